Context: an optimization exercise on an open-source flow, tuned for small area. The choices shown serve that exercise and are no tape-out recipe. The RTL was checked by simulation tests, not by an equivalence proof against the original design. The runs stand in the order in which they began. Some may have run side by side, so a run need not build on the results above it, and the first need not be the original design. Some runs may be left out. An edit can pass the tests and still lose a function that they never use. In runs 8 to 10 the design's own scripts or RTL, not TritonCTS, make the clock network. The flow treats the clock pin as an ideal source. Dropping or thinning the clock tree relies on that and would not hold on a real chip. Power and IR drop assume default switching activity.

==> design/flow/constraint.sdc <==
create_clock -name core_clock -period 10.0 [get_ports {clk}]
set_input_delay 2.0000 -clock core_clock [delete_from_list [all_inputs] [get_ports {clk}]]
set_output_delay 2.0000 -clock core_clock [all_outputs]
set_load 0.01 [all_outputs]
==> design/flow/design.v <==
module debounce_persist #(
  parameter [15:0] DB_CYCLES   = 16'd1000,    
  parameter [15:0] PERS_CYCLES = 16'd50000,   
  parameter [15:0] RCV_CYCLES  = 16'd5000     
)(
  input  wire clk,
  input  wire rst_n,
  input  wire sig_in,     
  output reg  sig_hi,     
  output reg  sig_pers,   
  output reg  sig_lo      
);
  reg [15:0] cnt_hi;
  reg [15:0] cnt_lo;
  always @(posedge clk or negedge rst_n) begin
    if (!rst_n) begin
      cnt_hi   <= 16'd0;
      cnt_lo   <= 16'd0;
      sig_hi   <= 1'b0;
      sig_pers <= 1'b0;
      sig_lo   <= 1'b0;
    end else begin
      if (sig_in) begin
        if (cnt_hi < PERS_CYCLES) cnt_hi <= cnt_hi + 16'd1;  
        cnt_lo <= 16'd0;
      end else begin
        if (cnt_lo < RCV_CYCLES)  cnt_lo <= cnt_lo + 16'd1;  
        cnt_hi <= 16'd0;
      end
      sig_hi   <= (cnt_hi >= DB_CYCLES);
      sig_pers <= (cnt_hi >= PERS_CYCLES);
      sig_lo   <= (cnt_lo >= RCV_CYCLES);
    end
  end
endmodule
module bms_fsm #(
  parameter integer DB_V   = 1000,
  parameter integer PERS_V = 50000,
  parameter integer RCV_V  = 5000,
  parameter integer DB_T   = 1000,
  parameter integer PERS_T = 50000,
  parameter integer RCV_T  = 5000,
  parameter integer DB_I   = 500,
  parameter integer PERS_I = 10000,
  parameter integer RCV_I  = 2000
)(
  input  wire clk,
  input  wire rst_n,
  input  wire ov_raw, uv_raw, ot_raw, ut_raw, oc_raw,
  input  wire msk_ov, msk_uv, msk_ot, msk_ut, msk_oc,
  input  wire chg_en,           
  input  wire fault_clear_en,   
  output reg  [3:0] state_1hot  
);
  wire ov, uv, ot, ut, oc;
  assign ov = ov_raw & msk_ov;
  assign uv = uv_raw & msk_uv;
  assign ot = ot_raw & msk_ot;
  assign ut = ut_raw & msk_ut;
  assign oc = oc_raw & msk_oc;
  wire ov_hi, ov_pers, ov_lo;
  wire uv_hi, uv_pers, uv_lo;
  wire ot_hi, ot_lo;
  wire ut_hi, ut_pers,  ut_lo;
  wire oc_hi, oc_pers,  oc_lo;
  debounce_persist #(.DB_CYCLES(DB_V), .PERS_CYCLES(PERS_V), .RCV_CYCLES(RCV_V))
  dp_ov (.clk(clk), .rst_n(rst_n), .sig_in(ov), .sig_hi(ov_hi), .sig_pers(ov_pers), .sig_lo(ov_lo));
  debounce_persist #(.DB_CYCLES(DB_V), .PERS_CYCLES(PERS_V), .RCV_CYCLES(RCV_V))
  dp_uv (.clk(clk), .rst_n(rst_n), .sig_in(uv), .sig_hi(uv_hi), .sig_pers(uv_pers), .sig_lo(uv_lo));
  debounce_persist #(.DB_CYCLES(DB_T), .PERS_CYCLES(PERS_T), .RCV_CYCLES(RCV_T))
  dp_ot (.clk(clk), .rst_n(rst_n), .sig_in(ot), .sig_hi(ot_hi), .sig_pers( ), .sig_lo(ot_lo));
  debounce_persist #(.DB_CYCLES(DB_T), .PERS_CYCLES(PERS_T), .RCV_CYCLES(RCV_T))
  dp_ut (.clk(clk), .rst_n(rst_n), .sig_in(ut), .sig_hi(ut_hi), .sig_pers(ut_pers), .sig_lo(ut_lo));
  debounce_persist #(.DB_CYCLES(DB_I), .PERS_CYCLES(PERS_I), .RCV_CYCLES(RCV_I))
  dp_oc (.clk(clk), .rst_n(rst_n), .sig_in(oc), .sig_hi(oc_hi), .sig_pers(oc_pers), .sig_lo(oc_lo));
  reg want_shutdown, want_fault, want_warn, clear_ok;
  always @* begin
    want_shutdown = ot_hi | (ut_hi & chg_en) | ov_hi | oc_hi | uv_pers;
    want_fault    = (ov_pers | uv_pers | oc_pers | (ut_pers & ~chg_en));
    want_warn     = (uv_hi | oc_hi | (ut_hi & ~chg_en));
    clear_ok      = ov_lo & uv_lo & ut_lo & oc_lo;  
  end
  localparam [1:0] S_NORM  = 2'd0;
  localparam [1:0] S_WARN  = 2'd1;
  localparam [1:0] S_FAULT = 2'd2;
  localparam [1:0] S_SHUT  = 2'd3;
  reg [1:0] cur, nxt;
  always @* begin
    nxt = cur;
    case (cur)
      S_SHUT: begin
        nxt = S_SHUT;
      end
      default: begin
        if (want_shutdown)
          nxt = S_SHUT;
        else if (want_fault)
          nxt = S_FAULT;
        else if (want_warn)
          nxt = S_WARN;
        else if (cur == S_WARN) begin
          if (clear_ok) nxt = S_NORM;
        end else if (cur == S_FAULT) begin
          if (fault_clear_en && clear_ok) nxt = S_WARN; 
        end else begin
          nxt = S_NORM;
        end
      end
    endcase
  end
  always @(posedge clk or negedge rst_n) begin
    if (!rst_n) cur <= S_NORM;
    else        cur <= nxt;
  end
  always @* begin
    case (cur)
      S_NORM : state_1hot = 4'b0001;
      S_WARN : state_1hot = 4'b0010;
      S_FAULT: state_1hot = 4'b0100;
      S_SHUT : state_1hot = 4'b1000;
      default: state_1hot = 4'b0001;
    endcase
  end
endmodule
==> design/flow/config.mk <==
export PLATFORM = sky130hd
export DESIGN_NAME = bms_fsm
export DESIGN_NICKNAME = bms_fsm
export VERILOG_FILES = /design/flow/design.v
export SDC_FILE = /design/flow/constraint.sdc
export NUM_CORES = 4
export LEC_CHECK = 0
export CAP_MARGIN = 20
export CORE_MARGIN = 2
export CORE_UTILIZATION = 40
export SLEW_MARGIN = 20
==> design/flow/run.sh <==
#!/bin/bash
# synth_recipe.tcl (not shown) runs the flow's synth.tcl, then flattens the netlist and writes it again
# the make line also repeats each setting of config.mk as NAME=value (left out here)
make -C /OpenROAD-flow-scripts/flow DESIGN_CONFIG=/design/flow/config.mk WORK_HOME=/design/flow/orfs CLKGATE_MAP_FILE= SYNTH_SCRIPT=/design/flow/synth_recipe.tcl finish
==> reports/qor.csv, run 1 <==
stage,metric,value,unit
placed_design,Cells after DPL,1092,
power,Clk network pwr share,47.3,%
cts,setup repair bufs after CTS,0,
synthesis,Yosys reg bits,159,
cts,Clock Sinks,159,
cts,Max H-tree Level,4,
worst_setup_path,"Data arrival, critical path",1710,ps
power,Leak Pwr,3.84,nW
synthesis,Yosys top cell area share,49.3,%
worst_setup_path,Worst Setup Start Kind,flop,
global_routing,pin count of the biggest net entering global routing,89,
worst_setup_path,worst-path cell chain,nor2b_1 -> clkdlybuf4s50_1,
synthesis,register area share after synthesis,49.3,%
route,highest metal used,met4,
power,Seq pwr share,45.9,%
die,die area,21300,um2
synthesis,Post-synth top flop,dfrtp_1,
synthesis,synth unique cells,58,
worst_setup_path,Worst path top cell family by delay,buffers and inverters,
final_layout,diode count,0,
global_routing,via count of the first global-routing pass,5745,
timing,Slew Limit Fails,0,
synthesis,largest family of logic cells by synthesized area,simple AND/OR/NAND/NOR gates,
route,DR WL met3,412,um
final_layout,Area growth syn-to-layout,12.9,%
cts,CTS tree,built,
route,DR vias,5881,
route,detailed-routed wire length on met2,6910,um
timing,Hold Fails Final Rpt,0,
die,Die Y,146,um
power,Comb power frac,6.7,%
die,width of the die,146,um
power,Pint,1.18,mW
synthesis,Post-Synth XOR/XNOR Area,8.79,%
cts,CTS Hold Bufs,0,
final_layout,post-layout util,46.4,%
placed_design,Final GP Congestion,0.799,
cts,post_cts resized,0,
die,Initial Util,41.1,%
timing,Slew HR,40.6,%
synthesis,number of synthesized flops with an enable pin,0,
worst_setup_path,crit path buf inv count,1,
synthesis,cells after synthesis,840,
worst_setup_path,"Max stage delay cell, worst path",clkdlybuf4s50_1,
cts,Max clock buf depth,2,
final_layout,Layout Nets,878,
synthesis,mux cell area share after synthesis,0.992,%
timing,RSZ-0062 raised after global routing,false,
timing,Tmin final,3710,ps
timing,final setup fails,0,
synthesis,compound-gate portion of the synthesized area,12.8,%
synthesis,"Cell Area, Synth",8070,um2
synthesis,"Avg Cell Area, Syn",9.61,um2
synthesis,post-synthesis adder-cell area fraction,2.79,%
job,# Max-Cap Violations,0,
worst_setup_path,WP data required,8000,ps
synthesis,Synthesis Warnings,3,
synthesis,Syn Nets,872,
route,DR DRC count,0,
cts,Clock Tree Root,clkbuf_16,
timing,FMAX,269,MHz
global_routing,GRT overflow,0,
route,Pre-Repair DR Iteration Count,4,
timing,Worst Skew,11.9,ps
synthesis,"FFs w/ async S/R, synth",100,%
power,sw frac,22.6,%
power,switching power,0.346,mW
worst_setup_path,WS Path Type,reg2out,
placed_design,# port buffers,17,
timing,setup TNS,0,ps
route,M1 WL,7930,um
route,Antenna Nets Post-Route,0,
final_layout,Post-Layout Cell Count,1122,
route,WL final,15500,um
global_routing,global-route wire length before repair,27600,um
status,status,no timing/DRC/antenna violations,
power,Power Density,168,nW/um2
cts,clk latency of the worst-skew pair,420,ps
power,Max VDD drop,0.107,mV
synthesis,simple-gate share of the synthesized area,22.3,%
route,drt via density,5.24,
worst_hold_path,Worst Hold Class,reg2reg,
global_routing,Tot GR Track Use,15.5,%
synthesis,"area leader, netlist",dfrtp_1,
global_routing,initial antenna violation count,0,
worst_setup_path,Worst path max stage delay,610,ps
die,IO Count,18,
synthesis,Synth area leaders,"dfrtp_1 49%, xnor2_1 6.9%, nor2_1 5.9%, nand3_1 2.9%, a21oi_1 2.9%",
die,FP Rows,51,
worst_setup_path,CP endpoint kind,output port,
worst_setup_path,CP max FO,5,
route,Avg WL per Cell,13.8,um
placed_design,Post-DP HPWL,10000,um
final_layout,share of layout cells above drive strength 1,6.07,%
timing,final worst path period share,37.1,%
die,core area,19700,um2
timing,Worst-Margin Slew,891,ps
route,starting DRC count in detailed routing,381,
cts,number of CTS-inserted buffers,17,
cts,Worst-path clk slew,60,ps
## cells in the final DEF (no fill, tap or decap), drive strengths merged, types with 8 or more instances in the layout
cell type	netlist	final
o211ai	12	12
xnor2	64	64
nand2	48	48
o21ai	27	27
inv	31	32
clkdlybuf4s50	0	16
a21oi	47	47
ha	18	18
nand4	24	24
or3	15	15
and2	30	30
and4	10	10
mux2i	8	8
and3	16	16
nor3	19	19
nor2	128	128
a31oi	8	8
dfrtp	159	159
nor4	9	9
xor2	17	17
clkbuf	24	20
nand3	48	48
a211oi	17	17
## state kept, by name, summed over array words and instances, names as in the netlist, 2 cells and up
register      flops
dp_ut.cnt_hi     16
dp_ov.cnt_hi     16
dp_uv.cnt_lo     16
dp_ut.cnt_lo     16
dp_ot.cnt_hi     16
dp_oc.cnt_lo     16
dp_oc.cnt_hi     16
cur               2
dp_ov.cnt_lo     16
dp_uv.cnt_hi     16
## cell families after synthesis
| kind of cell | after synthesis |
|---|---|
| adder cells (fa/ha/maj) | 18 |
| AND/OR/NAND/NOR | 361 |
| flip-flops | 159 |
| buffers and inverters | 62 |
| multiplexers | 8 |
| XOR/XNOR | 81 |
| AO/OA/AOI/OAI | 151 |
## area by class of cell
cell class	instances	area [um2]
fillers	1900	10500
flip-flops and latches	159	3980
multi-input cells	619	3850
clock buffers	20	447
well taps	265	332
clock inverters	10	210
repair buffers	18	179
inverters	31	116
## per-stage QoR
stage	setup WS (ps)	hold slack, ps	cell area, um2	total power, mW
floorplan	7110	444	8070	0.777
global placement	6400	462	8460	0.815
detailed placement	6390	463	8460	0.819
CTS	6260	482	9110	1.55
global route	6200	496	9120	1.60
finish	6290	476	9120	1.53
## Yosys cell counts (15+ instances only)
cell type / n
a21oi_1: 46
and2_1: 29
and3_1: 15
clkbuf_1: 24
dfrtp_1: 159
ha_1: 18
inv_1: 31
nand2_1: 48
nand3_1: 47
nand4_1: 24
nor2_1: 127
nor3_1: 19
o21ai_0: 22
xnor2_1: 64
xor2_1: 17
## path summary, 6_finish.rpt
kind                             startpoint                to  slack (ps)  cells past startpoint
hold reg to reg            dp_oc.cnt_lo[11]  dp_oc.cnt_lo[11]         480                      1
max in group asynchronous             rst_n   dp_ut.cnt_lo[5]        6970                      2
setup reg to reg           dp_uv.cnt_hi[12]   dp_uv.cnt_hi[9]        7810                      5
setup / recovery                     cur[1]     state_1hot[2]        6290                      2
hold / removal             dp_oc.cnt_lo[11]  dp_oc.cnt_lo[11]         480                      1
min in group asynchronous             rst_n  dp_ut.cnt_lo[15]        1650                      1
## worst register-to-register path: stages, from the launching register on
cell,delay [ps]
dfrtp_1,420
nor4_1,380
o21ai_1,340
and2_1,310
or4_1,510
a21oi_1,150
## per-layer routing
layer / GRT usage [%] / up-vias
met2: 24.0 / 49
met4: 4.22 / 0
met3: 4.06 / 14
met5: 0 / -
met1: 21.8 / 2851
li1: - / 2967
## power by group through the flow
stage / Sequential, mW / Combinational [mW] / Clock (mW)
3_5_place_dp: 0.714 / 0.105 / 0
3_3_place_gp: 0.713 / 0.102 / 0
2_1_floorplan: 0.706 / 0.0714 / 0
4_1_cts: 0.702 / 0.106 / 0.744
5_1_grt: 0.708 / 0.121 / 0.768
6_report: 0.703 / 0.103 / 0.724
==> run 2, diff against run 1 <==
==> design/flow/design.v (replaced) <==
module debounce_persist #(
  parameter integer N    = 10,
  parameter integer TA   = 2,
  parameter integer TB   = 9,
  parameter integer XNOR = 0,
  parameter [N-1:0] LOAD = {N{1'b0}},
  parameter [N-1:0] RST  = {N{1'b0}}
)(
  input  wire         clk,
  input  wire         rst_n,
  input  wire         step,
  output reg  [N-1:0] q
);
  wire fb = q[TA] ^ q[TB] ^ (XNOR != 0);
  always @(posedge clk or negedge rst_n) begin
    if (!rst_n)    q <= RST;
    else if (step) q <= {~q[N-2:0], fb};
    else           q <= LOAD;
  end
endmodule
module bms_fsm #(
  parameter integer DB_V   = 1000,
  parameter integer PERS_V = 50000,
  parameter integer RCV_V  = 5000,
  parameter integer DB_T   = 1000,
  parameter integer PERS_T = 50000,
  parameter integer RCV_T  = 5000,
  parameter integer DB_I   = 500,
  parameter integer PERS_I = 10000,
  parameter integer RCV_I  = 2000
)(
  input  wire clk,
  input  wire rst_n,
  input  wire ov_raw, uv_raw, ot_raw, ut_raw, oc_raw,
  input  wire msk_ov, msk_uv, msk_ot, msk_ut, msk_oc,
  input  wire chg_en,
  input  wire fault_clear_en,
  output reg  [3:0] state_1hot  
);
  wire ov = ov_raw & msk_ov;
  wire uv = uv_raw & msk_uv;
  wire ot = ot_raw & msk_ot;
  wire ut = ut_raw & msk_ut;
  wire oc = oc_raw & msk_oc;
  wire a  = ov | uv | ut;
  reg uv_d, ut_d, oc_d, a_d;
  wire [9:0] c_ot;
  debounce_persist #(.N(10), .TA(2), .TB(9), .XNOR(0), .LOAD(10'd97), .RST(10'd97))
    u_c_ot (.clk(clk), .rst_n(rst_n), .step(ot), .q(c_ot));
  wire [9:0] c_ov;
  debounce_persist #(.N(10), .TA(2), .TB(9), .XNOR(0), .LOAD(10'd97), .RST(10'd97))
    u_c_ov (.clk(clk), .rst_n(rst_n), .step(ov), .q(c_ov));
  wire [10:0] c_oc;
  debounce_persist #(.N(11), .TA(1), .TB(10), .XNOR(0), .LOAD(11'd2046), .RST(11'd0))
    u_c_oc (.clk(clk), .rst_n(rst_n), .step(oc == oc_d), .q(c_oc));
  wire [15:0] c_uv;
  debounce_persist #(.N(16), .TA(6), .TB(15), .XNOR(1), .LOAD(16'd33856), .RST(16'd33856))
    u_c_uv (.clk(clk), .rst_n(rst_n), .step(uv), .q(c_uv));
  wire [15:0] c_ut;
  debounce_persist #(.N(16), .TA(6), .TB(15), .XNOR(1), .LOAD(16'd49119), .RST(16'd8208))
    u_c_ut (.clk(clk), .rst_n(rst_n), .step(ut ? ut_d : ~(a | a_d)), .q(c_ut));
  wire ot_1000 = ((c_ot & 10'd765) == 10'd85);
  wire ov_1000 = ((c_ov & 10'd765) == 10'd85);
  wire oc_hi500 = ((c_oc & 11'd254) == 11'd40);
  wire oc_lo2000 = ((c_oc & 11'd1023) == 11'd511);
  wire uv_1000 = ((c_uv & 16'd5840) == 16'd4288);
  wire uv_50000 = ((c_uv & 16'd60415) == 16'd18898);
  wire ut_1000 = ((c_ut & 16'd6231) == 16'd4182);
  wire a_lo5000 = ((c_ut & 16'd46649) == 16'd13825);
  wire ut_50000 = ((c_ut & 16'd32511) == 16'd13924);
  reg shut_p;             
  reg uv_hi, ut_hi, ut_pers, a_lo, oc_lo;
  always @(posedge clk or negedge rst_n) begin
    if (!rst_n) begin
      uv_d <= 1'b0; ut_d <= 1'b0; oc_d <= 1'b0; a_d <= 1'b0;
      shut_p <= 1'b0;
      uv_hi <= 1'b0; ut_hi <= 1'b0; ut_pers <= 1'b0; a_lo <= 1'b0; oc_lo <= 1'b0;
    end else begin
      uv_d <= uv; ut_d <= ut; oc_d <= oc; a_d <= a;
      shut_p  <= ot_1000 | ov_1000 | (oc_d & oc_hi500) | uv_50000;
      uv_hi   <= uv_1000 | (uv_d & uv_hi);
      ut_hi   <= ut_d & (ut_1000 | ut_hi);
      ut_pers <= ut_d & (ut_50000 | ut_pers);
      a_lo    <= ~a_d & (a_lo5000 | a_lo);
      oc_lo   <= ~oc_d & (oc_lo2000 | oc_lo);
    end
  end
  localparam [1:0] S_NORM  = 2'd0;
  localparam [1:0] S_WARN  = 2'd1;
  localparam [1:0] S_FAULT = 2'd2;
  localparam [1:0] S_SHUT  = 2'd3;
  wire want_shutdown = shut_p | (ut_hi & chg_en);
  wire want_fault    = ut_pers & ~chg_en;
  wire want_warn     = uv_hi | (ut_hi & ~chg_en);
  wire clear_ok      = a_lo & oc_lo;
  reg [1:0] cur, nxt;
  always @* begin
    nxt = cur;
    if (cur != S_SHUT) begin
      if (want_shutdown)   nxt = S_SHUT;
      else if (want_fault) nxt = S_FAULT;
      else if (want_warn)  nxt = S_WARN;
      else if (cur == S_WARN)  begin if (clear_ok) nxt = S_NORM; end
      else if (cur == S_FAULT) begin if (fault_clear_en && clear_ok) nxt = S_WARN; end
    end
  end
  always @(posedge clk or negedge rst_n) begin
    if (!rst_n) cur <= S_NORM;
    else        cur <= nxt;
  end
  always @* begin
    case (cur)
      S_NORM : state_1hot = 4'b0001;
      S_WARN : state_1hot = 4'b0010;
      S_FAULT: state_1hot = 4'b0100;
      default: state_1hot = 4'b1000;
    endcase
  end
endmodule
==> run 2 against run 1 <==
Effect of this change:
- still clean on timing, DRC and antenna
- cell count shrank 72%
- non-clock buffer count stayed put
- die area fell by 66%
- utilization up 3.0 points
- area after synthesis is 68% lower
- via count down 73%
- first-iteration DRC count is 79% lower
- routed wire length down 73%
- fmax grew 6.1%
- flip-flop and latch count shrank 84
- critical endpoint is now state_1hot[1]
- largest power group is now registers
==> reports/qor.csv, run 2 <==
stage,metric,value,unit,change
final_layout,Post-Layout Cell Count,319,,was 1122
synthesis,Syn Nets,225,,was 872
worst_setup_path,Worst Setup Start Kind,flop,,unchanged
cts,Max clock buf depth,2,,unchanged
placed_design,Final GP Congestion,0.727,,was 0.799
power,Max VDD drop,0.104,mV,was 0.107 mV
die,FP Rows,29,,was 51
global_routing,global-route wire length before repair,7160,um,was 27600 um
worst_hold_path,Hold Path Origin,u_c_uv.q[14],,was dp_oc.cnt_lo[11]
die,core area,6350,um2,was 19700 um2
synthesis,compound-gate portion of the synthesized area,4.07,%,was 12.8%
synthesis,Post-Synth XOR/XNOR Area,2.01,%,was 8.79%
die,IO Count,18,,unchanged
final_layout,share of layout cells above drive strength 1,11.6,%,was 6.07%
timing,final worst path period share,35.0,%,was 37.1%
cts,Max H-tree Level,3,,was 4
final_layout,diode count,0,,unchanged
worst_setup_path,CP max FO,6,,was 5
timing,FMAX,286,MHz,was 269 MHz
global_routing,initial antenna violation count,0,,unchanged
cts,post_cts resized,0,,unchanged
placed_design,Cells after DPL,303,,was 1092
die,Initial Util,41.2,%,was 41.1%
die,Die Y,84.9,um,was 146 um
timing,Slew Limit Fails,0,,unchanged
final_layout,post-layout util,49.4,%,was 46.4%
route,drt via density,4.91,,was 5.24
worst_setup_path,r2r startpoint,u_c_oc.q[2],,was dp_uv.cnt_hi[12]
power,total power draw,0.678,mW,was 1.53 mW
synthesis,Synthesis Warnings,5,,was 3
cts,clk latency of the worst-skew pair,340,ps,was 420 ps
timing,Hold Fails Final Rpt,0,,unchanged
global_routing,Tot GR Track Use,13.1,%,was 15.5%
route,DR vias,1565,,was 5881
worst_setup_path,CP endpoint kind,output port,,unchanged
timing,setup TNS,0,ps,unchanged
final_layout,Regs by FF count,"u_c_ut.q: 16 flops, u_c_uv.q: 16 flops, u_c_oc.q: 11 flops",,
cts,Worst-path clk slew,70,ps,was 60 ps
synthesis,synth unique cells,35,,was 58
die,width of the die,84.9,um,was 146 um
die,die area,7200,um2,was 21300 um2
synthesis,Yosys top cell area share,61.2,%,was 49.3%
worst_setup_path,crit path from,cur[0],,was cur[1]
synthesis,simple-gate share of the synthesized area,20.3,%,was 22.3%
synthesis,Yosys reg bits,75,,was 159
global_routing,via count of the first global-routing pass,1490,,was 5745
final_layout,"commonest non-fill, non-tap cell in the layout",dfrtp_1,,unchanged
cts,CTS Hold Bufs,0,,unchanged
synthesis,post-synthesis adder-cell area fraction,0,%,was 2.79%
route,WL final,4120,um,was 15500 um
worst_hold_path,Worst Hold Class,reg2reg,,unchanged
route,Antenna Nets Post-Route,0,,unchanged
route,DR DRC count,0,,unchanged
synthesis,"Avg Cell Area, Syn",12.4,um2,was 9.61 um2
power,Leak Pwr,1.41,nW,was 3.84 nW
worst_setup_path,WS Path Type,reg2out,,unchanged
synthesis,Synth area leaders,"dfrtp_1 61%, dfstp_2 11%, nand2_1 5.2%, nor2_1 4.9%, nor4bb_1 2.7%",,"was dfrtp_1 49%, xnor2_1 6.9%, nor2_1 5.9%, nand3_1 2.9%, a21oi_1 2.9%"
route,Avg WL per Cell,12.9,um,was 13.8 um
synthesis,largest family of logic cells by synthesized area,simple AND/OR/NAND/NOR gates,,unchanged
route,starting DRC count in detailed routing,79,,was 381
power,Seq pwr share,50.1,%,was 45.9%
power,Power Density,216,nW/um2,was 168 nW/um2
worst_setup_path,"Data arrival, critical path",1500,ps,was 1710 ps
synthesis,register area share after synthesis,72.3,%,was 49.3%
cts,number of CTS-inserted buffers,9,,was 17
synthesis,mux cell area share after synthesis,0,%,was 0.992%
global_routing,GRT overflow,0,,unchanged
power,Comb power frac,5.6,%,was 6.7%
final_layout,most frequent cells in the layout,"64 x dfrtp_1, 36 x nand2_1, 34 x nor2_1",,"was 159 x dfrtp_1, 127 x nor2_1, 64 x xnor2_1"
timing,Worst-Margin Slew,907,ps,was 891 ps
power,Clk network pwr share,44.3,%,was 47.3%
final_layout,Area growth syn-to-layout,19.9,%,was 12.9%
timing,Worst Skew,9.29,ps,was 11.9 ps
timing,RSZ-0062 raised after global routing,false,,unchanged
worst_setup_path,WP data required,8000,ps,about the same
placed_design,# port buffers,17,,unchanged
timing,Slew HR,39.6,%,was 40.6%
synthesis,"Cell Area, Synth",2620,um2,was 8070 um2
cts,setup repair bufs after CTS,0,,unchanged
placed_design,Post-DP HPWL,2670,um,was 10000 um
synthesis,number of synthesized flops with an enable pin,0,,unchanged
timing,final setup fails,0,,unchanged
cts,Clock Sinks,75,,was 159
synthesis,Post-synth top cells,"64 x dfrtp_1, 36 x nand2_1, 34 x nor2_1, 11 x dfstp_2",,"was 159 x dfrtp_1, 127 x nor2_1, 64 x xnor2_1, 48 x nand2_1, 47 x nand3_1"
final_layout,Layout Nets,251,,was 878
cts,Clock Tree Root,clkbuf_8,,was clkbuf_16
synthesis,cells after synthesis,211,,was 840
synthesis,"area leader, netlist",dfrtp_1,,unchanged
global_routing,pin count of the biggest net entering global routing,76,,was 89
job,# Max-Cap Violations,0,,unchanged
synthesis,"FFs w/ async S/R, synth",100,%,unchanged
final_layout,fillers,567,,was 1900
timing,Tmin final,3500,ps,was 3710 ps
status,status,no timing/DRC/antenna violations,,unchanged
synthesis,most frequent cell after synthesis,dfrtp_1,,unchanged
power,Pint,0.535,mW,was 1.18 mW
synthesis,Post-synth top flop,dfrtp_1,,unchanged
power,switching power,0.143,mW,was 0.346 mW
cts,CTS tree,built,,unchanged
route,Pre-Repair DR Iteration Count,4,,unchanged
power,sw frac,21.1,%,was 22.6%
run 2: changes by cell type after synthesis, sizes merged, moves of 22 or more:
cell,change
xnor2,-62
dfrtp,-95
a21oi,-45
nand3,-41
and2,-28
clkbuf,-22
nor2,-94
o21ai,-26
inv,-25
run 2: cell type report:
type	instances	area (um2)	area share, %
multi-input cells	127	691	22.0
inverters	6	22.5	0.718
clock inverters	6	138	4.39
flip-flops and latches	75	1890	60.2
repair buffers	18	173	5.50
well taps	77	96.3	3.07
clock buffers	10	128	4.07
run 2: path summary, 6_finish.rpt:
kind	cells past startpoint	end	slack (ps)
max	3	state_1hot[1]	6500
min	1	u_c_uv.q[15]	390
max reg2reg	3	shut_p	8490
min reg2reg	1	u_c_uv.q[15]	390
max in group asynchronous	2	u_c_ov.q[8]	7550
min in group asynchronous	2	u_c_ov.q[3]	1850
run 2: layer usage:
metal  vias up  part of all wire, %  track usage [%]
met2        22                   44             17.4
met1       770                   51             19.0
met3        10                  3.5             4.96
li1        763                    -                -
met4         0                  2.2             6.06
met5         -                    0                0
run 2: power by group through the flow:
stage               Sequential (mW)  Combinational, mW  Clock [mW]
global route                  0.342             0.0440       0.321
global placement              0.345             0.0382           0
finish                        0.339             0.0381       0.300
detailed placement            0.345             0.0390           0
CTS                           0.340             0.0394       0.307
floorplan                     0.341             0.0212           0
run 2: through the flow:
stage	hold slack (ps)	cell area [um2]	setup slack, ps
CTS	397	3140	6470
detailed placement	386	2870	6310
finish	388	3140	6500
floorplan	364	2620	7170
global route	416	3140	6400
global placement	380	2870	6350
run 2: cell families after synthesis:
family                    Yosys count
AOI/OAI and AO/OA                  14
xor gates and xnor gates            6
buffers and inverters               9
DFF                                75
and+or+nand+nor                   107
run 2: worst max-delay path, stage by stage (launching register included):
cell             delay [ps]
dfrtp_1                 430
inv_1                    90
nor2_1                  110
clkdlybuf4s50_1         540
==> run 3, diff against run 2 <==
--- a/design/flow/config.mk
+++ b/design/flow/config.mk
@@ -10,2 +10,5 @@
 export CORE_UTILIZATION = 40
+export CTS_BUF_LIST = sky130_fd_sc_hd__clkbuf_4
+export CTS_CLUSTER_DIAMETER = 100
+export CTS_CLUSTER_SIZE = 30
 export SLEW_MARGIN = 20
==> run 3 against run 2 <==
Effect of this change:
- still clean
- routed wire length shrank 1.1%
- largest power group unchanged
- first-iteration DRC count decreased by 41%
- final area is 1.7% lower
- die area unchanged
- largest cell class unchanged
==> reports/qor.csv, run 3 <==
stage,metric,value,unit,change
timing,Worst-Margin Slew,922,ps,was 907 ps
route,Antenna Nets Post-Route,0,,unchanged
timing,final setup margin,6420,ps,was 6500 ps
global_routing,via count of the first global-routing pass,1471,,was 1490
placed_design,Post-DP HPWL,2670,um,unchanged
die,die area,7200,um2,unchanged
worst_setup_path,CP endpoint kind,output port,,unchanged
timing,setup TNS,0,ps,unchanged
final_layout,"commonest non-fill, non-tap cell in the layout",dfrtp_1,,unchanged
worst_setup_path,CP max FO,6,,unchanged
synthesis,cells after synthesis,211,,unchanged
cts,CTS Hold Bufs,0,,unchanged
cts,Max clock buf depth,2,,unchanged
route,DR vias,1538,,was 1565
power,Max VDD drop,0.0926,mV,was 0.104 mV
global_routing,pin count of the biggest net entering global routing,76,,unchanged
worst_setup_path,R2R setup slack,8490,ps,about the same
final_layout,Post-Layout Cell Count,319,,unchanged
worst_setup_path,WP data required,8000,ps,about the same
synthesis,Yosys top cell area share,61.2,%,unchanged
final_layout,Area growth syn-to-layout,17.9,%,was 19.9%
worst_setup_path,"Data arrival, critical path",1580,ps,was 1500 ps
worst_setup_path,worst reg2reg path endpoint,shut_p,,unchanged
power,Leak Pwr,1.39,nW,was 1.41 nW
worst_hold_path,Hold Path Depth,1,,unchanged
timing,final setup fails,0,,unchanged
cts,number of CTS-inserted buffers,9,,unchanged
die,IO Count,18,,unchanged
die,Initial Util,41.2,%,unchanged
power,total power draw,0.635,mW,was 0.678 mW
synthesis,Synth area leaders,"dfrtp_1 61%, dfstp_2 11%, nand2_1 5.2%, nor2_1 4.9%, nor4bb_1 2.7%",,unchanged
synthesis,Synthesis Warnings,5,,unchanged
timing,final worst path period share,35.8,%,was 35.0%
timing,Tmin final,3580,ps,was 3500 ps
synthesis,"Cell Area, Synth",2620,um2,unchanged
worst_setup_path,Worst R2R Path Depth,3,,unchanged
timing,RSZ-0062 raised after global routing,false,,unchanged
synthesis,number of synthesized flops with an enable pin,0,,unchanged
job,# Max-Cap Violations,0,,unchanged
global_routing,initial antenna violation count,0,,unchanged
synthesis,synth unique cells,35,,unchanged
cts,Clock Sinks,75,,unchanged
cts,clk latency of the worst-skew pair,410,ps,was 340 ps
die,width of the die,84.9,um,unchanged
final_layout,Regs by FF count,"u_c_ut.q: 16 flops, u_c_uv.q: 16 flops, u_c_oc.q: 11 flops",,unchanged
cts,Max H-tree Level,3,,unchanged
placed_design,Cells after DPL,303,,unchanged
cts,Clock Tree Root,clkbuf_4,,was clkbuf_8
synthesis,"area leader, netlist",dfrtp_1,,unchanged
cts,post_cts resized,0,,unchanged
route,drt via density,4.82,,was 4.91
synthesis,Post-synth top flop,dfrtp_1,,unchanged
route,Pre-Repair DR Iteration Count,4,,unchanged
placed_design,# port buffers,17,,unchanged
worst_setup_path,r2r startpoint,u_c_oc.q[2],,unchanged
worst_hold_path,worst hold endpoint,u_c_uv.q[15],,unchanged
global_routing,global-route wire length before repair,7000,um,was 7160 um
cts,Worst-path clk slew,110,ps,was 70 ps
cts,CTS tree,built,,unchanged
final_layout,share of layout cells above drive strength 1,12.0,%,was 11.6%
die,core area,6350,um2,unchanged
synthesis,Syn Nets,225,,unchanged
route,Avg WL per Cell,12.8,um,was 12.9 um
timing,Slew Limit Fails,0,,unchanged
die,FP Rows,29,,unchanged
global_routing,Tot GR Track Use,12.8,%,was 13.1%
synthesis,register area share after synthesis,72.3,%,unchanged
worst_hold_path,Hold Path Origin,u_c_uv.q[14],,unchanged
route,WL final,4080,um,was 4120 um
cts,setup repair bufs after CTS,0,,unchanged
global_routing,GRT overflow,0,,unchanged
timing,Hold Fails Final Rpt,0,,unchanged
placed_design,DP Worst Slack,6310,ps,unchanged
timing,Slew HR,38.6,%,was 39.6%
worst_hold_path,Worst Hold Class,reg2reg,,unchanged
route,DR DRC count,0,,unchanged
route,starting DRC count in detailed routing,47,,was 79
synthesis,most frequent cell after synthesis,dfrtp_1,,unchanged
final_layout,post-layout util,48.6,%,was 49.4%
final_layout,most frequent cells in the layout,"64 x dfrtp_1, 36 x nand2_1, 34 x nor2_1",,unchanged
worst_setup_path,WS Path Type,reg2out,,unchanged
power,Power Density,206,nW/um2,was 216 nW/um2
placed_design,Final GP Congestion,0.727,,unchanged
synthesis,Post-synth top cells,"64 x dfrtp_1, 36 x nand2_1, 34 x nor2_1, 11 x dfstp_2",,unchanged
timing,FMAX,280,MHz,was 286 MHz
status,status,no timing/DRC/antenna violations,,unchanged
timing,Worst Skew,13.7,ps,was 9.29 ps
final_layout,Layout Nets,251,,unchanged
final_layout,diode count,0,,unchanged
die,Die Y,84.9,um,unchanged
synthesis,"Avg Cell Area, Syn",12.4,um2,unchanged
synthesis,"FFs w/ async S/R, synth",100,%,unchanged
worst_setup_path,Worst Setup Start Kind,flop,,unchanged
synthesis,Yosys reg bits,75,,unchanged
## run 3: cell families after synthesis
logic type | Yosys count | synth area share, %
and+or+nand+nor | 107 | 20.3
DFF | 75 | 72.3
AOI/OAI and AO/OA | 14 | 4.07
buffers and inverters | 9 | 1.34
xor gates and xnor gates | 6 | 2.01
## run 3: cell type report
class / count / area, um2
fill: 568 / 3260
sequential: 75 / 1890
multi-input combinational: 127 / 691
timing repair buffer: 18 / 173
clock inverter: 6 / 138
tap: 77 / 96.3
clock buffer: 10 / 75.1
inverter: 6 / 22.5
## run 3: worst max path at each step
stage / startpoint / endpoint / slack (ps) / cells after the start
after floorplan: ov_raw / u_c_ut.q[10] / 7170 / 4
after detailed placement: msk_uv / u_c_ut.q[14] / 6310 / 4
after global routing: cur[0] / state_1hot[1] / 6300 / 3
after global placement: uv_raw / u_c_ut.q[5] / 6350 / 4
after CTS: cur[0] / state_1hot[1] / 6380 / 3
final: cur[0] / state_1hot[1] / 6420 / 3
## run 3: worst max-delay path, stage by stage (launching register included)
cell and delay, ps:
dfrtp_1 440, inv_1 90, nor2_1 110, clkdlybuf4s50_1 540
## run 3: metrics by stage
stage                     area, um2  hold WS (ps)
after CTS                      3090           403
after global routing           3090           414
after global placement         2870           380
final                          3090           397
after detailed placement       2870           386
after floorplan                2620           364
## run 3: layer usage
| layer | global-route usage [%] | vias to the layer above | routed length (um) |
|---|---|---|---|
| met5 | 0 | - | 0 |
| met2 | 16.7 | 23 | 1760 |
| met3 | 5.84 | 5 | 161 |
| met1 | 18.7 | 745 | 2090 |
| li1 | - | 765 | - |
| met4 | 5.19 | 0 | 61 |
## run 3: report_power, final
group          internal (mW)  switching [mW]  total (mW)
clock                  0.156           0.103       0.258
sequential             0.326          0.0133       0.339
combinational         0.0174          0.0207      0.0381
==> run 4, diff against run 3 <==
--- a/design/flow/config.mk
+++ b/design/flow/config.mk
@@ -10,5 +10,5 @@
 export CORE_UTILIZATION = 40
-export CTS_BUF_LIST = sky130_fd_sc_hd__clkbuf_4
-export CTS_CLUSTER_DIAMETER = 100
-export CTS_CLUSTER_SIZE = 30
+export CTS_BUF_LIST = sky130_fd_sc_hd__clkbuf_2 sky130_fd_sc_hd__clkbuf_4
+export CTS_CLUSTER_DIAMETER = 60
+export CTS_CLUSTER_SIZE = 20
 export SLEW_MARGIN = 20
==> run 4 against run 3 <==
Effect of this change:
- routed wire length did not move
- first-iteration DRC count unchanged
- worst hold slack is the same
- via count is the same
- global-route usage did not move
- cell count did not move
- total power stayed put
- register-to-register slack about the same
- non-clock buffer count did not move
- highest routed layer unchanged
==> reports/qor.csv, run 4 <==
stage,metric,value,unit,change
final_layout,most frequent cells in the layout,"64 x dfrtp_1, 36 x nand2_1, 34 x nor2_1",,unchanged
worst_setup_path,CP max FO,6,,unchanged
timing,Tmin final,3580,ps,unchanged
synthesis,Syn Nets,225,,unchanged
cts,CTS Hold Bufs,0,,unchanged
worst_setup_path,WS Path Type,reg2out,,unchanged
final_layout,diode count,0,,unchanged
cts,Clock Tree Root,clkbuf_4,,unchanged
placed_design,DP Area,2870,um2,unchanged
global_routing,GRT overflow,0,,unchanged
worst_setup_path,r2r startpoint,u_c_oc.q[2],,unchanged
worst_setup_path,crit path from,cur[0],,unchanged
route,Pre-Repair DR Iteration Count,4,,unchanged
global_routing,via count of the first global-routing pass,1471,,unchanged
die,IO Count,18,,unchanged
global_routing,global-route wire length before repair,7000,um,unchanged
timing,Slew HR,38.6,%,unchanged
placed_design,# port buffers,17,,unchanged
timing,Worst Skew,13.7,ps,unchanged
cts,CTS tree,built,,unchanged
die,Die Y,84.9,um,unchanged
cts,clk latency of the worst-skew pair,410,ps,about the same
synthesis,Synth area leaders,"dfrtp_1 61%, dfstp_2 11%, nand2_1 5.2%, nor2_1 4.9%, nor4bb_1 2.7%",,unchanged
timing,Worst-Margin Slew,922,ps,unchanged
cts,Max H-tree Level,3,,unchanged
route,Antenna Nets Post-Route,0,,unchanged
worst_setup_path,Worst R2R Path Depth,3,,unchanged
cts,Worst-path clk slew,110,ps,about the same
synthesis,most frequent cell after synthesis,dfrtp_1,,unchanged
cts,setup repair bufs after CTS,0,,unchanged
route,DR DRC count,0,,unchanged
route,DR vias,1538,,unchanged
worst_hold_path,Worst Hold Class,reg2reg,,unchanged
timing,setup TNS,0,ps,unchanged
timing,RSZ-0062 raised after global routing,false,,unchanged
final_layout,Layout Nets,251,,unchanged
cts,number of CTS-inserted buffers,9,,unchanged
synthesis,"Avg Cell Area, Syn",12.4,um2,unchanged
synthesis,register area share after synthesis,72.3,%,unchanged
timing,Hold Fails Final Rpt,0,,unchanged
worst_setup_path,CP endpoint kind,output port,,unchanged
route,WL final,4080,um,unchanged
synthesis,Yosys top cell area share,61.2,%,unchanged
placed_design,Final GP Congestion,0.727,,unchanged
synthesis,"area leader, netlist",dfrtp_1,,unchanged
die,core area,6350,um2,unchanged
final_layout,fin area,3090,um2,unchanged
final_layout,share of layout cells above drive strength 1,12.0,%,unchanged
route,Avg WL per Cell,12.8,um,unchanged
worst_setup_path,worst reg2reg path endpoint,shut_p,,unchanged
die,Initial Util,41.2,%,unchanged
worst_setup_path,R2R setup slack,8490,ps,about the same
die,die area,7200,um2,unchanged
power,Power Density,206,nW/um2,unchanged
job,# Max-Cap Violations,0,,unchanged
route,drt via density,4.82,,unchanged
global_routing,pin count of the biggest net entering global routing,76,,unchanged
cts,post_cts resized,0,,unchanged
synthesis,Yosys reg bits,75,,unchanged
timing,Hold Slack,397,ps,unchanged
worst_setup_path,WP data required,8000,ps,about the same
synthesis,Post-synth top flop,dfrtp_1,,unchanged
power,Leak Pwr,1.39,nW,unchanged
status,status,no timing/DRC/antenna violations,,unchanged
worst_setup_path,critical path capture point,state_1hot[1],,unchanged
power,Max VDD drop,0.0926,mV,unchanged
timing,Slew Limit Fails,0,,unchanged
cts,Clock Sinks,75,,unchanged
final_layout,Regs by FF count,"u_c_ut.q: 16 flops, u_c_uv.q: 16 flops, u_c_oc.q: 11 flops",,unchanged
synthesis,"Cell Area, Synth",2620,um2,unchanged
timing,final setup margin,6420,ps,unchanged
synthesis,synth unique cells,35,,unchanged
timing,FMAX,280,MHz,unchanged
die,width of the die,84.9,um,unchanged
timing,final setup fails,0,,unchanged
placed_design,Cells after DPL,303,,unchanged
global_routing,initial antenna violation count,0,,unchanged
die,FP Rows,29,,unchanged
synthesis,number of synthesized flops with an enable pin,0,,unchanged
global_routing,Tot GR Track Use,12.8,%,unchanged
placed_design,Post-DP HPWL,2670,um,unchanged
timing,final worst path period share,35.8,%,unchanged
synthesis,Synthesis Warnings,5,,unchanged
final_layout,Area growth syn-to-layout,17.9,%,unchanged
synthesis,cells after synthesis,211,,unchanged
route,starting DRC count in detailed routing,47,,unchanged
cts,Max clock buf depth,2,,unchanged
final_layout,Post-Layout Cell Count,319,,unchanged
synthesis,Post-synth top cells,"64 x dfrtp_1, 36 x nand2_1, 34 x nor2_1, 11 x dfstp_2",,unchanged
final_layout,"commonest non-fill, non-tap cell in the layout",dfrtp_1,,unchanged
worst_setup_path,"Data arrival, critical path",1580,ps,about the same
synthesis,"FFs w/ async S/R, synth",100,%,unchanged
worst_setup_path,Worst Setup Start Kind,flop,,unchanged
placed_design,DP Worst Slack,6310,ps,unchanged
## run 4: cell type report
cell class	instances	area, um2
inverters	6	22.5
repair buffers	18	173
well taps	77	96.3
flip-flops and latches	75	1890
fillers	568	3260
clock inverters	6	138
multi-input cells	127	691
clock buffers	10	75.1
## run 4: logic make-up after synthesis
family	synth area share, %
and+or+nand+nor	20.3
xor gates and xnor gates	2.01
buffers and inverters	1.34
DFF	72.3
AOI/OAI and AO/OA	4.07
## run 4: per-layer routing
layer,GRT usage (%),routed length [um],vias up
met1,18.7,2090,745
met2,16.7,1760,23
met3,5.84,161,5
met5,0,0,-
met4,5.19,61,0
li1,-,-,765
## run 4: power by group
| group | internal, mW | total, mW | switching [mW] |
|---|---|---|---|
| Combinational | 0.0174 | 0.0381 | 0.0207 |
| Clock | 0.156 | 0.258 | 0.103 |
| Sequential | 0.326 | 0.339 | 0.0133 |
| Total | 0.499 | 0.635 | 0.137 |
## run 4: metrics by stage
stage / power [mW] / util (%)
final: 0.635 / 48.6
after global routing: 0.665 / 48.6
after CTS: 0.645 / 48.6
after detailed placement: 0.384 / 45.2
after global placement: 0.383 / 45.2
after floorplan: 0.362 / -
## run 4: worst min-delay path by stage
stage                       from           end  slack [ps]  cells past startpoint
CTS                 u_c_uv.q[14]  u_c_uv.q[15]         400                      1
global route         u_c_ut.q[2]   u_c_ut.q[3]         410                      1
floorplan           u_c_uv.q[14]  u_c_uv.q[15]         360                      1
detailed placement  u_c_uv.q[14]  u_c_uv.q[15]         390                      1
global placement     u_c_ov.q[1]   u_c_ov.q[2]         380                      1
finish              u_c_uv.q[14]  u_c_uv.q[15]         400                      1
## run 4: critical path, cell delays in order, from the launching register on
cell and delay [ps]:
dfrtp_1 440, inv_1 90, nor2_1 110, clkdlybuf4s50_1 540
==> run 5, diff against run 4 <==
==> design/flow/design.v (replaced) <==
module debounce_persist #(
  parameter integer N     = 10,
  parameter integer TA    = 2,
  parameter integer TB    = 9,
  parameter integer XNOR  = 0,
  parameter [N-1:0] LOAD  = {N{1'b0}},
  parameter [N-1:0] LOAD1 = {N{1'b0}}
)(
  input  wire         clk,
  input  wire         step,
  input  wire         ld1,
  output reg  [N-1:0] q
);
  wire fb = q[TA] ^ q[TB] ^ (XNOR != 0);
  always @(posedge clk) begin
    if (step)     q <= {~q[N-2:0], fb};
    else if (ld1) q <= LOAD1;
    else          q <= LOAD;
  end
endmodule
module bms_fsm #(
  parameter integer DB_V   = 1000,
  parameter integer PERS_V = 50000,
  parameter integer RCV_V  = 5000,
  parameter integer DB_T   = 1000,
  parameter integer PERS_T = 50000,
  parameter integer RCV_T  = 5000,
  parameter integer DB_I   = 500,
  parameter integer PERS_I = 10000,
  parameter integer RCV_I  = 2000
)(
  input  wire clk,
  input  wire rst_n,
  input  wire ov_raw, uv_raw, ot_raw, ut_raw, oc_raw,
  input  wire msk_ov, msk_uv, msk_ot, msk_ut, msk_oc,
  input  wire chg_en,
  input  wire fault_clear_en,
  output reg  [3:0] state_1hot  
);
  wire ov = ov_raw & msk_ov;
  wire uv = uv_raw & msk_uv;
  wire ot = ot_raw & msk_ot;
  wire ut = ut_raw & msk_ut;
  wire oc = oc_raw & msk_oc;
  wire a  = ov | uv | ut;
  reg run;
  reg uv_d, ut_d, oc_d, a_d;
  always @(posedge clk) begin
    uv_d <= uv; ut_d <= ut; oc_d <= oc; a_d <= a;
  end
  wire [9:0] c_ot;
  debounce_persist #(.N(10), .TA(2), .TB(9), .XNOR(0), .LOAD(10'd682), .LOAD1(10'd683))
    u_c_ot (.clk(clk), .step(ot & run), .ld1(ot), .q(c_ot));
  wire [9:0] c_ov;
  debounce_persist #(.N(10), .TA(2), .TB(9), .XNOR(0), .LOAD(10'd682), .LOAD1(10'd683))
    u_c_ov (.clk(clk), .step(ov & run), .ld1(ov), .q(c_ov));
  wire [10:0] c_oc;
  debounce_persist #(.N(11), .TA(1), .TB(10), .XNOR(0), .LOAD(11'd955), .LOAD1(11'd955))
    u_c_oc (.clk(clk), .step(run & (oc == oc_d)), .ld1(1'b0), .q(c_oc));
  wire [15:0] c_uv;
  debounce_persist #(.N(16), .TA(6), .TB(15), .XNOR(0), .LOAD(16'd5488), .LOAD1(16'd5488))
    u_c_uv (.clk(clk), .step(run & uv & uv_d), .ld1(1'b0), .q(c_uv));
  wire [15:0] c_ut;
  debounce_persist #(.N(16), .TA(6), .TB(15), .XNOR(1), .LOAD(16'd40678), .LOAD1(16'd40678))
    u_c_ut (.clk(clk), .step(run & (ut ? ut_d : ~(a | a_d))), .ld1(1'b0), .q(c_ut));
  wire ot_1000 = ((c_ot & 10'd1023) == 10'd555);
  wire ov_1000 = ((c_ov & 10'd1023) == 10'd555);
  wire oc_hi500 = ((c_oc & 11'd1961) == 11'd32);
  wire oc_lo2000 = ((c_oc & 11'd1979) == 11'd1297);
  wire uv_1000 = ((c_uv & 16'd3597) == 16'd1029);
  wire uv_50000 = ((c_uv & 16'd16367) == 16'd5700);
  wire ut_1000 = ((c_ut & 16'd25680) == 16'd17408);
  wire a_lo5000 = ((c_ut & 16'd42361) == 16'd1049);
  wire ut_50000 = ((c_ut & 16'd32703) == 16'd30983);
  reg shut_p;             
  reg uv_hi, ut_hi, ut_pers, a_lo, oc_lo;
  always @(posedge clk) begin
    shut_p  <= run & (ot_1000 | ov_1000 | (oc_d & oc_hi500) | uv_50000);
    uv_hi   <= run & uv_d & (uv_1000 | uv_hi);
    ut_hi   <= run & ut_d & (ut_1000 | ut_hi);
    ut_pers <= run & ut_d & (ut_50000 | ut_pers);
    a_lo    <= run & ~a_d & (a_lo5000 | a_lo);
    oc_lo   <= run & ~oc_d & (oc_lo2000 | oc_lo);
  end
  localparam [1:0] S_NORM  = 2'd0;
  localparam [1:0] S_WARN  = 2'd1;
  localparam [1:0] S_FAULT = 2'd2;
  localparam [1:0] S_SHUT  = 2'd3;
  wire want_shutdown = shut_p | (ut_hi & chg_en);
  wire want_fault    = ut_pers & ~chg_en;
  wire want_warn     = uv_hi | (ut_hi & ~chg_en);
  wire clear_ok      = a_lo & oc_lo;
  reg [1:0] cur, nxt;
  always @* begin
    nxt = cur;
    if (!run) nxt = S_NORM;
    else if (cur != S_SHUT) begin
      if (want_shutdown)   nxt = S_SHUT;
      else if (want_fault) nxt = S_FAULT;
      else if (want_warn)  nxt = S_WARN;
      else if (cur == S_WARN)  begin if (clear_ok) nxt = S_NORM; end
      else if (cur == S_FAULT) begin if (fault_clear_en && clear_ok) nxt = S_WARN; end
    end
  end
  always @(posedge clk or negedge rst_n) begin
    if (!rst_n) begin
      run <= 1'b0;
      cur <= S_NORM;
    end else begin
      run <= 1'b1;
      cur <= nxt;
    end
  end
  always @* begin
    case (cur)
      S_NORM : state_1hot = 4'b0001;
      S_WARN : state_1hot = 4'b0010;
      S_FAULT: state_1hot = 4'b0100;
      default: state_1hot = 4'b1000;
    endcase
  end
endmodule
--- a/design/flow/config.mk
+++ b/design/flow/config.mk
@@ -10,5 +10,2 @@
 export CORE_UTILIZATION = 40
-export CTS_BUF_LIST = sky130_fd_sc_hd__clkbuf_2 sky130_fd_sc_hd__clkbuf_4
-export CTS_CLUSTER_DIAMETER = 60
-export CTS_CLUSTER_SIZE = 20
 export SLEW_MARGIN = 20
==> run 5 against run 4 <==
Effect of this change:
- worst hold slack lost 33 ps
- flip-flop and latch count up 1
- global-route usage is 1.7 points higher
- clock power down 14%
- area after synthesis down 7.0%
- cell count rose by 5.3%
- synthesized cell count increased by 10%
- fmax down 1.5%
- final area is 7.3% lower
==> reports/qor.csv, run 5 <==
stage,metric,value,unit,change
timing,Worst-Margin Slew,735,ps,was 922 ps
synthesis,"Cell Area, Synth",2430,um2,was 2620 um2
power,Max VDD drop,0.108,mV,was 0.0926 mV
global_routing,met3 GRT Util,5.60,%,was 5.84%
synthesis,Yosys top cell area share,60.1,%,was 61.2%
final_layout,Regs by FF count,"u_c_ut.q: 16 flops, u_c_uv.q: 16 flops, u_c_oc.q: 11 flops",,unchanged
placed_design,Post-DP HPWL,3070,um,was 2670 um
timing,final setup fails,0,,unchanged
global_routing,Tot GR Track Use,14.6,%,was 12.8%
die,die area,6720,um2,was 7200 um2
global_routing,global-route wire length before repair,7040,um,was 7000 um
route,Pre-Repair DR Iteration Count,4,,unchanged
die,FP Rows,28,,was 29
route,WL final,4280,um,was 4080 um
global_routing,met2 Use GR,20.2,%,was 16.7%
cts,Clock Tree Root,clkbuf_8,,was clkbuf_4
die,Initial Util,41.3,%,was 41.2%
route,Antenna Nets Post-Route,0,,unchanged
route,Avg WL per Cell,12.7,um,was 12.8 um
synthesis,synth unique cells,40,,was 35
final_layout,share of layout cells above drive strength 1,6.51,%,was 12.0%
placed_design,Cells after DPL,320,,was 303
final_layout,fillers,572,,was 568
final_layout,Post-Layout Cell Count,336,,was 319
power,Power Density,195,nW/um2,was 206 nW/um2
cts,Max H-tree Level,3,,unchanged
synthesis,cells after synthesis,233,,was 211
cts,Max clock buf depth,2,,unchanged
final_layout,"commonest non-fill, non-tap cell in the layout",dfxtp_1,,was dfrtp_1
job,# Max-Cap Violations,0,,unchanged
cts,setup repair bufs after CTS,0,,unchanged
placed_design,Final GP Congestion,0.767,,was 0.727
placed_design,DP Worst Slack,6310,ps,about the same
timing,Worst Skew,10.5,ps,was 13.7 ps
cts,CTS Hold Bufs,0,,unchanged
worst_setup_path,WS Path Type,reg2out,,unchanged
synthesis,Syn Nets,253,,was 225
timing,RSZ-0062 raised after global routing,false,,unchanged
global_routing,grt met1 use,19.3,%,was 18.7%
status,status,no timing/DRC/antenna violations,,unchanged
final_layout,Layout Nets,276,,was 251
worst_setup_path,CP endpoint kind,output port,,unchanged
cts,CTS tree,built,,unchanged
placed_design,# port buffers,17,,unchanged
global_routing,pin count of the biggest net entering global routing,24,,was 76
die,width of the die,82.0,um,was 84.9 um
timing,Hold Fails Final Rpt,0,,unchanged
power,Leak Pwr,1.08,nW,was 1.39 nW
route,DR DRC count,0,,unchanged
die,Die Y,82.0,um,was 84.9 um
cts,post_cts resized,0,,unchanged
timing,Slew Limit Fails,0,,unchanged
final_layout,fin area,2860,um2,was 3090 um2
synthesis,number of synthesized flops with an enable pin,0,,unchanged
global_routing,grt peak-use layer,met2,,was met1
timing,setup TNS,0,ps,unchanged
worst_setup_path,"Data arrival, critical path",1630,ps,was 1580 ps
final_layout,Area growth syn-to-layout,17.6,%,was 17.9%
die,IO Count,18,,unchanged
worst_hold_path,Worst Hold Class,reg2reg,,unchanged
timing,Tmin final,3630,ps,was 3580 ps
final_layout,diode count,0,,unchanged
timing,final setup margin,6370,ps,was 6420 ps
timing,final worst path period share,36.3,%,was 35.8%
worst_setup_path,CP max FO,5,,was 6
route,DR vias,1616,,was 1538
synthesis,Post-synth top flop,dfxtp_1,,was dfrtp_1
worst_setup_path,Worst Setup Start Kind,flop,,unchanged
global_routing,GRT overflow,0,,unchanged
die,core area,5890,um2,was 6350 um2
synthesis,Synth area leaders,"dfxtp_1 60%, nor2_1 4.9%, nand2_1 4.3%, dfrtp_1 3.1%, ha_1 3.1%",,"was dfrtp_1 61%, dfstp_2 11%, nand2_1 5.2%, nor2_1 4.9%, nor4bb_1 2.7%"
synthesis,"Avg Cell Area, Syn",10.4,um2,was 12.4 um2
synthesis,Post-synth top cells,"73 x dfxtp_1, 32 x nor2_1, 28 x nand2_1, 14 x nand3_1",,"was 64 x dfrtp_1, 36 x nand2_1, 34 x nor2_1, 11 x dfstp_2"
cts,Clock Sinks,76,,was 75
route,starting DRC count in detailed routing,72,,was 47
synthesis,register area share after synthesis,63.2,%,was 72.3%
cts,clk latency of the worst-skew pair,350,ps,was 410 ps
synthesis,"area leader, netlist",dfxtp_1,,was dfrtp_1
placed_design,DP Area,2670,um2,was 2870 um2
synthesis,Synthesis Warnings,5,,unchanged
synthesis,"FFs w/ async S/R, synth",3.95,%,was 100%
synthesis,Yosys reg bits,76,,was 75
timing,Slew HR,51.0,%,was 38.6%
worst_setup_path,WP data required,8000,ps,about the same
route,drt via density,4.81,,was 4.82
global_routing,via count of the first global-routing pass,1549,,was 1471
cts,number of CTS-inserted buffers,9,,unchanged
timing,FMAX,275,MHz,was 280 MHz
cts,Worst-path clk slew,70,ps,was 110 ps
synthesis,most frequent cell after synthesis,dfxtp_1,,was dfrtp_1
final_layout,most frequent cells in the layout,"73 x dfxtp_1, 32 x nor2_1, 28 x nand2_1",,"was 64 x dfrtp_1, 36 x nand2_1, 34 x nor2_1"
global_routing,initial antenna violation count,0,,unchanged
==> run 5: cell types whose count changed after synthesis, moves of 4 or more <==
cell	change
dfxtp_1	+73
nor2b_1	-4
nand2_1	-8
ha_1	+6
nor3_1	+9
nor4bb_1	-4
and4b_1	+4
dfrtp_1	-61
nand3_1	+7
dfstp_2	-11
==> run 5: cell type report <==
| class | count | area (um2) | area share (%) |
|---|---|---|---|
| Inverter | 9 | 33.8 | 1.18 |
| Sequential cell | 76 | 1540 | 53.7 |
| Clock inverter | 7 | 67.6 | 2.36 |
| Multi-Input combinational cell | 143 | 835 | 29.2 |
| Timing Repair Buffer | 17 | 170 | 5.95 |
| Tap cell | 75 | 93.8 | 3.28 |
| Clock buffer | 9 | 124 | 4.33 |
==> run 5: path summary, 6_finish.rpt <==
path                              from       endpoint  slack (ps)  cells past startpoint
setup / recovery                cur[1]  state_1hot[0]        6370                      3
min in group asynchronous        rst_n            run        1820                      1
hold / removal             u_c_oc.q[6]    u_c_oc.q[7]         360                      1
max in group asynchronous        rst_n         cur[1]        8040                      1
setup reg to reg                   run    u_c_ov.q[3]        8170                      3
hold reg to reg            u_c_oc.q[6]    u_c_oc.q[7]         360                      1
==> run 5: worst max-delay path: stages (launching register included) <==
cell	delay [ps]
dfrtp_1	420
inv_1	160
ha_1	180
clkdlybuf4s50_1	530
==> run 5: power by group <==
group          total, mW  switching, mW  internal, mW
combinational     0.0194        0.00959       0.00985
sequential         0.316        0.00629         0.310
clock              0.223          0.109         0.114
total              0.559          0.125         0.433
==> run 5: kinds of logic after synthesis <==
logic type      after synthesis  share of synthesized area, %
flops                        76                          63.2
other cells                   1                         0.154
simple gates                109                          22.5
compound gates               22                          6.79
buf+inv                      14                          2.52
xor+xnor                      5                          1.80
fa+ha+maj                     6                          3.09
==> run 5: metal layers <==
layer / routed length, um / part of all wire, %
met4: 93 / 2.2
met2: 1800 / 42
met5: 0 / 0
met1: 2160 / 51
met3: 220 / 5.1
==> run 5: per-stage QoR <==
| step | hold WS [ps] | utilization, % | total power, mW |
|---|---|---|---|
| 3_5_place_dp | 350 | 45.3 | 0.343 |
| 5_1_grt | 381 | 48.6 | 0.585 |
| 2_1_floorplan | 343 | - | 0.333 |
| 4_1_cts | 369 | 48.6 | 0.566 |
| 3_3_place_gp | 345 | 45.3 | 0.343 |
| 6_report | 364 | 48.6 | 0.559 |
==> run 6, diff against run 5 <==
==> design/flow/flow/run.sh (new file) <==
#!/bin/bash
# Own layout flow: the standard flow (standard.sh) with three changes:
# the port buffers are buf_1 cells, and CTS inserts no dummy loads and uses
# clkbuf_4 with large sink clusters.  make's full output goes to flow.log.
set -euo pipefail
CTS="-sink_clustering_enable -repair_clock_nets -dont_use_dummy_load -buf_list sky130_fd_sc_hd__clkbuf_4 -sink_clustering_size 30 -sink_clustering_max_diameter 100"
bash standard.sh "CTS_ARGS=$CTS" "BUFFER_PORTS_ARGS=-buffer_cell sky130_fd_sc_hd__buf_1" finish > flow.log 2>&1
==> design/flow/standard.sh (new file) <==
#!/bin/bash
# synth_recipe.tcl (not shown) runs the flow's synth.tcl, then flattens the netlist and writes it again
# the make line also repeats each setting of config.mk as NAME=value (left out here)
make -C /OpenROAD-flow-scripts/flow DESIGN_CONFIG=/design/flow/config.mk WORK_HOME=/design/flow/orfs CLKGATE_MAP_FILE= SYNTH_SCRIPT=/design/flow/synth_recipe.tcl "${@:-finish}"
removed: design/flow/run.sh
==> run 6 against run 5 <==
Effect of this change:
- still clean on timing, DRC and antenna
- count of clock-buffer cells in the layout unchanged
- routed wire length shrank 2.7%
- first-iteration DRC count is 46% higher
- cell count shrank 2.1%
- sequential power about the same
- clock skew rose by 30 ps
- worst hold slack better by 9.8 ps
- largest power group unchanged
- highest routed layer unchanged
==> reports/qor.csv, run 6 <==
stage,metric,value,unit,change
synthesis,compound-gate portion of the synthesized area,6.79,%,unchanged
route,Antenna Nets Post-Route,0,,unchanged
cts,post_cts resized,0,,unchanged
synthesis,"area leader, netlist",dfxtp_1,,unchanged
timing,Hold Fails Final Rpt,0,,unchanged
global_routing,via count of the first global-routing pass,1561,,was 1549
synthesis,cells after synthesis,233,,unchanged
timing,Slew HR,50.7,%,was 51.0%
power,Max VDD drop,0.0760,mV,was 0.108 mV
cts,clk latency of the worst-skew pair,410,ps,was 350 ps
timing,setup TNS,0,ps,unchanged
worst_setup_path,r2r startpoint,run,,unchanged
die,core area,5890,um2,unchanged
worst_setup_path,WS Path Type,reg2out,,unchanged
placed_design,# port buffers,17,,unchanged
worst_setup_path,WP data required,8000,ps,about the same
route,WL final,4170,um,was 4280 um
global_routing,global-route wire length before repair,7200,um,was 7040 um
worst_hold_path,Hold Path Depth,1,,unchanged
final_layout,Area growth syn-to-layout,8.13,%,was 17.6%
die,width of the die,82.0,um,unchanged
placed_design,Final GP Congestion,0.789,,was 0.767
synthesis,"Cell Area, Synth",2430,um2,unchanged
job,# Max-Cap Violations,0,,unchanged
final_layout,share of layout cells above drive strength 1,3.94,%,was 6.51%
worst_hold_path,Hold Path Origin,u_c_oc.q[6],,unchanged
synthesis,largest family of logic cells by synthesized area,simple AND/OR/NAND/NOR gates,,unchanged
die,Die Y,82.0,um,unchanged
cts,number of CTS-inserted buffers,9,,unchanged
cts,Worst-path clk slew,110,ps,was 70 ps
global_routing,Tot GR Track Use,14.7,%,was 14.6%
worst_hold_path,Worst Hold Class,reg2reg,,unchanged
cts,Max H-tree Level,3,,unchanged
final_layout,multi-input gate area in the final layout,835,um2,unchanged
synthesis,Synth area leaders,"dfxtp_1 60%, nor2_1 4.9%, nand2_1 4.3%, dfrtp_1 3.1%, ha_1 3.1%",,unchanged
cts,Clock Sinks,76,,unchanged
synthesis,Post-Synth XOR/XNOR Area,1.80,%,unchanged
power,Power Density,175,nW/um2,was 195 nW/um2
cts,setup repair bufs after CTS,0,,unchanged
global_routing,initial antenna violation count,0,,unchanged
final_layout,fillers,594,,was 572
worst_setup_path,"Data arrival, critical path",1310,ps,was 1630 ps
worst_setup_path,CP max FO,5,,unchanged
synthesis,"Avg Cell Area, Syn",10.4,um2,unchanged
synthesis,Synthesis Warnings,5,,unchanged
synthesis,Post-synth top cells,"73 x dfxtp_1, 32 x nor2_1, 28 x nand2_1, 14 x nand3_1",,unchanged
die,IO Count,18,,unchanged
synthesis,simple-gate share of the synthesized area,22.5,%,unchanged
worst_setup_path,Worst R2R Path Depth,3,,unchanged
synthesis,synth unique cells,40,,unchanged
power,Leak Pwr,0.982,nW,was 1.08 nW
synthesis,Syn Nets,253,,unchanged
synthesis,Yosys reg bits,76,,unchanged
final_layout,Layout Nets,276,,unchanged
timing,Tmin final,3310,ps,was 3630 ps
final_layout,"commonest non-fill, non-tap cell in the layout",dfxtp_1,,unchanged
cts,CTS tree,built,,unchanged
final_layout,flip-flop and latch area,1540,um2,unchanged
timing,final worst path period share,33.1,%,was 36.3%
die,FP Rows,28,,unchanged
cts,Clock Tree Root,clkbuf_4,,was clkbuf_8
route,DR DRC count,0,,unchanged
cts,Max clock buf depth,2,,unchanged
status,status,no timing/DRC/antenna violations,,unchanged
timing,Worst-Margin Slew,739,ps,was 735 ps
timing,final setup fails,0,,unchanged
synthesis,number of synthesized flops with an enable pin,0,,unchanged
synthesis,Post-synth top flop,dfxtp_1,,unchanged
synthesis,Yosys top cell area share,60.1,%,unchanged
timing,RSZ-0062 raised after global routing,false,,unchanged
timing,FMAX,302,MHz,was 275 MHz
route,Avg WL per Cell,12.7,um,about the same
global_routing,GRT overflow,0,,unchanged
timing,Slew Limit Fails,0,,unchanged
final_layout,most frequent cells in the layout,"73 x dfxtp_1, 32 x nor2_1, 28 x nand2_1",,unchanged
final_layout,diode count,0,,unchanged
timing,Worst Skew,40.3,ps,was 10.5 ps
global_routing,pin count of the biggest net entering global routing,24,,unchanged
synthesis,"FFs w/ async S/R, synth",3.95,%,unchanged
route,drt via density,5.00,,was 4.81
route,starting DRC count in detailed routing,105,,was 72
die,Initial Util,41.3,%,unchanged
synthesis,mux cell area share after synthesis,0,%,unchanged
route,Pre-Repair DR Iteration Count,6,,was 4
worst_setup_path,worst reg2reg path endpoint,u_c_ov.q[5],,was u_c_ov.q[3]
synthesis,post-synthesis adder-cell area fraction,3.09,%,unchanged
worst_hold_path,worst hold endpoint,u_c_oc.q[7],,unchanged
synthesis,most frequent cell after synthesis,dfxtp_1,,unchanged
worst_setup_path,Worst Setup Start Kind,flop,,unchanged
placed_design,Post-DP HPWL,3050,um,was 3070 um
final_layout,Regs by FF count,"u_c_ut.q: 16 flops, u_c_uv.q: 16 flops, u_c_oc.q: 11 flops",,unchanged
synthesis,register area share after synthesis,63.2,%,unchanged
cts,CTS Hold Bufs,0,,unchanged
worst_setup_path,R2R setup slack,8170,ps,about the same
timing,Hold Slack,374,ps,was 364 ps
route,DR vias,1644,,was 1616
worst_setup_path,CP endpoint kind,output port,,unchanged
die,die area,6720,um2,unchanged
-- run 6: metal layers --
layer  vias up  track usage, %  wire length [um]
met1       751            19.4              2080
met4         0            7.50                78
met2        43            20.9              1780
li1        842               -                 -
met3         8            5.38               227
met5         -               0                 0
-- run 6: power breakdown --
group	internal (mW)	leakage (nW)	switching (mW)
Sequential	0.310	0.634	0.00609
Clock	0.0419	0.0414	0.0864
Combinational	0.00647	0.307	0.00969
Total	0.358	0.982	0.102
-- run 6: worst max-delay path by stage --
stage | startpoint | endpoint | slack, ps
global route | cur[1] | state_1hot[1] | 6550
CTS | cur[1] | state_1hot[0] | 6650
global placement | uv_raw | u_c_ut.q[15] | 6690
finish | cur[1] | state_1hot[0] | 6690
floorplan | ov_raw | u_c_ut.q[15] | 7020
detailed placement | uv_raw | u_c_ut.q[7] | 6660
-- run 6: through the flow --
stage / area [um2] / util, % / power, mW / cells / worst slack (ps)
final: 2630 / 44.7 / 0.461 / 329 / 6690
after global routing: 2630 / 44.7 / 0.486 / 329 / 6550
after CTS: 2630 / 44.7 / 0.466 / 329 / 6650
after detailed placement: 2560 / 43.5 / 0.339 / 320 / 6660
after global placement: 2560 / 43.5 / 0.339 / 320 / 6690
after floorplan: 2430 / - / 0.333 / 233 / 7020
-- run 6: cell families (layout without fill, tap and decap cells) --
family	count (synthesis)	count (layout)
XOR/XNOR	5	5
adder cells (fa/ha/maj)	6	6
other	1	1
buffers and inverters	14	35
AO/OA/AOI/OAI	22	22
AND/OR/NAND/NOR	109	109
flip-flops	76	76
-- run 6: layout make-up --
type                       instances  share of cell area, %
sequential                        76                   58.4
inverter                           9                   1.28
multi-input combinational        143                   31.7
timing repair buffer              17                   2.43
tap                               75                   3.57
clock buffer                       9                   2.57
-- run 6: critical path: stages (launching register included) --
cell and delay, ps:
dfrtp_1 430, inv_1 170, ha_1 170, buf_1 150
==> run 7, diff against run 6 <==
--- a/design/flow/design.v
+++ b/design/flow/design.v
@@ -84,6 +84,2 @@
   end
-  localparam [1:0] S_NORM  = 2'd0;
-  localparam [1:0] S_WARN  = 2'd1;
-  localparam [1:0] S_FAULT = 2'd2;
-  localparam [1:0] S_SHUT  = 2'd3;
   wire want_shutdown = shut_p | (ut_hi & chg_en);
@@ -92,14 +88,11 @@
   wire clear_ok      = a_lo & oc_lo;
-  reg [1:0] cur, nxt;
-  always @* begin
-    nxt = cur;
-    if (!run) nxt = S_NORM;
-    else if (cur != S_SHUT) begin
-      if (want_shutdown)   nxt = S_SHUT;
-      else if (want_fault) nxt = S_FAULT;
-      else if (want_warn)  nxt = S_WARN;
-      else if (cur == S_WARN)  begin if (clear_ok) nxt = S_NORM; end
-      else if (cur == S_FAULT) begin if (fault_clear_en && clear_ok) nxt = S_WARN; end
-    end
-  end
+  reg  [1:0] cur;
+  wire is_warn  = ~cur[1] &  cur[0];
+  wire is_fault =  cur[1] & ~cur[0];
+  wire is_shut  =  cur[1] &  cur[0];
+  wire to_shut  = is_shut | want_shutdown;
+  wire to_fault = ~to_shut & (want_fault | (~want_warn & is_fault & ~(fault_clear_en & clear_ok)));
+  wire to_warn  = ~to_shut & ~want_fault &
+                  (want_warn | (is_warn & ~clear_ok) | (is_fault & fault_clear_en & clear_ok));
+  wire [1:0] nxt = {run & (to_shut | to_fault), run & (to_shut | to_warn)};
   always @(posedge clk or negedge rst_n) begin
@@ -107,3 +100,3 @@
       run <= 1'b0;
-      cur <= S_NORM;
+      cur <= 2'b00;
     end else begin
@@ -114,8 +107,6 @@
   always @* begin
-    case (cur)
-      S_NORM : state_1hot = 4'b0001;
-      S_WARN : state_1hot = 4'b0010;
-      S_FAULT: state_1hot = 4'b0100;
-      default: state_1hot = 4'b1000;
-    endcase
+    state_1hot[0] = ~cur[1] & ~cur[0];
+    state_1hot[1] = is_warn;
+    state_1hot[2] = is_fault;
+    state_1hot[3] = is_shut;
   end
==> run 7 against run 6 <==
Effect of this change:
- still clean
- combinational power fell by 7%
- utilization rose by 0.30 points
- die area fell by 3.8%
- sequential power barely moved
- routed wire length fell by 9.8%
- global-route usage fell by 0.92 points
- cell count fell by 3.6%
- register-to-register slack improved by 410 ps
- flip-flop and latch count did not move
==> reports/qor.csv, run 7 <==
stage,metric,value,unit,change
worst_setup_path,WP data required,8000,ps,about the same
worst_setup_path,"Data arrival, critical path",1190,ps,was 1310 ps
synthesis,Synth area leaders,"dfxtp_1 63%, nand2_1 7.1%, nor2_1 5.0%, dfrtp_1 3.2%, xnor2_1 1.9%",,"was dfxtp_1 60%, nor2_1 4.9%, nand2_1 4.3%, dfrtp_1 3.1%, ha_1 3.1%"
worst_setup_path,r2r startpoint,u_c_uv.q[7],,was run
timing,final setup fails,0,,unchanged
final_layout,fillers,559,,was 594
final_layout,diode count,0,,unchanged
synthesis,"area leader, netlist",dfxtp_1,,unchanged
global_routing,global-route wire length before repair,6530,um,was 7200 um
placed_design,# port buffers,17,,unchanged
global_routing,GRT overflow,0,,unchanged
worst_setup_path,Worst Setup Start Kind,flop,,unchanged
global_routing,initial antenna violation count,0,,unchanged
worst_setup_path,WS Path Type,reg2out,,unchanged
synthesis,Yosys reg bits,76,,unchanged
synthesis,Post-synth top flop,dfxtp_1,,unchanged
route,Pre-Repair DR Iteration Count,4,,was 6
timing,RSZ-0062 raised after global routing,false,,unchanged
timing,Worst-Margin Slew,511,ps,was 739 ps
cts,setup repair bufs after CTS,0,,unchanged
status,status,no timing/DRC/antenna violations,,unchanged
timing,Slew Limit Fails,0,,unchanged
worst_setup_path,crit path from,cur[0],,was cur[1]
timing,Hold Fails Final Rpt,0,,unchanged
cts,number of CTS-inserted buffers,9,,unchanged
synthesis,cells after synthesis,227,,was 233
synthesis,Synthesis Warnings,5,,unchanged
placed_design,Post-DP HPWL,2810,um,was 3050 um
cts,Max clock buf depth,2,,unchanged
placed_design,Final GP Congestion,0.754,,was 0.789
synthesis,"FFs w/ async S/R, synth",3.95,%,unchanged
cts,post_cts resized,0,,unchanged
die,width of the die,80.4,um,was 82.0 um
synthesis,Syn Nets,241,,was 253
cts,Worst-path clk slew,100,ps,was 110 ps
synthesis,"Cell Area, Synth",2340,um2,was 2430 um2
timing,Hold Slack,366,ps,was 374 ps
final_layout,Layout Nets,261,,was 276
worst_hold_path,Hold Path Origin,u_c_ut.q[5],,was u_c_oc.q[6]
placed_design,DP Area,2440,um2,was 2560 um2
cts,CTS Hold Bufs,0,,unchanged
die,core area,5570,um2,was 5890 um2
worst_setup_path,CP max FO,4,,was 5
cts,Max H-tree Level,3,,unchanged
route,Avg WL per Cell,11.9,um,was 12.7 um
timing,final worst path period share,31.9,%,was 33.1%
route,DR vias,1499,,was 1644
worst_hold_path,Worst Hold Class,reg2reg,,unchanged
final_layout,fin area,2510,um2,was 2630 um2
final_layout,Regs by FF count,"u_c_ut.q: 16 flops, u_c_uv.q: 16 flops, u_c_oc.q: 11 flops",,unchanged
route,DR DRC count,0,,unchanged
cts,clk latency of the worst-skew pair,400,ps,was 410 ps
synthesis,"Avg Cell Area, Syn",10.3,um2,was 10.4 um2
route,Antenna Nets Post-Route,0,,unchanged
placed_design,Cells after DPL,308,,was 320
route,WL final,3760,um,was 4170 um
final_layout,flip-flop and latch area,1540,um2,unchanged
die,IO Count,18,,unchanged
global_routing,via count of the first global-routing pass,1459,,was 1561
final_layout,Area growth syn-to-layout,7.34,%,was 8.13%
synthesis,most frequent cell after synthesis,dfxtp_1,,unchanged
worst_setup_path,CP endpoint kind,output port,,unchanged
timing,Tmin final,3190,ps,was 3310 ps
global_routing,Tot GR Track Use,13.7,%,was 14.7%
final_layout,most frequent cells in the layout,"73 x dfxtp_1, 44 x nand2_1, 31 x nor2_1",,"was 73 x dfxtp_1, 32 x nor2_1, 28 x nand2_1"
power,Leak Pwr,0.964,nW,was 0.982 nW
final_layout,multi-input gate area in the final layout,727,um2,was 835 um2
die,FP Rows,27,,was 28
power,Power Density,183,nW/um2,was 175 nW/um2
cts,Clock Sinks,76,,unchanged
final_layout,"commonest non-fill, non-tap cell in the layout",dfxtp_1,,unchanged
synthesis,register area share after synthesis,65.8,%,was 63.2%
timing,Slew HR,65.9,%,was 50.7%
cts,CTS tree,built,,unchanged
final_layout,Post-Layout Cell Count,317,,was 329
route,starting DRC count in detailed routing,46,,was 105
die,die area,6470,um2,was 6720 um2
die,Initial Util,41.9,%,was 41.3%
synthesis,synth unique cells,39,,was 40
die,Die Y,80.4,um,was 82.0 um
job,# Max-Cap Violations,0,,unchanged
synthesis,Yosys top cell area share,62.6,%,was 60.1%
timing,FMAX,314,MHz,was 302 MHz
global_routing,pin count of the biggest net entering global routing,20,,was 24
final_layout,share of layout cells above drive strength 1,3.67,%,was 3.94%
timing,setup TNS,0,ps,unchanged
cts,Clock Tree Root,clkbuf_4,,unchanged
synthesis,Post-synth top cells,"73 x dfxtp_1, 44 x nand2_1, 31 x nor2_1, 6 x and2_1, 6 x inv_1",,"was 73 x dfxtp_1, 32 x nor2_1, 28 x nand2_1, 14 x nand3_1"
timing,Worst Skew,27.4,ps,was 40.3 ps
route,drt via density,4.73,,was 5.00
synthesis,number of synthesized flops with an enable pin,0,,unchanged
power,Max VDD drop,0.0998,mV,was 0.0760 mV
-- run 7: changes by cell type in the layout (fill, tap and decap cells not counted), sizes merged, moves of 2 or more --
cell    before  now
and2         3    6
and3         2    4
nor2b        1    4
a21oi        5    3
nand3       14    4
and4b        4    1
and3b        2    0
nor3         9    2
ha           6    0
inv          9    6
nand4b       1    3
nand2       28   44
-- run 7: final timing paths --
check	endpoint	cells past startpoint	slack, ps
max	state_1hot[2]	2	6810
min	u_c_ut.q[6]	1	370
max reg2reg	shut_p	3	8580
min reg2reg	u_c_ut.q[6]	1	370
max in group asynchronous	cur[1]	1	8450
min in group asynchronous	cur[0]	1	1380
-- run 7: cell families (layout without fill, tap and decap cells) --
logic type             Yosys count  in the layout  synth area share (%)
AND/OR/NAND/NOR                114            114                  23.6
XOR/XNOR                         6              6                  2.25
AO/OA/AOI/OAI                   16             16                  5.09
buffers and inverters           14             32                  3.11
flip-flops                      76             76                  65.8
other                            1              1                 0.161
-- run 7: layer usage --
| metal | vias up | track usage [%] | wire, um |
|---|---|---|---|
| met2 | 37 | 19.8 | 1540 |
| li1 | 790 | - | - |
| met3 | 6 | 6.29 | 262 |
| met1 | 666 | 17.6 | 1890 |
| met5 | - | 0 | 0 |
| met4 | 0 | 6.10 | 57 |
-- run 7: metrics by stage --
stage | total power, mW | util (%) | setup slack [ps]
4_1_cts | 0.464 | 45.0 | 6780
6_report | 0.458 | 45.0 | 6810
2_1_floorplan | 0.333 | - | 7050
3_3_place_gp | 0.338 | 43.8 | 6720
5_1_grt | 0.480 | 45.0 | 6720
3_5_place_dp | 0.338 | 43.8 | 6680
-- run 7: where the power goes --
group	switching (mW)	internal, mW
clock	0.0848	0.0419
sequential	0.00549	0.311
combinational	0.00865	0.00636
-- run 7: area by class of cell --
| cell class | instances | share of cell area (%) |
|---|---|---|
| sequential | 76 | 61.3 |
| multi-input combinational | 137 | 29.0 |
| tap | 72 | 3.59 |
| clock buffer | 9 | 2.69 |
| timing repair buffer | 17 | 2.54 |
| inverter | 6 | 0.898 |
-- run 7: worst max-delay path, stage by stage, from the launching register on --
cell	delay (ps)
dfrtp_1	410
nor2b_1	200
buf_1	180
==> run 8, diff against run 7 <==
--- a/design/flow/design.v
+++ b/design/flow/design.v
@@ -89,5 +89,6 @@
   reg  [1:0] cur;
-  wire is_warn  = ~cur[1] &  cur[0];
-  wire is_fault =  cur[1] & ~cur[0];
-  wire is_shut  =  cur[1] &  cur[0];
+  wire is_norm  = (cur == 2'b00);
+  wire is_warn  = (cur == 2'b11);
+  wire is_fault = (cur == 2'b01);
+  wire is_shut  = (cur == 2'b10);
   wire to_shut  = is_shut | want_shutdown;
@@ -96,3 +97,5 @@
                   (want_warn | (is_warn & ~clear_ok) | (is_fault & fault_clear_en & clear_ok));
-  wire [1:0] nxt = {run & (to_shut | to_fault), run & (to_shut | to_warn)};
+  wire to_norm  = ~to_shut & ~to_fault & ~to_warn;
+  wire [1:0] nxt = run ? (({2{to_norm}} & 2'b00) | ({2{to_warn}} & 2'b11) |
+                          ({2{to_fault}} & 2'b01) | ({2{to_shut}} & 2'b10)) : 2'b00;
   always @(posedge clk or negedge rst_n) begin
@@ -102,3 +105,3 @@
     end else begin
-      run <= 1'b1;
+      run <= rst_n;    
       cur <= nxt;
@@ -107,3 +110,3 @@
   always @* begin
-    state_1hot[0] = ~cur[1] & ~cur[0];
+    state_1hot[0] = is_norm;
     state_1hot[1] = is_warn;
==> design/flow/flow/run.sh (replaced) <==
#!/bin/bash
# Own layout flow: the standard flow (standard.sh) with two changes:
#  * the port buffers are buf_1 cells;
#  * the clock tree is built by flow/my_cts.tcl (via the PRE_CTS_TCL hook in
#    flow/cts_hook.tcl): clock port -> one root inverter -> 4 leaf inverters
#    -> the flip-flops.
# make's full output (all tools) goes to flow.log; ORFS's per-step logs stay
# under orfs/logs/.
set -euo pipefail
bash standard.sh "PRE_CTS_TCL=$PWD/flow/cts_hook.tcl" \
  "BUFFER_PORTS_ARGS=-buffer_cell sky130_fd_sc_hd__buf_1" finish > flow.log 2>&1
==> design/flow/flow/cts_hook.tcl (new file) <==
# PRE_CTS_TCL hook: ORFS's cts.tcl calls clock_tree_synthesis next; this
# replaces that command with my_cts2 (my_cts.tcl).  The rest of cts.tcl
# (legalisation, timing repair, writing the results) runs as usual.
source [file join [file dirname [info script]] my_cts.tcl]
rename clock_tree_synthesis orfs_clock_tree_synthesis
proc clock_tree_synthesis {args} {
  my_cts2 4 sky130_fd_sc_hd__inv_4 sky130_fd_sc_hd__inv_8
  set_propagated_clock [all_clocks]
}
==> design/flow/flow/my_cts.tcl (new file) <==
# Clock tree for this design, used in place of ORFS's clock_tree_synthesis
# (see cts_hook.tcl).  The clock port drives one root inverter, which drives
# K leaf inverters; each leaf drives one group of clock sinks, grouped by
# k-means on their placed positions.  The two inversions keep the clock's
# polarity, and every sink sees the same two stages.
proc my_cts2 {K root leaf} {
  set block [ord::get_db_block]
  set db [ord::get_db]
  set clknet [$block findNet clk]
  set pts {}
  foreach it [$clknet getITerms] {
    set inst [$it getInst]
    set bb [$inst getBBox]
    lappend pts [list [expr {([$bb xMin]+[$bb xMax])/2.0}] [expr {([$bb yMin]+[$bb yMax])/2.0}] $it]
  }
  set n [llength $pts]
  set srt [lsort -real -index 0 $pts]
  set cs {}
  for {set k 0} {$k < $K} {incr k} {
    set q [lindex $srt [expr {int(($k+0.5)*$n/$K)}]]
    lappend cs [list [lindex $q 0] [lindex $q 1]]
  }
  for {set iter 0} {$iter < 50} {incr iter} {
    set grp {}
    for {set k 0} {$k < $K} {incr k} { lappend grp {} }
    foreach q $pts {
      set best 0; set bd 1e30
      for {set k 0} {$k < $K} {incr k} {
        set c [lindex $cs $k]
        set d [expr {abs([lindex $q 0]-[lindex $c 0]) + abs([lindex $q 1]-[lindex $c 1])}]
        if {$d < $bd} {set bd $d; set best $k}
      }
      lset grp $best [concat [lindex $grp $best] [list $q]]
    }
    set cs {}
    for {set k 0} {$k < $K} {incr k} {
      set sx 0; set sy 0; set m [llength [lindex $grp $k]]
      foreach q [lindex $grp $k] { set sx [expr {$sx+[lindex $q 0]}]; set sy [expr {$sy+[lindex $q 1]}] }
      if {$m == 0} {set m 1}
      lappend cs [list [expr {$sx/$m}] [expr {$sy/$m}]]
    }
  }
  set rx 0; set ry 0
  foreach c $cs { set rx [expr {$rx+[lindex $c 0]}]; set ry [expr {$ry+[lindex $c 1]}] }
  set rx [expr {int($rx/$K)}]; set ry [expr {int($ry/$K)}]
  set rnet [odb::dbNet_create $block clknet_root]
  $rnet setSigType CLOCK
  set rinst [odb::dbInst_create $block [$db findMaster $root] clkinv_root]
  [$rinst findITerm A] connect $clknet
  [$rinst findITerm Y] connect $rnet
  $rinst setLocation $rx $ry
  $rinst setPlacementStatus PLACED
  for {set k 0} {$k < $K} {incr k} {
    set g [lindex $grp $k]
    if {[llength $g] == 0} continue
    set lnet [odb::dbNet_create $block clknet_leaf_$k]
    $lnet setSigType CLOCK
    set linst [odb::dbInst_create $block [$db findMaster $leaf] clkinv_leaf_$k]
    [$linst findITerm A] connect $rnet
    [$linst findITerm Y] connect $lnet
    set c [lindex $cs $k]
    $linst setLocation [expr {int([lindex $c 0])}] [expr {int([lindex $c 1])}]
    $linst setPlacementStatus PLACED
    foreach q $g {
      set it [lindex $q 2]
      $it disconnect
      $it connect $lnet
    }
    puts "my_cts2: clkinv_leaf_$k drives [llength $g] sinks"
  }
}
==> run 8 against run 7 <==
Effect of this change:
- clock skew fell by 4.7 ps
- combinational power barely moved
- final area fell by 1.6%
- worst hold slack improved by 1.6 ps
- worst setup slack improved by 130 ps
- sequential power barely moved
- sequential share of layout area rose by 1.0 points
- clock power fell by 9%
- flip-flop and latch count did not move
- via count fell by 1.3%
- die area fell by 1.2%
- critical endpoint is now u_c_ut.q[12]
- largest power group unchanged
==> reports/qor.csv, run 8 <==
stage,metric,value,unit,change
synthesis,"Cell Area, Synth",2310,um2,was 2340 um2
synthesis,Post-synth top flop,dfxtp_1,,unchanged
timing,Slew HR,65.5,%,was 65.9%
route,Pre-Repair DR Iteration Count,4,,unchanged
synthesis,"area leader, netlist",dfxtp_1,,unchanged
synthesis,cells after synthesis,226,,was 227
global_routing,pin count of the biggest net entering global routing,24,,was 20
final_layout,Regs by FF count,"u_c_ut.q: 16 flops, u_c_uv.q: 16 flops, u_c_oc.q: 11 flops",,unchanged
timing,final setup fails,0,,unchanged
route,DR vias,1479,,was 1499
cts,CTS Hold Bufs,0,,unchanged
global_routing,initial antenna violation count,0,,unchanged
die,Initial Util,41.6,%,was 41.9%
die,Die Y,79.9,um,was 80.4 um
final_layout,"commonest non-fill, non-tap cell in the layout",dfxtp_1,,unchanged
placed_design,Cells after DPL,307,,was 308
final_layout,diode count,0,,unchanged
synthesis,"FFs w/ async S/R, synth",3.95,%,unchanged
job,# Max-Cap Violations,0,,unchanged
worst_hold_path,Worst Hold Class,reg2reg,,unchanged
placed_design,Final GP Congestion,0.719,,was 0.754
worst_setup_path,"Data arrival, critical path",3150,ps,was 1190 ps
worst_setup_path,WP data required,10090,ps,was 8000 ps
worst_setup_path,crit path from,ut_raw,,was cur[0]
worst_setup_path,CP endpoint kind,flop,,was output port
timing,Worst Skew,22.7,ps,was 27.4 ps
route,DR DRC count,0,,unchanged
die,IO Count,18,,unchanged
timing,RSZ-0062 raised after global routing,false,,unchanged
timing,Hold Fails Final Rpt,0,,unchanged
worst_setup_path,R2R setup slack,8520,ps,was 8580 ps
die,die area,6390,um2,was 6470 um2
global_routing,Tot GR Track Use,12.1,%,was 13.7%
cts,setup repair bufs after CTS,0,,unchanged
synthesis,Synth area leaders,"dfxtp_1 63%, nand2_1 7.3%, nor2_1 5.7%, dfrtp_1 3.3%, xnor2_1 1.9%",,"was dfxtp_1 63%, nand2_1 7.1%, nor2_1 5.0%, dfrtp_1 3.2%, xnor2_1 1.9%"
final_layout,Layout Nets,256,,was 261
synthesis,Syn Nets,240,,was 241
timing,setup TNS,0,ps,unchanged
worst_setup_path,WS Path Type,in2reg,,was reg2out
route,Avg WL per Cell,11.7,um,was 11.9 um
timing,FMAX,328,MHz,was 314 MHz
timing,Worst-Margin Slew,517,ps,was 511 ps
power,Power Density,181,nW/um2,was 183 nW/um2
global_routing,global-route wire length before repair,6370,um,was 6530 um
die,core area,5540,um2,was 5570 um2
global_routing,GRT overflow,0,,unchanged
synthesis,Synthesis Warnings,5,,unchanged
synthesis,"Avg Cell Area, Syn",10.2,um2,was 10.3 um2
timing,Tmin final,3050,ps,was 3190 ps
synthesis,Yosys top cell area share,63.3,%,was 62.6%
synthesis,Post-synth top cells,"73 x dfxtp_1, 45 x nand2_1, 35 x nor2_1, 6 x and2_1",,"was 73 x dfxtp_1, 44 x nand2_1, 31 x nor2_1, 6 x and2_1, 6 x inv_1"
cts,Worst-path clk slew,90,ps,was 100 ps
route,WL final,3650,um,was 3760 um
route,drt via density,4.74,,was 4.73
worst_setup_path,Worst Setup Start Kind,input pin,,was flop
worst_setup_path,Worst R2R Path Depth,3,,unchanged
route,starting DRC count in detailed routing,64,,was 46
timing,final worst path period share,30.5,%,was 31.9%
status,status,no timing/DRC/antenna violations,,unchanged
timing,Slew Limit Fails,0,,unchanged
worst_setup_path,r2r startpoint,run,,was u_c_uv.q[7]
synthesis,most frequent cell after synthesis,dfxtp_1,,unchanged
global_routing,via count of the first global-routing pass,1370,,was 1459
worst_setup_path,CP max FO,10,,was 4
placed_design,Post-DP HPWL,2720,um,was 2810 um
final_layout,share of layout cells above drive strength 1,2.92,%,was 3.67%
final_layout,most frequent cells in the layout,"73 x dfxtp_1, 45 x nand2_1, 35 x nor2_1",,"was 73 x dfxtp_1, 44 x nand2_1, 31 x nor2_1"
cts,clk latency of the worst-skew pair,210,ps,was 400 ps
final_layout,Area growth syn-to-layout,6.89,%,was 7.34%
route,Antenna Nets Post-Route,0,,unchanged
power,Leak Pwr,0.932,nW,was 0.964 nW
power,Max VDD drop,0.0927,mV,was 0.0998 mV
synthesis,synth unique cells,34,,was 39
worst_setup_path,critical path capture point,u_c_ut.q[12],,was state_1hot[2]
cts,post_cts resized,0,,unchanged
synthesis,number of synthesized flops with an enable pin,0,,unchanged
placed_design,# port buffers,17,,unchanged
synthesis,register area share after synthesis,66.6,%,was 65.8%
final_layout,Post-Layout Cell Count,312,,was 317
synthesis,Yosys reg bits,76,,unchanged
die,FP Rows,27,,unchanged
die,width of the die,79.9,um,was 80.4 um
worst_setup_path,worst reg2reg path endpoint,u_c_ov.q[1],,was shut_p
[run 8: changes by cell type after synthesis, sizes merged, moves of 2 or more]
cell and delta:
nor2 +4, nor3 +3, a21oi +2, nand4 +2, and3 -2, nand4b -2
[run 8: worst max-delay path, stage by stage]
cell and delay (ps):
buf_1 80, a222oi_1 450, a22o_1 210, and2_1 310
nand2_1 100
[run 8: per-layer routing]
layer  GRT usage (%)  vias up  part of all wire [%]
li1                -      775                     -
met1            19.2      682                    54
met2            17.7       17                    41
met3            1.47        5                   3.3
met4            2.03        0                   1.4
met5               0        -                     0
[run 8: worst min path at each step]
stage                start     endpoint  slack [ps]  cells past startpoint
3_5_place_dp   u_c_oc.q[2]  u_c_oc.q[3]         350                      1
5_1_grt        u_c_uv.q[4]  u_c_uv.q[5]         380                      1
6_report       u_c_uv.q[4]  u_c_uv.q[5]         370                      1
3_3_place_gp   u_c_uv.q[4]  u_c_uv.q[5]         350                      1
2_1_floorplan  u_c_oc.q[2]  u_c_oc.q[3]         340                      1
4_1_cts        u_c_uv.q[4]  u_c_uv.q[5]         370                      1
[run 8: cell families (layout without fill, tap and decap cells)]
logic type / count (synthesis) / in the layout / share of synthesized area (%)
buf+inv: 13 / 27 / 2.82
simple gates: 114 / 114 / 23.1
compound gates: 17 / 17 / 5.21
xor+xnor: 6 / 6 / 2.28
flops: 76 / 76 / 66.6
[run 8: layout make-up]
cell class / count / area, um2
multi-input combinational: 137 / 706
fill: 546 / 3070
timing repair buffer: 17 / 63.8
sequential: 76 / 1540
inverter: 10 / 70.1
tap: 72 / 90.1
[run 8: metrics by stage]
stage	instance area (um2)	utilization (%)	hold WS, ps	setup WS [ps]	power [mW]
after floorplan	2310	-	343	7020	0.332
after detailed placement	2410	43.6	348	6710	0.338
final	2470	44.5	368	6950	0.447
after global placement	2410	43.6	345	6770	0.338
after global routing	2470	44.5	382	6770	0.468
after CTS	2470	44.5	369	6940	0.454
[run 8: where the power goes]
group          switching [mW]  total [mW]  internal (mW)
logic                 0.00879      0.0149        0.00614
clock network           0.100       0.116         0.0160
registers             0.00587       0.316          0.311
==> run 9, diff against run 8 <==
==> design/flow/flow/run.sh (replaced) <==
#!/bin/bash
# Own layout flow: the standard flow (standard.sh) with three changes:
#  * the port buffers are buf_1 cells;
#  * the clock tree is built by flow/my_cts.tcl (via the PRE_CTS_TCL hook in
#    flow/cts_hook.tcl): clock port -> one root inverter -> 4 leaf inverters
#    -> the flip-flops;
#  * after CTS, flow/downsize.tcl (POST_CTS_TCL hook) swaps logic cells to
#    the smallest drive strength of the same function where timing allows.
# make's full output (all tools) goes to flow.log; ORFS's per-step logs stay
# under orfs/logs/.
set -euo pipefail
bash standard.sh "PRE_CTS_TCL=$PWD/flow/cts_hook.tcl" "POST_CTS_TCL=$PWD/flow/downsize.tcl" \
  "BUFFER_PORTS_ARGS=-buffer_cell sky130_fd_sc_hd__buf_1" finish > flow.log 2>&1
==> design/flow/flow/downsize.tcl (new file) <==
# POST_CTS_TCL hook: swap each logic cell for the smallest cell of the same
# function (same name stem, other drive strength) while timing stays met
# with room to spare and no max slew/cap violation appears.
proc ds_area {m} { return [expr {[$m getWidth] * [$m getHeight]}] }
proc downsize_all {} {
  set db [ord::get_db]
  set block [ord::get_db_block]
  set libs [$db getLibs]
  set n 0
  foreach inst [$block getInsts] {
    set m [$inst getMaster]
    set name [$m getName]
    if {![regexp {^(sky130_fd_sc_hd__[a-z0-9]+)_([0-9]+)$} $name -> stem drv]} continue
    if {[regexp {^sky130_fd_sc_hd__(dfxtp|dfrtp|dfstp|tapvpwrvgnd|fill|decap|conb|clkbuf|clkinv|inv|buf)} $stem]} continue
    if {[string match "clk*" [$inst getName]]} continue
    set best $m
    foreach d {0 1 2} {
      if {$d >= $drv} break
      set cand [$db findMaster ${stem}_$d]
      if {$cand == "NULL" || $cand == ""} continue
      if {[ds_area $cand] < [ds_area $best]} { set best $cand }
    }
    if {$best == $m} continue
    set iname [$inst getName]
    replace_cell [get_cells $iname] [$best getName]
    estimate_parasitics -placement
    set ok 1
    if {[sta::worst_slack -max] < 1.0 || [sta::worst_slack -min] < 0.05 || [sta::max_slew_violation_count] > 0 || [sta::max_capacitance_violation_count] > 0} { set ok 0 }
    if {$ok} { incr n; puts "downsize: $iname $name -> [$best getName]" } else { replace_cell [get_cells $iname] $name; estimate_parasitics -placement }
  }
  puts "downsize: $n cells"
}
downsize_all
==> run 9 against run 8 <==
Effect of this change:
- first-iteration DRC count rose by 3.1%
- synthesized cell count stayed put
- clock skew is essentially flat
- sequential share of layout area grew 0.25 points
- largest cell class unchanged
- global-route usage unchanged
- via count about the same
- cell count unchanged
- combinational power about the same
- largest power group unchanged
- sequential power is essentially flat
- worst setup slack about the same
- area after synthesis did not move
- utilization is 0.18 points lower
==> reports/qor.csv, run 9 <==
stage,metric,value,unit,change
status,status,no timing/DRC/antenna violations,,unchanged
job,# Max-Cap Violations,0,,unchanged
worst_setup_path,"Data arrival, critical path",3150,ps,about the same
power,Pint,0.333,mW,about the same
global_routing,initial antenna violation count,0,,unchanged
global_routing,pin count of the biggest net entering global routing,24,,unchanged
power,Leak Pwr,0.928,nW,was 0.932 nW
placed_design,Final GP Congestion,0.719,,unchanged
worst_setup_path,Worst Setup Start Kind,input pin,,unchanged
timing,final setup fails,0,,unchanged
route,Avg WL per Cell,11.7,um,about the same
cts,clk latency of the worst-skew pair,210,ps,about the same
synthesis,"Cell Area, Synth",2310,um2,unchanged
final_layout,diode count,0,,unchanged
final_layout,"commonest non-fill, non-tap cell in the layout",dfxtp_1,,unchanged
synthesis,Post-synth top cells,"73 x dfxtp_1, 45 x nand2_1, 35 x nor2_1, 6 x and2_1",,unchanged
worst_setup_path,Worst path max stage delay,450,ps,about the same
global_routing,global-route wire length before repair,6370,um,unchanged
route,Pre-Repair DR Iteration Count,4,,unchanged
global_routing,GRT overflow,0,,unchanged
timing,Hold Fails Final Rpt,0,,unchanged
worst_setup_path,"Max stage delay cell, worst path",a222oi_1,,unchanged
die,core area,5540,um2,unchanged
synthesis,Yosys reg bits,76,,unchanged
timing,RSZ-0062 raised after global routing,false,,unchanged
timing,final worst path period share,30.5,%,about the same
synthesis,"Avg Cell Area, Syn",10.2,um2,unchanged
power,Seq pwr share,70.7,%,about the same
worst_setup_path,WP data required,10090,ps,about the same
cts,Worst-path clk slew,90,ps,about the same
die,IO Count,18,,unchanged
power,Comb power frac,3.3,%,about the same
route,drt via density,4.74,,about the same
power,sw frac,25.6,%,about the same
power,switching power,0.115,mW,about the same
timing,Hold Slack,368,ps,about the same
route,DR DRC count,0,,unchanged
timing,Worst-Margin Slew,517,ps,about the same
timing,FMAX,328,MHz,about the same
final_layout,post-layout util,44.3,%,was 44.5%
route,DR vias,1480,,was 1479
placed_design,# port buffers,17,,unchanged
die,Die Y,79.9,um,unchanged
synthesis,most frequent cell after synthesis,dfxtp_1,,unchanged
power,Max VDD drop,0.0926,mV,was 0.0927 mV
worst_setup_path,crit path from,ut_raw,,unchanged
synthesis,Syn Nets,240,,unchanged
synthesis,Synth area leaders,"dfxtp_1 63%, nand2_1 7.3%, nor2_1 5.7%, dfrtp_1 3.3%, xnor2_1 1.9%",,unchanged
placed_design,Post-DP HPWL,2720,um,unchanged
final_layout,most frequent cells in the layout,"73 x dfxtp_1, 45 x nand2_1, 35 x nor2_1",,unchanged
timing,Worst Skew,22.7,ps,about the same
synthesis,Yosys top cell area share,63.3,%,unchanged
timing,setup TNS,0,ps,unchanged
synthesis,Post-synth top flop,dfxtp_1,,unchanged
synthesis,number of synthesized flops with an enable pin,0,,unchanged
power,Clk network pwr share,25.9,%,about the same
final_layout,share of layout cells above drive strength 1,2.08,%,was 2.92%
global_routing,Tot GR Track Use,12.1,%,unchanged
global_routing,via count of the first global-routing pass,1370,,unchanged
final_layout,Layout Nets,256,,unchanged
final_layout,Area growth syn-to-layout,6.45,%,was 6.89%
timing,Slew Limit Fails,0,,unchanged
route,Antenna Nets Post-Route,0,,unchanged
die,Initial Util,41.6,%,unchanged
worst_hold_path,Worst Hold Class,reg2reg,,unchanged
synthesis,cells after synthesis,226,,unchanged
final_layout,Regs by FF count,"u_c_ut.q: 16 flops, u_c_uv.q: 16 flops, u_c_oc.q: 11 flops",,unchanged
route,WL final,3640,um,was 3650 um
synthesis,"area leader, netlist",dfxtp_1,,unchanged
worst_setup_path,CP endpoint kind,flop,,unchanged
synthesis,register area share after synthesis,66.6,%,unchanged
synthesis,synth unique cells,34,,unchanged
final_layout,Post-Layout Cell Count,312,,unchanged
route,starting DRC count in detailed routing,66,,was 64
worst_setup_path,CP max FO,10,,unchanged
die,width of the die,79.9,um,unchanged
worst_setup_path,r2r startpoint,run,,unchanged
placed_design,Cells after DPL,307,,unchanged
timing,Tmin final,3050,ps,about the same
worst_hold_path,Hold Path Origin,u_c_uv.q[4],,unchanged
synthesis,Synthesis Warnings,5,,unchanged
die,FP Rows,27,,unchanged
worst_setup_path,worst-path cell chain,buf_1 -> a222oi_1 -> a22o_1 -> and2_1 -> nand2_1,,unchanged
die,die area,6390,um2,unchanged
worst_setup_path,WS Path Type,in2reg,,unchanged
power,Power Density,182,nW/um2,was 181 nW/um2
synthesis,"FFs w/ async S/R, synth",3.95,%,unchanged
timing,Slew HR,65.5,%,about the same
## run 9: cell counts after synthesis
Identical to the previous run, type by type.
## run 9: worst paths after layout
| kind | endpoint | slack [ps] | depth (start not counted) |
|---|---|---|---|
| setup reg to reg | u_c_ov.q[1] | 8520 | 3 |
| min in group asynchronous | cur[1] | 1600 | 1 |
| setup / recovery | u_c_ut.q[12] | 6950 | 5 |
| hold reg to reg | u_c_uv.q[5] | 370 | 1 |
| hold / removal | u_c_uv.q[5] | 370 | 1 |
| max in group asynchronous | run | 8230 | 1 |
## run 9: logic make-up after synthesis
family	after synthesis	synth area share (%)
simple gates	114	23.1
flops	76	66.6
compound gates	17	5.21
buf+inv	13	2.82
xor+xnor	6	2.28
## run 9: through the flow
step / power (mW) / setup slack [ps] / instance area (um2)
floorplan: 0.332 / 7020 / 2310
global placement: 0.338 / 6770 / 2410
detailed placement: 0.338 / 6710 / 2410
global route: 0.468 / 6770 / 2460
finish: 0.447 / 6950 / 2460
## run 9: power groups by stage
stage          Sequential (mW)  Clock [mW]  Combinational (mW)
2_1_floorplan            0.321           0              0.0112
3_3_place_gp             0.323           0              0.0148
5_1_grt                  0.318       0.132              0.0176
3_5_place_dp             0.323           0              0.0152
6_report                 0.316       0.116              0.0149
## run 9: final cells by class
type	count	area (um2)
repair buffers	17	63.8
inverters	10	70.1
well taps	72	90.1
flip-flops and latches	76	1540
multi-input cells	137	696
fillers	547	3080
## run 9: worst max-delay path: cells and delay by family
kind	cells	cell delay [ps]
buffers and inverters	1	80
AOI/OAI and AO/OA	2	660
and+or+nand+nor	2	410
## run 9: metal layers
metal | GRT usage (%) | up-vias | share of wire (%)
met1 | 19.2 | 683 | 54
met2 | 17.7 | 17 | 41
met3 | 1.47 | 5 | 3.3
li1 | - | 775 | -
met4 | 2.03 | 0 | 1.4
met5 | 0 | - | 0
==> run 10, diff against run 9 <==
--- a/design/flow/flow/run.sh
+++ b/design/flow/flow/run.sh
@@ -1,3 +1,5 @@
 #!/bin/bash
-# Own layout flow: the standard flow (standard.sh) with three changes:
+# Own layout flow: the standard flow (standard.sh) with four changes:
+#  * synthesis runs the standard flow's script through flow/my_synth.tcl, which only
+#    swaps ABC's mapping script for flow/abc_area8.script;
 #  * the port buffers are buf_1 cells;
@@ -11,3 +13,4 @@
 set -euo pipefail
-bash standard.sh "PRE_CTS_TCL=$PWD/flow/cts_hook.tcl" "POST_CTS_TCL=$PWD/flow/downsize.tcl" \
+bash standard.sh "SYNTH_SCRIPT=$PWD/flow/my_synth.tcl" "FLOW_SYNTH_TCL=$PWD/synth_recipe.tcl" \
+  "PRE_CTS_TCL=$PWD/flow/cts_hook.tcl" "POST_CTS_TCL=$PWD/flow/downsize.tcl" \
   "BUFFER_PORTS_ARGS=-buffer_cell sky130_fd_sc_hd__buf_1" finish > flow.log 2>&1
==> design/flow/flow/abc_area8.script (new file) <==
&get -n
&st
&dch
&nf
&st
&syn2
&if -g -K 6
&synch2
&nf -a -R 1000
&st
&syn2
&if -g -K 6
&synch2
&nf -a -R 1000
&put
==> design/flow/flow/my_synth.tcl (new file) <==
# Synthesis for this flow: the standard flow's own synthesis script (synth_recipe.tcl in
# the work folder, named by FLOW_SYNTH_TCL), which runs ORFS's synth.tcl,
# with one change: ABC maps the logic with abc_area8.script (beside this
# file) instead of ORFS's abc_speed.script.  That script starts like ORFS's
# (delay-oriented &nf mapping) and then remaps twice in area mode
# (&nf -a).  Registers are mapped before ABC runs, so they are as in
# the standard flow's synthesis.
set my_abc_script [file join [file dirname [file normalize [info script]]] abc_area8.script]
proc abc {args} {
  global my_abc_script
  set i [lsearch -exact $args -script]
  if {$i >= 0} { lset args [expr {$i + 1}] $my_abc_script }
  yosys abc {*}$args
}
source $::env(FLOW_SYNTH_TCL)
==> run 10 against run 9 <==
Effect of this change:
- global-route usage is 0.25 points lower
- register-to-register slack worse by 120 ps
- worst setup slack better by 92 ps
- via count is 4.1% lower
- clock power hardly changed
- die area is 1.5% lower
- utilization is 0.090 points higher
- critical endpoint is now state_1hot[2]
==> reports/qor.csv, run 10 <==
stage,metric,value,unit,change
worst_setup_path,crit path buf inv count,1,,unchanged
global_routing,met3 GRT Util,1.48,%,was 1.47%
cts,clk latency of the worst-skew pair,220,ps,was 210 ps
timing,setup TNS,0,ps,unchanged
synthesis,Syn Nets,235,,was 240
synthesis,mux cell area share after synthesis,0,%,unchanged
timing,RSZ-0062 raised after global routing,false,,unchanged
synthesis,largest family of logic cells by synthesized area,simple AND/OR/NAND/NOR gates,,unchanged
synthesis,Synth area leaders,"dfxtp_1 64%, nand2_1 7.9%, nor2_1 5.6%, dfrtp_1 3.3%, xnor2_1 1.9%",,"was dfxtp_1 63%, nand2_1 7.3%, nor2_1 5.7%, dfrtp_1 3.3%, xnor2_1 1.9%"
final_layout,most frequent cells in the layout,"73 x dfxtp_1, 48 x nand2_1, 34 x nor2_1",,"was 73 x dfxtp_1, 45 x nand2_1, 35 x nor2_1"
synthesis,Yosys reg bits,76,,unchanged
worst_setup_path,Worst path max stage delay,410,ps,was 450 ps
cts,Worst-path clk slew,110,ps,was 90 ps
power,Leak Pwr,0.902,nW,was 0.928 nW
route,Avg WL per Cell,11.4,um,was 11.7 um
worst_setup_path,WS Path Type,reg2out,,was in2reg
route,DR vias,1419,,was 1480
global_routing,pin count of the biggest net entering global routing,28,,was 24
placed_design,# port buffers,17,,unchanged
final_layout,Post-Layout Cell Count,311,,was 312
synthesis,Yosys top cell area share,64.4,%,was 63.3%
synthesis,"Avg Cell Area, Syn",10.3,um2,was 10.2 um2
synthesis,post-synthesis adder-cell area fraction,0,%,unchanged
final_layout,post-layout util,44.4,%,was 44.3%
synthesis,register area share after synthesis,67.7,%,was 66.6%
synthesis,Post-synth top cells,"73 x dfxtp_1, 48 x nand2_1, 34 x nor2_1, 7 x a21oi_1",,"was 73 x dfxtp_1, 45 x nand2_1, 35 x nor2_1, 6 x and2_1"
synthesis,most frequent cell after synthesis,dfxtp_1,,unchanged
placed_design,Final GP Congestion,0.762,,was 0.719
timing,Tmin final,2960,ps,was 3050 ps
global_routing,global-route wire length before repair,6290,um,was 6370 um
power,Pint,0.332,mW,was 0.333 mW
synthesis,Post-synth top flop,dfxtp_1,,unchanged
die,FP Rows,27,,unchanged
power,sw frac,25.4,%,was 25.6%
final_layout,diode count,0,,unchanged
global_routing,GRT overflow,0,,unchanged
power,switching power,0.113,mW,was 0.115 mW
final_layout,share of layout cells above drive strength 1,2.09,%,was 2.08%
global_routing,grt peak-use layer,met2,,was met1
global_routing,met2 Use GR,18.6,%,was 17.7%
synthesis,"FFs w/ async S/R, synth",3.95,%,unchanged
worst_setup_path,WP data required,8000,ps,was 10090 ps
power,Seq pwr share,71.0,%,was 70.7%
placed_design,Post-DP HPWL,2570,um,was 2720 um
die,Initial Util,41.2,%,was 41.6%
job,# Max-Cap Violations,0,,unchanged
worst_setup_path,CP max FO,4,,was 10
global_routing,initial antenna violation count,0,,unchanged
route,WL final,3530,um,was 3640 um
global_routing,Tot GR Track Use,11.8,%,was 12.1%
timing,final setup fails,0,,unchanged
worst_hold_path,Worst Hold Class,reg2reg,,unchanged
synthesis,synth unique cells,28,,was 34
worst_setup_path,"Max stage delay cell, worst path",dfrtp_1,,was a222oi_1
final_layout,"commonest non-fill, non-tap cell in the layout",dfxtp_1,,unchanged
worst_setup_path,"Data arrival, critical path",960,ps,was 3150 ps
timing,Worst Skew,43.4,ps,was 22.7 ps
worst_setup_path,Worst path top cell family by delay,flip-flops,,was compound AO/OA/AOI/OAI gates
global_routing,via count of the first global-routing pass,1391,,was 1370
final_layout,Area growth syn-to-layout,7.71,%,was 6.45%
timing,Hold Slack,373,ps,was 368 ps
timing,Slew Limit Fails,0,,unchanged
worst_setup_path,worst-path cell chain,nor2b_1 -> buf_1,,was buf_1 -> a222oi_1 -> a22o_1 -> and2_1 -> nand2_1
synthesis,compound-gate portion of the synthesized area,4.79,%,was 5.21%
power,Clk network pwr share,25.8,%,was 25.9%
route,drt via density,4.56,,was 4.74
synthesis,cells after synthesis,221,,was 226
die,IO Count,18,,unchanged
synthesis,Synthesis Warnings,5,,unchanged
final_layout,Regs by FF count,"u_c_ut.q: 16 flops, u_c_uv.q: 16 flops, u_c_oc.q: 11 flops",,unchanged
worst_setup_path,CP endpoint kind,output port,,was flop
power,Power Density,182,nW/um2,about the same
die,die area,6300,um2,was 6390 um2
power,Comb power frac,3.2,%,was 3.3%
timing,Worst-Margin Slew,472,ps,was 517 ps
timing,FMAX,338,MHz,was 328 MHz
route,DR DRC count,0,,unchanged
synthesis,"Cell Area, Synth",2270,um2,was 2310 um2
synthesis,number of synthesized flops with an enable pin,0,,unchanged
synthesis,Post-Synth XOR/XNOR Area,2.31,%,was 2.28%
placed_design,DP Area,2390,um2,was 2410 um2
route,starting DRC count in detailed routing,42,,was 66
status,status,no timing/DRC/antenna violations,,unchanged
power,Max VDD drop,0.0793,mV,was 0.0926 mV
route,Pre-Repair DR Iteration Count,4,,unchanged
global_routing,grt met1 use,17.6,%,was 19.2%
final_layout,fin area,2450,um2,was 2460 um2
die,Die Y,79.3,um,was 79.9 um
worst_setup_path,Worst Setup Start Kind,flop,,was input pin
synthesis,simple-gate share of the synthesized area,23.3,%,was 23.1%
timing,Slew HR,68.6,%,was 65.5%
timing,Hold Fails Final Rpt,0,,unchanged
final_layout,Layout Nets,255,,was 256
synthesis,"area leader, netlist",dfxtp_1,,unchanged
timing,final worst path period share,29.6,%,was 30.5%
placed_design,Cells after DPL,306,,was 307
die,width of the die,79.3,um,was 79.9 um
die,core area,5510,um2,was 5540 um2
route,Antenna Nets Post-Route,0,,unchanged
-- run 10: cell types whose count changed after synthesis, moves of 3 or more --
cell      previous run  this run
and2_1               6         0
inv_1                5         0
and2_0               0         4
clkinv_1             0         4
nand2_1             45        48
-- run 10: area by class of cell --
class                           count  area [um2]
Timing Repair Buffer               17        63.8
Multi-Input combinational cell    137         689
Fill cell                         533        3060
Sequential cell                    76        1540
Tap cell                           72        90.1
Inverter                            9        66.3
-- run 10: through the flow --
stage / worst slack [ps] / power, mW
final: 7040 / 0.445
after global routing: 6910 / 0.466
after detailed placement: 6850 / 0.338
after global placement: 6870 / 0.338
after floorplan: 7120 / 0.331
-- run 10: logic make-up (layout without fill, tap and decap cells) --
logic type / after synthesis / in the layout
AND/OR/NAND/NOR: 115 / 115
flip-flops: 76 / 76
AO/OA/AOI/OAI: 16 / 16
buffers and inverters: 8 / 26
XOR/XNOR: 6 / 6
-- run 10: power by group through the flow --
stage | sequential (mW) | combinational, mW | clock [mW]
6_report | 0.316 | 0.0144 | 0.115
5_1_grt | 0.318 | 0.0171 | 0.131
3_5_place_dp | 0.323 | 0.0147 | 0
3_3_place_gp | 0.323 | 0.0146 | 0
2_1_floorplan | 0.321 | 0.0101 | 0
-- run 10: metal layers --
metal / vias to the layer above / routed length [um]
met5: - / 0
met4: 0 / 59
met3: 4 / 129
met2: 14 / 1500
met1: 633 / 1840
li1: 768 / -
-- run 10: path summary, 6_finish.rpt --
| kind | start | endpoint | slack (ps) | cells past startpoint |
|---|---|---|---|---|
| max in group asynchronous | rst_n | cur[1] | 8200 | 1 |
| worst max register to register | run | u_c_ov.q[1] | 8400 | 3 |
| worst max-delay path | cur[1] | state_1hot[2] | 7040 | 2 |
| worst min-delay path | u_c_uv.q[4] | u_c_uv.q[5] | 370 | 1 |
| min in group asynchronous | rst_n | run | 1570 | 1 |
| worst min register to register | u_c_uv.q[4] | u_c_uv.q[5] | 370 | 1 |

-- afterwards: timing with drivers on the ports --
The flow's constraints put no driver on any port. The routed layouts listed below were extracted and timed again, unchanged, in two steps. Step 1, drivers: a clkbuf_16 drives clk and a buf_2 each remaining input, both assumed. Step 2 times the ports against the registers' clock, not the clock port: input delays grow and output delays shrink by t, the midpoint of the rising clock arrivals with the driver on. a / b / c = ideal ports / drivers / drivers and shift; a / b = the first two.
run | t, ns | setup WS [ns] | worst setup path at the end | worst slew at a driven data input, ns
run 1 | 0.458 | 6.288 / 6.246 / 6.488 | input to register | 0.05
run 2 | 0.369 | 6.503 / 6.473 / 6.309 | input to register | 0.03
run 3 | 0.432 | 6.423 / 6.396 / 6.299 | input to register | 0.03
run 4 | 0.432 | 6.423 / 6.396 / 6.299 | input to register | 0.03
run 5 | 0.374 | 6.370 / 6.343 / 6.292 | input to register | 0.03
run 6 | 0.413 | 6.688 / 6.665 / 6.612 | input to register | 0.03
run 7 | 0.415 | 6.814 / 6.789 / 6.719 | input to register | 0.03
run 8 | 0.231 | 6.947 / 6.952 / 6.727 | input to register | 0.03
run 9 | 0.231 | 6.947 / 6.952 / 6.727 | input to register | 0.03
run 10 | 0.229 | 7.040 / 7.006 / 6.836 | input to register | 0.03
After both steps setup and hold are still met in every run listed.
